Background: an optimization exercise with open tools, aiming at small area. Do not read the settings as production practice. Where RTL was checked, it was by simulation tests only, not by an equivalence proof against the original. Order is by start time. A run may have started before the one above it ended, and the first run may already hold edits. Some runs may be left out. An edit can pass the tests and still lose a function that they never use. No functional check of the RTL was part of run 7. The clock cells of runs 8 to 17 come from the design's own scripts or RTL, not from TritonCTS. The flow treats the clock pin as an ideal source. Dropping or thinning the clock tree relies on that and would not hold on a real chip. Power is estimated from default activity; no workload was simulated.

File: flow/run.sh
#!/bin/bash
# synth_recipe.tcl (not shown) runs the flow's synth.tcl, then flattens the netlist and writes it again
# the make line also repeats each setting of config.mk as NAME=value (left out here)
make -C /OpenROAD-flow-scripts/flow DESIGN_CONFIG=/design/flow/config.mk WORK_HOME=/design/flow/orfs CLKGATE_MAP_FILE= SYNTH_SCRIPT=/design/flow/synth_recipe.tcl finish
File: flow/config.mk
export PLATFORM = sky130hd
export DESIGN_NAME = axi_stream_router
export DESIGN_NICKNAME = axi_stream_router
export VERILOG_FILES = /design/flow/design.v
export SDC_FILE = /design/flow/constraint.sdc
export NUM_CORES = 4
export LEC_CHECK = 0
export CAP_MARGIN = 20
export CORE_MARGIN = 2
export CORE_UTILIZATION = 40
export PLACE_DENSITY = 0.6
export SLEW_MARGIN = 20
File: flow/constraint.sdc
create_clock -name core_clock -period 4.0 [get_ports {clk}]
set_input_delay 0.8000 -clock core_clock [delete_from_list [all_inputs] [get_ports {clk}]]
set_output_delay 0.8000 -clock core_clock [all_outputs]
set_load 0.01 [all_outputs]
File: flow/design.v
typedef struct packed {
    logic [7:0] port0_count;
    logic [7:0] port1_count;
    logic [7:0] port2_count;
} config_t;
module axi_stream_router (
    input  logic         clk,
    input  logic         rst,
    input  logic         s_tvalid,
    input  logic [21:0]   s_tdata,
    output logic         s_tready,
    input  logic         config_tvalid,
    input  logic [23:0] config_tdata,  
    output logic         config_tready,
    output logic         m0_tvalid,
    output logic [21:0]   m0_tdata,
    input  logic         m0_tready,
    output logic         m1_tvalid,
    output logic [21:0]   m1_tdata,
    input  logic         m1_tready,
    output logic         m2_tvalid,
    output logic [21:0]   m2_tdata,
    input  logic         m2_tready
);
    typedef enum logic [2:0] {
        IDLE, CONFIG_READ, ROUTE_M0, ROUTE_M1, ROUTE_M2, DONE
    } state_t;
    state_t pre_state, next_state;
    config_t config_struct;
    logic [7:0] config_data[0:2];  
    logic [7:0] count0, count1, count2;
    logic flag;
    always_ff @(posedge clk or posedge rst) begin
        if (rst)
            pre_state <= IDLE;
        else
            pre_state <= next_state;
    end
    always_comb begin
        case (pre_state)
            IDLE:
                next_state = CONFIG_READ;
            CONFIG_READ:
                    if(config_tvalid && config_tready) next_state = ROUTE_M0;
                    else next_state = CONFIG_READ;
            ROUTE_M0:
                next_state = ((count0 == config_struct.port0_count) && m0_tvalid && m0_tready) ? ROUTE_M1 : ROUTE_M0;
            ROUTE_M1:
                next_state = ((count1 == config_struct.port1_count) && m1_tvalid && m1_tready) ? ROUTE_M2 : ROUTE_M1;
            ROUTE_M2:
                next_state = ((count2 == config_struct.port2_count) && m2_tvalid && m2_tready) ? DONE : ROUTE_M2;
            DONE:
                next_state = IDLE;
            default:
                next_state = IDLE;
        endcase
    end
    always_ff @(posedge clk or posedge rst) begin
        if (rst) begin
            m0_tdata <= 0;
            m1_tdata <= 0;
            m2_tdata <= 0;
            m0_tvalid<=0;
            m1_tvalid<=0;
            m2_tvalid<=0;
            count0 <= 0;
            count1 <= 0;
            count2 <= 0;
            config_struct<=0;
        end else  begin
            case (pre_state)
                IDLE: begin
                   m0_tdata <= 0;
                   m1_tdata <= 0;
                   m2_tdata <= 0;
                   m0_tvalid<=0;
                   m1_tvalid<=0;
                   m2_tvalid<=0;
                   count0 <= 0;
                   count1 <= 0;
                   count2 <= 0;
                   flag <= 0;
                end
                CONFIG_READ: begin
                     config_struct<=config_tdata;
                  end
                ROUTE_M0: begin
                    m1_tvalid<=0;
                    m2_tvalid<=0;
                    if(s_tvalid && s_tready && m0_tready) begin   
                        m0_tdata <= s_tdata;
                        m0_tvalid <= s_tvalid;
                        count0 <= count0+1'b1;
                    end
                    else begin
                        m0_tdata <=  m0_tdata;
                        m0_tvalid <= 1'b0;
                       count0 <= count0;
                    end
                end 
                ROUTE_M1: begin
                    m0_tvalid<=0;
                    m2_tvalid<=0;
                 if(s_tvalid && s_tready && m1_tready) begin
                        m1_tdata <= s_tdata;
                        m1_tvalid <= s_tvalid;
                        count1 <= count1+1'b1;
                    end
                    else begin
                        m1_tdata <=  m1_tdata;
                        m1_tvalid <= 1'b0;
                        count1 <= count1;
                    end
                  end
                ROUTE_M2: begin
                   m0_tvalid<=0;
                    m1_tvalid<=0;
                    if(s_tvalid && s_tready && m2_tready) begin
                        m2_tdata <= s_tdata;
                        m2_tvalid <= s_tvalid;
                       count2 <= count2+1'b1;
                    end
                    else begin
                        m2_tdata <=  m2_tdata;
                        m2_tvalid <= 1'b0;
                       count2 <= count2;
                    end
                end 
                DONE: begin
                   m0_tdata <= 0;
                   m1_tdata <= 0;
                   m2_tdata <= 0;
                   m0_tvalid<=0;
                   m1_tvalid<=0;
                   m2_tvalid<=0;
                end
           default: begin
                    m0_tdata <= 0;
                    m1_tdata <= 0;
                    m2_tdata <= 0;
                end
            endcase
        end
    end
    always_comb begin
            case(pre_state)
                IDLE: begin
                    s_tready = 1'b0;
                    config_tready = 1'b0;
                end
                CONFIG_READ: begin
                    s_tready = 1'b0;
                    config_tready = 1'b1;
                end
                ROUTE_M0: begin
                    s_tready = 1'b1;
                    config_tready = 1'b0;
                end 
                ROUTE_M1: begin
                    s_tready = 1'b1;
                    config_tready = 1'b0;
                end
                ROUTE_M2: begin
                    s_tready = 1'b1;
                    config_tready = 1'b0;
                end 
                DONE: begin
                    s_tready = 1'b0;
                    config_tready = 1'b0;
                end
           default: begin
                    s_tready = 1'b0;
                    config_tready = 1'b0;
                end  
           endcase
    end
endmodule
==> impl_metrics.json, run 1 <==
{
  "cp.arrival_ns": 2.43,
  "synthFlopType": "dfrtp_1",
  "irDropWorstVdd_mv": 0.245,
  "grt_max_degree": 67,
  "drt-initial-drc-count": 263,
  "grt_pass1_vias": 3780,
  "met3_usage_pct": 4.72,
  "cts_buffers": 17,
  "gr-total-overflow": 0,
  "die_y_um": 117,
  "clockBufferDepth": 2,
  "worstMarginPinSlew_ns": 1.03,
  "grt_util_met2_pct": 28.0,
  "place_hpwl_mm": 8.24,
  "worst-setup-path-type": "flop to output port",
  "core_area_sq_mm": 0.0125,
  "fmax_ghz": 0.310,
  "busiest_layer": "met2",
  "yosys_warnings": 1,
  "grt_pass1_wl_mm": 19.6,
  "vias": 3801,
  "slew_headroom_pct": 31.2,
  "yosysTopAreaCell": "dfrtp_1",
  "crit_path_max_fanout": 18,
  "nFillCells": 1076,
  "die-area_sq_mm": 0.0136,
  "cts_sinks": 120,
  "setup_viol": 0,
  "cts_tree": "done",
  "finalMaxSlewViolations": 0,
  "die_w_um": 117,
  "port_buffers": 123,
  "cts_hold_buf": 0,
  "synth_nets": 455,
  "avgSynthCellArea_sq_um": 12.7,
  "end_kind": "output port",
  "htree_num_levels": 4,
  "rsz0062_at_grt": "false",
  "postSynthCellCount": 399,
  "rows": 41,
  "postCtsSetupRepairBufs": 0,
  "place.gp.congestion": 0.861,
  "run_status": "timing/DRC/antenna clean",
  "grt_use_total_pct": 19.0,
  "power_mw": 4.88,
  "min_period_ns": 3.23,
  "skew_ns": 0.00789,
  "dr.pass1.iters": 4,
  "wl_mm": 12.3,
  "powerDensity_mw_per_mm2": 686,
  "drc": 0,
  "start_util_pct": 40.6,
  "synth_edf_count": 0,
  "cp-start-kind": "flop",
  "p_leak_nw": 3.11,
  "viasPerCell": 5.35,
  "areaGrowthSynthToFinish_pct": 40.2,
  "crit_required_ns": 3.20,
  "clock_latency_ns": 0.42,
  "synth.top_cell.area_share_pct": 59.1,
  "pin_count": 124,
  "drtAntennaViolNets": 0,
  "syn_area_sq_mm": 0.00508,
  "antennaDiodeCount": 0,
  "nets": 582,
  "ys_async_sr_fraction_pct": 100,
  "ys_types": 45,
  "grtUsageMet1_pct": 26.5,
  "setup_tns_ns": 0,
  "antenna_found_initial": 0,
  "post-route-period-util_pct": 80.7,
  "drive_gt1_share_pct": 13.8,
  "cts_resized": 0,
  "maxCapViolCount": 0,
  "wire_per_inst_um": 17.3,
  "ys_top_cells_by_area": "dfrtp_1, a22o_1, mux2_2, xor2_1, xnor2_1",
  "path_clk_slew_ns": 0.05,
  "hold_class": "flop to flop",
  "cts-root-buf": "clkbuf_16",
  "synth.yosys.seq_area_share_pct": 59.1,
  "final_hold_viol_count": 0,
  "synth_seq_cells": 120
}
routing by layer:
metal,vias to the layer above,wire [um]
met5,-,0
met4,0,308
met3,24,747
met2,135,5310
met1,1912,5940
li1,1730,-
worst paths after layout:
path | start | to | slack, ns | depth (start not counted)
max | pre_state[2] | s_tready | 0.77 | 3
min | m0_tdata[21] | m0_tdata[21] | 0.50 | 1
max reg2reg | pre_state[2] | m1_tdata[16] | 1.82 | 4
min reg2reg | m0_tdata[21] | m0_tdata[21] | 0.50 | 1
max in group asynchronous | rst | m2_tdata[0] | 2.36 | 3
min in group asynchronous | rst | config_struct[13] | 0.87 | 2
cell usage in the layout, fill, tap and decap left out, types with 2 or more instances in the layout:
master | synthesis | routed
and4_1 | 3 | 3
inv_1 | 5 | 4
or4_1 | 2 | 2
xnor2_1 | 17 | 17
a21o_1 | 3 | 3
nor2_2 | 1 | 2
nor3b_4 | 2 | 2
nand3_1 | 10 | 10
nand4_1 | 8 | 8
mux2_2 | 23 | 23
a31oi_1 | 2 | 2
nor4_1 | 9 | 9
nand2_1 | 17 | 17
clkbuf_8 | 0 | 5
o31ai_1 | 2 | 2
o21ai_0 | 8 | 7
nor3_1 | 3 | 2
and3_1 | 2 | 2
bufinv_16 | 0 | 3
and2_1 | 5 | 5
mux2i_1 | 2 | 2
nor2_1 | 20 | 19
clkinv_2 | 0 | 4
dfrtp_1 | 120 | 120
ha_1 | 3 | 3
a21oi_1 | 5 | 5
xor2_1 | 22 | 22
a22o_1 | 66 | 66
clkdlybuf4s50_1 | 0 | 123
clkbuf_16 | 0 | 17
buf_4 | 5 | 7
power by group:
group,switching (mW),internal [mW],leakage (nW)
Combinational,0.548,0.839,1.29
Clock,0.513,1.05,0.305
Sequential,0.325,1.60,1.52
Total,1.39,3.50,3.11
through the flow:
step	std cells	hold slack (ns)	util [%]	setup WS, ns	area, sq um
finish	710	0.500	56.9	0.772	7120
global route	710	0.513	56.9	0.673	7120
CTS	710	0.500	56.8	0.767	7110
detailed placement	679	0.481	51.9	0.933	6500
global placement	679	0.484	51.9	1.05	6500
floorplan	399	0.480	-	0.0142	5080
sequential cells by signal, summed over array words and instances, names as in the netlist:
signal         count
config_struct     24
count0             8
count1             8
count2             8
m0_tdata          22
m0_tvalid          1
m1_tdata          22
m1_tvalid          1
m2_tdata          22
m2_tvalid          1
pre_state          3
kinds of logic (layout without fill, tap and decap cells):
logic type	Yosys count	in the layout	share of synthesized area (%)
and+or+nand+nor	91	91	10.2
muxes	26	26	5.71
xor gates and xnor gates	39	39	6.72
AOI/OAI and AO/OA	92	92	14.6
buffers and inverters	28	167	2.86
adders and majority gates	3	3	0.739
DFF	120	120	59.1
synthesized netlist by cell type (2+ instances only):
cell type and number:
a21o_1 3, a21oi_1 5, a22o_1 66, a31oi_1 2, and2_1 5, and3_1 2, and4_1 3, buf_2 16
buf_4 5, dfrtp_1 120, ha_1 3, inv_1 5, mux2_2 23, mux2i_1 2, nand2_1 17, nand3_1 10
nand4_1 8, nor2_1 20, nor3_1 3, nor3b_4 2, nor4_1 9, o21ai_0 8, o31ai_1 2, or4_1 2
xnor2_1 17, xor2_1 22
layout make-up:
class                   count  area (sq um)  area share, %
clock inverters             8           118           1.65
inverters                   5          21.3          0.299
repair buffers            131          1300           18.3
well taps                 172           215           3.02
multi-input cells         251          1960           27.6
flip-flops and latches    120          3000           42.2
clock buffers              23           498           6.99
worst max-delay path, cell delays in order, from the launching register on:
cell	delay [ns]
dfrtp_1	0.78
or3b_4	0.51
o21ai_0	0.11
clkdlybuf4s50_1	0.61
==> inputs of run 2 (changes only) <==
==> flow/design.v (replaced) <==
typedef struct packed {
    logic [7:0] port0_count;
    logic [7:0] port1_count;
    logic [7:0] port2_count;
} config_t;
module axi_stream_router (
    input  logic         clk,
    input  logic         rst,
    input  logic         s_tvalid,
    input  logic [21:0]  s_tdata,
    output logic         s_tready,
    input  logic         config_tvalid,
    input  logic [23:0]  config_tdata,
    output logic         config_tready,
    output logic         m0_tvalid,
    output logic [21:0]  m0_tdata,
    input  logic         m0_tready,
    output logic         m1_tvalid,
    output logic [21:0]  m1_tdata,
    input  logic         m1_tready,
    output logic         m2_tvalid,
    output logic [21:0]  m2_tdata,
    input  logic         m2_tready
);
    logic [2:0]  ph;
    logic [21:0] data;
    logic [7:0]  rem;      
    logic [7:0]  cnt1, cnt2;
    wire st_idle   = ~ph[2] & ~ph[0];
    wire st_config =  ph[0] & ~ph[1];
    wire st_r0     =  ph[1] & ~ph[2];
    wire st_r1     =  ph[2] &  ph[0];
    wire st_r2     =  ph[1] & ~ph[0];
    wire st_done   =  ph[2] & ~ph[1];
    assign s_tready      = ph[1];
    assign config_tready = st_config;
    wire cap0 = st_r0 & s_tvalid & m0_tready;
    wire cap1 = st_r1 & s_tvalid & m1_tready;
    wire cap2 = st_r2 & s_tvalid & m2_tready;
    wire cap  = cap0 | cap1 | cap2;
    wire zero = (rem == 8'd0);
    wire fin  = zero & ((st_r0 & m0_tvalid & m0_tready) |
                        (st_r1 & m1_tvalid & m1_tready) |
                        (st_r2 & m2_tvalid & m2_tready));
    wire adv = st_idle | st_done | (st_config & config_tvalid) | fin;
    always_ff @(posedge clk or posedge rst) begin
        if (rst) begin
            ph        <= 3'b000;
            m0_tvalid <= 1'b0;
            m1_tvalid <= 1'b0;
            m2_tvalid <= 1'b0;
        end else begin
            if (adv) ph <= {ph[1], ph[0], ~ph[2]};
            m0_tvalid <= cap0;
            m1_tvalid <= cap1;
            m2_tvalid <= cap2;
        end
    end
    always_ff @(posedge clk) begin
        data <= s_tdata;
        if (!ph[1]) begin
            rem  <= config_tdata[23:16];
            cnt1 <= config_tdata[15:8];
            cnt2 <= config_tdata[7:0];
        end else if (fin) begin
            rem  <= cnt1;
            cnt1 <= cnt2;
        end else begin
            rem  <= rem - {7'd0, cap};
        end
    end
    assign m0_tdata = data;
    assign m1_tdata = data;
    assign m2_tdata = data;
endmodule
==> run 2 against run 1 <==
Via count down 62%. Worst hold slack gained 0.031 ns. Die area down 56%. Sequential share of layout area is 3.9 points lower. Clock-buffer cell count fell by 18. Largest cell class is now non-clock buffers.
==> impl_metrics.json, run 2 <==
{
  "die_y_um": 77.1,
  "slowest_stage": "dfrtp_1",
  "fmax_ghz": 0.370,
  "min_to": "rem[3]",
  "powerDensity_mw_per_mm2": 341,
  "reg2reg_from": "ph[1]",
  "min_path_cells": 2,
  "final_hold_viol_count": 0,
  "mostFrequentLayoutCells": "clkdlybuf4s50_1, dfxtp_1, edfxtp_1, nand2_1, mux2_2",
  "cp.arrival_ns": 1.90,
  "clockBufferDepth": 2,
  "worst-setup-path-type": "flop to output port",
  "areaGrowthSynthToFinish_pct": 50.7,
  "drtAntennaViolNets": 0,
  "nets": 315,
  "min_period_ns": 2.70,
  "synth_nets": 233,
  "postSynthCellCount": 178,
  "pin_count": 124,
  "synthFlopType": "dfxtp_1",
  "synth.yosys.seq_area_share_pct": 57.6,
  "avgSynthCellArea_sq_um": 12.0,
  "yosys_warnings": 1,
  "grt_pass1_wl_mm": 7.08,
  "setup_viol": 0,
  "maxUsedRoutingLayer": "met4",
  "wl_met1_mm": 1.79,
  "start_util_pct": 41.6,
  "largest_reg_flops": 22,
  "nFillCells": 447,
  "synthMostInstantiatedCell": "buf_4",
  "port_buffers": 123,
  "postLayoutCellArea_sq_mm": 0.00322,
  "ys_top_cells_by_area": "dfxtp_1, edfxtp_1, buf_4, dfrtp_1, mux2_2",
  "antenna_found_initial": 0,
  "die_w_um": 77.1,
  "rrSetupSlack_ns": 1.63,
  "cp-start-kind": "flop",
  "path_buf_inv": 2,
  "cts_resized": 0,
  "crit_path_max_fanout": 19,
  "synth.top_cell.area_share_pct": 28.1,
  "timing.rr.end": "rem[7]",
  "grt_use_total_pct": 15.3,
  "die-area_sq_mm": 0.00594,
  "drt-initial-drc-count": 36,
  "min-delay-start": "cnt1[3]",
  "postCtsSetupRepairBufs": 0,
  "crit_path_cell_trace": "buf_4, clkdlybuf4s50_1",
  "core_area_sq_mm": 0.00514,
  "post-route-period-util_pct": 67.5,
  "rows": 26,
  "end_kind": "output port",
  "grt_pass1_vias": 1459,
  "final_common_cell": "clkdlybuf4s50_1",
  "crit_required_ns": 3.20,
  "slew_headroom_pct": 63.8,
  "syn_area_sq_mm": 0.00214,
  "largest_register": "data",
  "htree_num_levels": 2,
  "place.gp.congestion": 0.763,
  "wl_mm": 4.45,
  "hold_class": "flop to flop",
  "worstMarginPinSlew_ns": 0.538,
  "cpPeakStageDelay_ns": 0.69,
  "cts_hold_buf": 0,
  "irDropWorstVdd_mv": 0.260,
  "gr-total-overflow": 0,
  "wire_per_inst_um": 13.5,
  "drive_gt1_share_pct": 7.66,
  "placed_area_sq_mm": 0.00311,
  "cts_buffers": 5,
  "synth_edf_count": 16,
  "run_status": "timing/DRC/antenna clean",
  "grt_max_degree": 21,
  "yosysTopAreaCell": "dfxtp_1",
  "place_hpwl_mm": 3.49,
  "dr.pass1.iters": 4,
  "synthTopCellsByCount": "buf_4, dfxtp_1, edfxtp_1",
  "path_clk_slew_ns": 0.09,
  "wl_met3_um": 324,
  "setup_tns_ns": 0,
  "ys_types": 32,
  "finalMaxSlewViolations": 0,
  "skew_ns": 0.00452,
  "reg2reg_depth": 8,
  "final_util_pct": 62.6,
  "drc": 0,
  "path_delay_family": "buffers and inverters",
  "cts-root-buf": "clkbuf_8",
  "clock_latency_ns": 0.30,
  "wl_met2_mm": 2.30,
  "viasPerCell": 4.32,
  "cts_sinks": 52,
  "vias": 1429,
  "maxCapViolCount": 0,
  "ys_async_sr_fraction_pct": 11.5,
  "rsz0062_at_grt": "false",
  "whs_ns": 0.531,
  "cts_tree": "done",
  "p_leak_nw": 1.26,
  "antennaDiodeCount": 0,
  "synth_seq_cells": 52
}
==> run 2: worst register-to-register path, delay by kind of cell (launching register included) <==
kind            cells  cell delay, ns
flops               1            0.69
compound gates      1            0.21
simple gates        5            1.07
xor+xnor            1            0.16
fa+ha+maj           1            0.15
==> run 2: cell type report <==
class                           count  area (sq um)  share of cell area, %
Inverter                            8          30.0                  0.933
Timing Repair Buffer              125          1250                   38.7
Tap cell                           70          87.6                   2.72
Multi-Input combinational cell     68           513                   15.9
Sequential cell                    52          1230                   38.2
Clock inverter                      3          42.5                   1.32
Clock buffer                        5          68.8                   2.14
==> run 2: kinds of logic (layout without fill, tap and decap cells) <==
| family | Yosys count | after routing | share of synthesized area [%] |
|---|---|---|---|
| compound gates | 16 | 16 | 6.86 |
| xor+xnor | 6 | 6 | 2.46 |
| fa+ha+maj | 2 | 2 | 1.17 |
| buf+inv | 58 | 141 | 18.3 |
| flops | 52 | 52 | 57.6 |
| mux | 8 | 8 | 4.22 |
| simple gates | 36 | 36 | 9.32 |
==> run 2: routing by layer <==
metal,track usage (%),vias up
met3,5.76,5
li1,-,727
met5,0,-
met2,26.1,48
met4,4.82,0
met1,17.8,649
==> run 2: worst max-delay path by stage <==
| stage | from | to | cells after the start |
|---|---|---|---|
| after floorplan | m1_tready | rem[4] | 8 |
| after global placement | s_tvalid | rem[7] | 9 |
| after detailed placement | s_tvalid | rem[7] | 9 |
| after CTS | ph[1] | s_tready | 2 |
| after global routing | ph[1] | s_tready | 2 |
| final | ph[1] | s_tready | 2 |
==> run 2: per-stage QoR <==
stage	cells	total power [mW]	setup slack, ns
2_1_floorplan	178	0.667	1.68
3_3_place_gp	323	0.761	1.11
3_5_place_dp	323	0.761	1.06
4_1_cts	331	1.11	1.25
5_1_grt	331	1.14	1.17
6_report	331	1.10	1.30
==> run 2: power by group <==
part           internal, mW  switching, mW  total [mW]
Clock                 0.185          0.164       0.349
Combinational         0.115         0.0482       0.163
Sequential            0.569         0.0156       0.584
Total                 0.869          0.228        1.10
==> inputs of run 3 (changes only) <==
==> flow/flow/run.sh (new file) <==
#!/bin/bash
# Standard ORFS layout, with the smallest buffer on the ports and small clock buffers
# without dummy loads in CTS. Each tool's output goes to a log of its own in this folder;
# ORFS keeps per-step logs under orfs/logs/.
set -euo pipefail
bash standard.sh \
  "BUFFER_PORTS_ARGS=-buffer_cell sky130_fd_sc_hd__buf_1" \
  "CTS_ARGS=-sink_clustering_enable -repair_clock_nets -dont_use_dummy_load -buf_list {sky130_fd_sc_hd__clkbuf_2 sky130_fd_sc_hd__clkbuf_4 sky130_fd_sc_hd__clkbuf_8}" \
  finish > make_finish.log 2>&1
==> flow/standard.sh (new file) <==
#!/bin/bash
# synth_recipe.tcl (not shown) runs the flow's synth.tcl, then flattens the netlist and writes it again
# the make line also repeats each setting of config.mk as NAME=value (left out here)
make -C /OpenROAD-flow-scripts/flow DESIGN_CONFIG=/design/flow/config.mk WORK_HOME=/design/flow/orfs CLKGATE_MAP_FILE= SYNTH_SCRIPT=/design/flow/synth_recipe.tcl "${@:-finish}"
removed: flow/run.sh
==> run 3 against run 2 <==
Die area stayed put. Largest power group unchanged. Sequential share of layout area is 13 points higher. Fmax is 19% higher. Critical endpoint is now rem[4]. Global-route usage is 2.4 points lower. Still clean. Total power is 15% lower. Non-clock buffer count is 1 lower. Highest routed layer unchanged. Worst hold slack worse by 0.14 ns. Setup slack better by 0.44 ns. First-iteration DRC count is 64% higher.
==> impl_metrics.json, run 3 <==
{
  "pin_count": 124,
  "synth_mux_area_share_pct": 4.22,
  "maxCapViolCount": 0,
  "fmax_ghz": 0.442,
  "rows": 26,
  "post-route-period-util_pct": 56.5,
  "core_area_sq_mm": 0.00514,
  "irDropWorstVdd_mv": 0.254,
  "synth_xor_area_share_pct": 2.46,
  "hold_class": "input port to asynchronous set/reset pin",
  "setup_viol": 0,
  "end_kind": "flop",
  "nFillCells": 529,
  "htree_num_levels": 2,
  "synthFlopType": "dfxtp_1",
  "grt_pass1_vias": 1383,
  "cts-root-buf": "clkbuf_8",
  "synth_compound_area_share_pct": 6.85,
  "drive_gt1_share_pct": 6.61,
  "wl_mm": 3.74,
  "setup_tns_ns": 0,
  "antennaDiodeCount": 0,
  "largest_reg_flops": 22,
  "synth_nets": 233,
  "antenna_found_initial": 0,
  "die_w_um": 77.1,
  "place.gp.congestion": 0.743,
  "areaGrowthSynthToFinish_pct": 12.4,
  "grt_use_total_pct": 12.9,
  "pwr-share-seq_pct": 62.8,
  "dr.pass1.iters": 4,
  "yosysTopAreaCell": "dfxtp_1",
  "synth.yosys.seq_area_share_pct": 57.6,
  "crit_required_ns": 4.13,
  "preCtsSetupSlack_ns": 1.43,
  "cts_sinks": 52,
  "synth_edf_count": 16,
  "worst_slack_ns": 1.74,
  "ys_top_cells_by_area": "dfxtp_1, edfxtp_1, buf_4, dfrtp_1, mux2_2",
  "p_leak_nw": 0.899,
  "run_status": "timing/DRC/antenna clean",
  "finalMaxSlewViolations": 0,
  "powerDensity_mw_per_mm2": 387,
  "largest_register": "data",
  "avgSynthCellArea_sq_um": 12.0,
  "worstMarginPinSlew_ns": 0.764,
  "cts_tree": "done",
  "vias": 1419,
  "final_hold_viol_count": 0,
  "synth_top_family_by_area": "buffers and inverters",
  "cts_hold_buf": 0,
  "drtAntennaViolNets": 0,
  "cts_resized": 0,
  "postCtsSetupRepairBufs": 0,
  "start_util_pct": 41.6,
  "grt_max_degree": 33,
  "synth.top_cell.area_share_pct": 28.1,
  "drt-initial-drc-count": 59,
  "gr-total-overflow": 0,
  "final_common_cell": "buf_1",
  "skew_ns": 0.0150,
  "place_hpwl_mm": 2.90,
  "port_buffers": 123,
  "mostFrequentLayoutCells": "buf_1, dfxtp_1, edfxtp_1, nand2_1, mux2_2",
  "synthMostInstantiatedCell": "buf_4",
  "ys_types": 32,
  "ys_async_sr_fraction_pct": 11.5,
  "p_switching_mw": 0.207,
  "power_mw": 0.928,
  "grt_pass1_wl_mm": 6.02,
  "yosys_warnings": 1,
  "cp.arrival_ns": 2.39,
  "p_comb_share_pct": 9.4,
  "viasPerCell": 4.34,
  "nets": 314,
  "wire_per_inst_um": 11.4,
  "synth_fa_ha_area_share_pct": 1.17,
  "cp-start-kind": "input port",
  "met3_usage_pct": 3.88,
  "slew_headroom_pct": 49.0,
  "synthTopCellsByCount": "buf_4, dfxtp_1, edfxtp_1",
  "die_y_um": 77.1,
  "min_period_ns": 2.26,
  "pwr-share-clk_pct": 27.8,
  "die-area_sq_mm": 0.00594,
  "drc": 0,
  "clockBufferDepth": 2,
  "worst-setup-path-type": "input port to flop",
  "clock_latency_ns": 0.30,
  "crit_path_max_fanout": 3,
  "grt_util_met2_pct": 21.3,
  "postSynthCellCount": 178,
  "syn_area_sq_mm": 0.00214,
  "rsz0062_at_grt": "false",
  "p_int_mw": 0.721,
  "p_sw_share_pct": 22.3,
  "busiest_layer": "met2",
  "cts_buffers": 5,
  "grtUsageMet1_pct": 15.4,
  "synth_seq_cells": 52,
  "synthSimpleGateAreaFrac_pct": 9.31,
  "path_clk_slew_ns": 0.08
}
run 3: cell types whose count changed in the layout (fill, tap and decap cells not counted), sizes merged:
cell           before  now
clkinv              3    1
clkdlybuf4s50     123    0
bufinv              1    0
buf                 2  124
run 3: per-layer routing:
metal / wire [um] / vias to the layer above
met4: 39 / 0
met5: 0 / -
met2: 1860 / 52
met1: 1570 / 641
met3: 272 / 4
li1: - / 722
run 3: cell type report:
class	count	area (sq um)	area share [%]
inverters	8	30.0	1.25
multi-input cells	68	513	21.4
clock buffers	5	68.8	2.87
flip-flops and latches	52	1230	51.3
repair buffers	124	469	19.6
well taps	70	87.6	3.65
run 3: power by group through the flow:
stage / Clock, mW / Sequential, mW / Combinational, mW
2_1_floorplan: 0 / 0.600 / 0.0672
6_report: 0.258 / 0.583 / 0.0872
3_5_place_dp: 0 / 0.595 / 0.0883
5_1_grt: 0.289 / 0.586 / 0.0974
3_3_place_gp: 0 / 0.595 / 0.0880
4_1_cts: 0.270 / 0.583 / 0.0889
run 3: per-stage QoR:
| stage | cell area [sq um] | hold WS, ns | util (%) | std cells |
|---|---|---|---|---|
| 2_1_floorplan | 2140 | 0.464 | - | 178 |
| 3_3_place_gp | 2330 | 0.504 | 45.4 | 322 |
| 3_5_place_dp | 2330 | 0.504 | 45.4 | 322 |
| 4_1_cts | 2400 | 0.390 | 46.7 | 327 |
| 5_1_grt | 2400 | 0.401 | 46.7 | 327 |
| 6_report | 2400 | 0.388 | 46.7 | 327 |
run 3: kinds of logic after synthesis:
kind of cell	count (synthesis)
AO/OA/AOI/OAI	16
XOR/XNOR	6
adder cells (fa/ha/maj)	2
buffers and inverters	58
flip-flops	52
multiplexers	8
AND/OR/NAND/NOR	36
run 3: worst paths after layout:
kind                       startpoint         to  slack (ns)  depth (start not counted)
min in group core_clock         ph[2]      ph[0]        0.51                          1
hold reg to reg                 ph[2]      ph[0]        0.51                          1
setup reg to reg                ph[0]     rem[4]        1.83                          8
setup / recovery            m1_tready     rem[4]        1.74                          9
hold / removal                    rst      ph[1]        0.39                          2
max in group asynchronous         rst  m0_tvalid        3.41                          2
run 3: critical path: stages:
cell	delay, ns
buf_1	0.08
and4_1	0.20
or3_1	0.38
ha_1	0.21
ha_1	0.22
nor3b_1	0.16
xor2_1	0.14
nand3_1	0.09
o221ai_1	0.11
==> inputs of run 4 (changes only) <==
--- a/flow/design.v
+++ b/flow/design.v
@@ -65,4 +65,3 @@
         end else if (fin) begin
-            rem  <= cnt1;
-            cnt1 <= cnt2;
+            rem  <= ph[2] ? cnt2 : cnt1;
         end else begin
==> flow/flow/run.sh (replaced) <==
#!/bin/bash
# Standard ORFS layout, with the smallest buffer on the ports and a small clock tree
# without dummy loads. Each tool's output goes to a log of its own in this folder;
# ORFS keeps per-step logs under orfs/logs/.
set -euo pipefail
bash standard.sh \
  "BUFFER_PORTS_ARGS=-buffer_cell sky130_fd_sc_hd__buf_1" \
  "CTS_ARGS=-repair_clock_nets -dont_use_dummy_load -root_buf sky130_fd_sc_hd__clkbuf_16 -buf_list {sky130_fd_sc_hd__clkbuf_16}" \
  finish > make_finish.log 2>&1
==> run 4 against run 3 <==
Still clean. Sequential share of layout area decreased by 0.080 points. Wire length increased by 4.8%. Synthesized cell count decreased by 5.6%. Via count decreased by 0.49%. Core utilization increased by 0.37 points. Critical endpoint is now rem[6].
==> impl_metrics.json, run 4 <==
{
  "antennaDiodeCount": 0,
  "synth_nets": 223,
  "postCtsSetupRepairBufs": 0,
  "yosys_warnings": 1,
  "pin_count": 124,
  "drt-initial-drc-count": 43,
  "cts_hold_buf": 0,
  "place_hpwl_mm": 2.92,
  "vias": 1412,
  "p_leak_nw": 0.871,
  "areaGrowthSynthToFinish_pct": 14.2,
  "postSynthCellCount": 168,
  "nets": 302,
  "synthMostInstantiatedCell": "buf_4",
  "p_switching_mw": 0.222,
  "slowest_stage": "dfrtp_1",
  "crit_path_max_fanout": 18,
  "grt_util_met2_pct": 22.3,
  "ys_top_cells_by_area": "dfxtp_1, edfxtp_1, buf_4, dfrtp_1, mux2i_1",
  "crit_path_cell_trace": "nand2_1, nor3b_1, or3_1, ha_1, ha_1, or3b_2, nor3_1, xor2_1, a31o_2",
  "die-area_sq_mm": 0.00586,
  "grt_pass1_vias": 1274,
  "pwr-share-clk_pct": 36.4,
  "p_sw_share_pct": 21.1,
  "min_period_ns": 2.76,
  "clockBufferDepth": 2,
  "p_comb_share_pct": 8.0,
  "cts-root-buf": "clkbuf_16",
  "cts_sinks": 52,
  "run_status": "timing/DRC/antenna clean",
  "slew_headroom_pct": 37.2,
  "viasPerCell": 4.48,
  "grt_use_total_pct": 13.6,
  "p_int_mw": 0.830,
  "worst-setup-path-type": "flop to flop",
  "place.gp.congestion": 0.761,
  "synth_edf_count": 16,
  "syn_area_sq_mm": 0.00210,
  "maxCapViolCount": 0,
  "antenna_found_initial": 0,
  "synthTopCellsByCount": "buf_4, dfxtp_1, edfxtp_1",
  "clock_latency_ns": 0.28,
  "yosysTopAreaCell": "dfxtp_1",
  "ys_types": 38,
  "wl_mm": 3.92,
  "skew_ns": 0.0118,
  "setup_tns_ns": 0,
  "port_buffers": 123,
  "finalMaxSlewViolations": 0,
  "grt_pass1_wl_mm": 6.12,
  "busiest_layer": "met2",
  "finalNonFillerCells": 315,
  "drc": 0,
  "synth.yosys.seq_area_share_pct": 58.5,
  "htree_num_levels": 2,
  "fmax_ghz": 0.363,
  "grt_max_degree": 27,
  "end_kind": "flop",
  "path_clk_slew_ns": 0.06,
  "ys_async_sr_fraction_pct": 11.5,
  "irDropWorstVdd_mv": 0.186,
  "cts_buffers": 5,
  "rsz0062_at_grt": "false",
  "met3_usage_pct": 4.62,
  "powerDensity_mw_per_mm2": 437,
  "whs_ns": 0.415,
  "cp-start-kind": "flop",
  "pwr-share-seq_pct": 55.5,
  "dr.pass1.iters": 4,
  "gr-total-overflow": 0,
  "largest_reg_flops": 22,
  "power_mw": 1.05,
  "hold_class": "input port to asynchronous set/reset pin",
  "synth_seq_cells": 52,
  "placed_cells": 310,
  "post-route-period-util_pct": 68.9,
  "cpPeakStageDelay_ns": 0.71,
  "avgSynthCellArea_sq_um": 12.5,
  "final_common_cell": "buf_1",
  "worstMarginPinSlew_ns": 0.941,
  "grtUsageMet1_pct": 16.3,
  "final_hold_viol_count": 0,
  "cts_tree": "done",
  "synth.top_cell.area_share_pct": 28.5,
  "drtAntennaViolNets": 0,
  "nFillCells": 506,
  "rows": 26,
  "start_util_pct": 41.2,
  "cp.arrival_ns": 2.93,
  "synthFlopType": "dfxtp_1",
  "crit_top_cell": "ha_1",
  "drive_gt1_share_pct": 6.53,
  "cts_resized": 0,
  "wire_per_inst_um": 12.5,
  "core_area_sq_mm": 0.00511,
  "die_y_um": 76.5,
  "crit_required_ns": 4.17,
  "mostFrequentLayoutCells": "buf_1, dfxtp_1, edfxtp_1, mux2i_1",
  "largest_register": "data",
  "die_w_um": 76.5,
  "setup_viol": 0
}
-- run 4: cell count changes after synthesis, moves of 3 or more --
cell	before	now
a31o_1	3	0
a31o_2	0	3
mux2_2	8	3
mux2i_1	0	10
nand2_1	13	6
nor2_1	6	1
o221ai_1	3	0
-- run 4: cell type report --
type / instances / area [sq um] / share of cell area [%]
flip-flops and latches: 52 / 1230 / 51.2
multi-input cells: 60 / 479 / 19.9
repair buffers: 123 / 462 / 19.2
clock buffers: 5 / 125 / 5.21
well taps: 70 / 87.6 / 3.64
inverters: 5 / 18.8 / 0.781
-- run 4: power groups by stage --
stage	clock network (mW)	registers, mW	logic, mW
after floorplan	0	0.599	0.0650
after global placement	0	0.594	0.0854
after detailed placement	0	0.595	0.0860
after CTS	0.397	0.584	0.0863
after global routing	0.421	0.587	0.0929
final	0.383	0.584	0.0846
-- run 4: metal layers --
metal | up-vias | wire, um
li1 | 689 | -
met5 | - | 0
met2 | 73 | 1930
met1 | 648 | 1630
met3 | 2 | 340
met4 | 0 | 25
-- run 4: worst max-delay path: cells and delay by family, from the launching register on --
kind            cells  cell delay [ns]
compound gates      1             0.25
xor+xnor            1             0.10
fa+ha+maj           2             0.34
flops               1             0.71
simple gates        5             1.26
-- run 4: final timing paths --
path / slack [ns] / depth (start not counted) / start / to
max: 1.24 / 9 / ph[1] / rem[6]
min: 0.41 / 2 / rst / ph[1]
max reg2reg: 1.24 / 9 / ph[1] / rem[6]
min reg2reg: 0.61 / 2 / cnt1[3] / rem[3]
max in group asynchronous: 3.39 / 2 / rst / m0_tvalid
min in group core_clock: 0.60 / 1 / s_tdata[5] / data[5]
-- run 4: metrics by stage --
| step | setup slack [ns] | area (sq um) | util (%) |
|---|---|---|---|
| 6_report | 1.24 | 2400 | 47.1 |
| 5_1_grt | 1.04 | 2400 | 47.1 |
| 4_1_cts | 1.22 | 2400 | 47.1 |
| 3_5_place_dp | 1.11 | 2280 | 44.6 |
| 3_3_place_gp | 1.19 | 2280 | 44.6 |
| 2_1_floorplan | 1.42 | 2100 | - |
-- run 4: cells by family (layout without fill, tap and decap cells) --
logic type,Yosys count,count (layout),synth area share (%)
AOI/OAI and AO/OA,14,14,5.41
xor gates and xnor gates,6,6,2.50
adders and majority gates,2,2,1.19
buffers and inverters,56,133,18.7
DFF,52,52,58.5
muxes,13,13,6.36
and+or+nand+nor,25,25,7.31
==> inputs of run 5 (changes only) <==
--- a/flow/flow/run.sh
+++ b/flow/flow/run.sh
@@ -7,3 +7,3 @@
   "BUFFER_PORTS_ARGS=-buffer_cell sky130_fd_sc_hd__buf_1" \
-  "CTS_ARGS=-repair_clock_nets -dont_use_dummy_load -root_buf sky130_fd_sc_hd__clkbuf_16 -buf_list {sky130_fd_sc_hd__clkbuf_16}" \
+  "CTS_ARGS=-sink_clustering_enable -sink_clustering_size 30 -sink_clustering_max_diameter 200 -repair_clock_nets -dont_use_dummy_load -root_buf sky130_fd_sc_hd__clkbuf_8 -buf_list {sky130_fd_sc_hd__clkbuf_8}" \
   finish > make_finish.log 2>&1
==> run 5 against run 4 <==
Global-route usage decreased by 0.21 points. Total power is 11% lower. Synthesized cell count unchanged. Clock-buffer cell count did not move. Clock skew rose by 0.0060 ns. Largest power group unchanged.
==> impl_metrics.json, run 5 <==
{
  "crit_required_ns": 4.19,
  "grt_pass1_wl_mm": 6.09,
  "place_hpwl_mm": 2.92,
  "core_area_sq_mm": 0.00511,
  "synthTopCellsByCount": "buf_4, dfxtp_1, edfxtp_1",
  "wire_per_inst_um": 12.4,
  "cts_tree": "done",
  "start_util_pct": 41.2,
  "setup_tns_ns": 0,
  "path_clk_slew_ns": 0.08,
  "setup_viol": 0,
  "gr-total-overflow": 0,
  "cp.arrival_ns": 2.95,
  "ys_top_cells_by_area": "dfxtp_1, edfxtp_1, buf_4, dfrtp_1, mux2i_1",
  "place.gp.congestion": 0.761,
  "port_buffers": 123,
  "power_mw": 0.931,
  "largest_register": "data",
  "worst_slack_ns": 1.24,
  "wl_mm": 3.90,
  "final_hold_viol_count": 0,
  "whs_ns": 0.401,
  "skew_ns": 0.0178,
  "grt_max_degree": 27,
  "htree_num_levels": 2,
  "cts_sinks": 52,
  "synthFlopType": "dfxtp_1",
  "drive_gt1_share_pct": 6.53,
  "synth.yosys.seq_area_share_pct": 58.5,
  "antennaDiodeCount": 0,
  "pin_count": 124,
  "postLayoutCellArea_sq_mm": 0.00235,
  "ys_async_sr_fraction_pct": 11.5,
  "fmax_ghz": 0.362,
  "cts_hold_buf": 0,
  "vias": 1419,
  "placed_cells": 310,
  "run_status": "timing/DRC/antenna clean",
  "end_kind": "flop",
  "hold_class": "input port to asynchronous set/reset pin",
  "viasPerCell": 4.50,
  "avgSynthCellArea_sq_um": 12.5,
  "nets": 302,
  "worstMarginPinSlew_ns": 0.944,
  "post-route-period-util_pct": 69.0,
  "antenna_found_initial": 0,
  "grt_pass1_vias": 1278,
  "mostFrequentLayoutCells": "buf_1, dfxtp_1, edfxtp_1, mux2i_1",
  "die_w_um": 76.5,
  "dr.pass1.iters": 4,
  "synthMostInstantiatedCell": "buf_4",
  "worst-setup-path-type": "flop to flop",
  "rsz0062_at_grt": "false",
  "synth_seq_cells": 52,
  "rows": 26,
  "clock_latency_ns": 0.30,
  "final_util_pct": 46.0,
  "busiest_layer": "met2",
  "preCtsSetupSlack_ns": 1.11,
  "synth.top_cell.area_share_pct": 28.5,
  "grt_use_total_pct": 13.4,
  "synth_edf_count": 16,
  "powerDensity_mw_per_mm2": 397,
  "crit_path_max_fanout": 18,
  "grtUsageMet1_pct": 16.3,
  "finalNonFillerCells": 315,
  "clockBufferDepth": 2,
  "yosys_warnings": 1,
  "finalMaxSlewViolations": 0,
  "drt-initial-drc-count": 27,
  "met3_usage_pct": 4.27,
  "p_leak_nw": 0.846,
  "maxCapViolCount": 0,
  "drtAntennaViolNets": 0,
  "postSynthCellCount": 168,
  "cts-root-buf": "clkbuf_8",
  "cp-start-kind": "flop",
  "min_period_ns": 2.76,
  "drc": 0,
  "final_common_cell": "buf_1",
  "syn_area_sq_mm": 0.00210,
  "slew_headroom_pct": 37.0,
  "cts_resized": 0,
  "yosysTopAreaCell": "dfxtp_1",
  "areaGrowthSynthToFinish_pct": 11.5,
  "cts_buffers": 5,
  "postCtsSetupRepairBufs": 0,
  "synth_nets": 223,
  "die-area_sq_mm": 0.00586,
  "ys_types": 38,
  "placed_area_sq_mm": 0.00228,
  "largest_reg_flops": 22,
  "die_y_um": 76.5,
  "irDropWorstVdd_mv": 0.174,
  "grt_util_met2_pct": 22.1
}
-- run 5: cell count changes in the layout (fill, tap and decap cells not counted) --
cell / previous run / this run
clkbuf_16: 5 / 0
clkbuf_8: 0 / 5
-- run 5: critical path: stages, from the launching register on --
cell	delay, ns
dfrtp_1	0.72
nand2_1	0.15
nor3b_1	0.29
or3_1	0.16
ha_1	0.16
ha_1	0.18
or3b_2	0.47
nor3_1	0.19
xor2_1	0.10
a31o_2	0.25
-- run 5: where the power goes --
| part | switching, mW | internal, mW |
|---|---|---|
| clock network | 0.150 | 0.113 |
| registers | 0.0142 | 0.569 |
| logic | 0.0456 | 0.0389 |
-- run 5: path summary, 6_finish.rpt --
kind                             startpoint   endpoint  slack (ns)  cells after the start
min in group core_clock         s_tdata[18]   data[18]        0.58                      1
max in group asynchronous               rst      ph[2]        3.41                      2
worst min register to register      cnt1[3]     rem[3]        0.61                      2
worst min-delay path                    rst  m1_tvalid        0.40                      2
worst max register to register        ph[1]     rem[6]        1.24                      9
worst max-delay path                  ph[1]     rem[6]        1.24                      9
-- run 5: final cells by class --
cell class | instances | area [sq um]
flip-flops and latches | 52 | 1230
well taps | 70 | 87.6
fillers | 511 | 2760
clock buffers | 5 | 68.8
multi-input cells | 60 | 479
inverters | 5 | 18.8
repair buffers | 123 | 462
-- run 5: layer usage --
metal	vias to the layer above	share of wire, %
li1	684	-
met3	5	9.2
met5	-	0
met1	653	40
met2	77	49
met4	0	1.4
-- run 5: kinds of logic (layout without fill, tap and decap cells) --
| group | count (synthesis) | count (layout) | share of synthesized area [%] |
|---|---|---|---|
| AO/OA/AOI/OAI | 14 | 14 | 5.41 |
| AND/OR/NAND/NOR | 25 | 25 | 7.31 |
| buffers and inverters | 56 | 133 | 18.7 |
| multiplexers | 13 | 13 | 6.36 |
| adder cells (fa/ha/maj) | 2 | 2 | 1.19 |
| flip-flops | 52 | 52 | 58.5 |
| XOR/XNOR | 6 | 6 | 2.50 |
==> inputs of run 6 (changes only) <==
==> flow/flow/run.sh (replaced) <==
#!/bin/bash
# Standard ORFS layout, with the smallest buffer on the ports and a small clock tree
# without dummy loads. Each tool's output goes to a log of its own in this folder;
# ORFS keeps per-step logs under orfs/logs/.
set -euo pipefail
bash standard.sh \
  "BUFFER_PORTS_ARGS=-buffer_cell sky130_fd_sc_hd__buf_1" \
  "CTS_ARGS=-sink_clustering_enable -repair_clock_nets -dont_use_dummy_load -root_buf sky130_fd_sc_hd__clkbuf_8 -buf_list {sky130_fd_sc_hd__clkbuf_8}" \
  finish > make_finish.log 2>&1
==> run 6 against run 5 <==
Sequential power hardly changed. Core utilization stayed put. Clock-buffer cell count stayed put. Combinational power hardly changed. Via count stayed put. Fmax stayed put. Critical path type unchanged. Largest power group unchanged.
==> impl_metrics.json, run 6 <==
{
  "p_comb_share_pct": 9.1,
  "cts_resized": 0,
  "fmax_ghz": 0.362,
  "crit_path_cell_trace": "nand2_1, nor3b_1, or3_1, ha_1, ha_1, or3b_2, nor3_1, xor2_1, a31o_2",
  "final_hold_viol_count": 0,
  "cpPeakStageDelay_ns": 0.72,
  "whs_ns": 0.401,
  "synth_fa_ha_area_share_pct": 1.19,
  "final_common_cell": "buf_1",
  "p_switching_mw": 0.210,
  "timing.rr.end": "rem[6]",
  "place_hpwl_mm": 2.92,
  "post-route-period-util_pct": 69.0,
  "synthMostInstantiatedCell": "buf_4",
  "cts_tree": "done",
  "cts_sinks": 52,
  "drc": 0,
  "nFillCells": 511,
  "reg2reg_depth": 9,
  "synth_top_family_by_area": "buffers and inverters",
  "viasPerCell": 4.50,
  "postSynthCellCount": 168,
  "synthFlopType": "dfxtp_1",
  "p_sw_share_pct": 22.5,
  "crit_required_ns": 4.19,
  "grt_use_total_pct": 13.4,
  "path_buf_inv": 0,
  "grt_pass1_wl_mm": 6.09,
  "slew_headroom_pct": 37.0,
  "reg2reg_from": "ph[1]",
  "dr.pass1.iters": 4,
  "die_w_um": 76.5,
  "synthTopCellsByCount": "buf_4, dfxtp_1, edfxtp_1",
  "largest_register": "data",
  "cp.arrival_ns": 2.95,
  "drive_gt1_share_pct": 6.53,
  "drt-initial-drc-count": 27,
  "synth.top_cell.area_share_pct": 28.5,
  "synth_xor_area_share_pct": 2.50,
  "postCtsSetupRepairBufs": 0,
  "maxCapViolCount": 0,
  "core_area_sq_mm": 0.00511,
  "clock_latency_ns": 0.30,
  "synth_edf_count": 16,
  "yosysTopAreaCell": "dfxtp_1",
  "nets": 302,
  "slowest_stage": "dfrtp_1",
  "synth.yosys.seq_area_share_pct": 58.5,
  "grt_max_degree": 27,
  "antenna_found_initial": 0,
  "rrSetupSlack_ns": 1.24,
  "end_kind": "flop",
  "setup_viol": 0,
  "avgSynthCellArea_sq_um": 12.5,
  "ys_top_cells_by_area": "dfxtp_1, edfxtp_1, buf_4, dfrtp_1, mux2i_1",
  "areaGrowthSynthToFinish_pct": 11.5,
  "powerDensity_mw_per_mm2": 397,
  "port_buffers": 123,
  "rows": 26,
  "hold_class": "input port to asynchronous set/reset pin",
  "start_util_pct": 41.2,
  "crit_path_max_fanout": 18,
  "pin_count": 124,
  "worstMarginPinSlew_ns": 0.944,
  "die_y_um": 76.5,
  "grt_pass1_vias": 1278,
  "synth_seq_cells": 52,
  "pwr-share-clk_pct": 28.3,
  "p_leak_nw": 0.846,
  "cts_buffers": 5,
  "synth_mux_area_share_pct": 6.36,
  "place.gp.congestion": 0.761,
  "skew_ns": 0.0178,
  "synth_nets": 223,
  "synth_compound_area_share_pct": 5.41,
  "gr-total-overflow": 0,
  "die-area_sq_mm": 0.00586,
  "wl_mm": 3.90,
  "run_status": "timing/DRC/antenna clean",
  "synthSimpleGateAreaFrac_pct": 7.31,
  "rsz0062_at_grt": "false",
  "final_util_pct": 46.0,
  "min_period_ns": 2.76,
  "cp-start-kind": "flop",
  "htree_num_levels": 2,
  "clockBufferDepth": 2,
  "antennaDiodeCount": 0,
  "cts_hold_buf": 0,
  "finalMaxSlewViolations": 0,
  "pwr-share-seq_pct": 62.7,
  "irDropWorstVdd_mv": 0.174,
  "ys_types": 38,
  "p_int_mw": 0.721,
  "path_clk_slew_ns": 0.08,
  "crit_top_cell": "ha_1",
  "syn_area_sq_mm": 0.00210,
  "cts-root-buf": "clkbuf_8",
  "wire_per_inst_um": 12.4,
  "path_delay_family": "simple AND/OR/NAND/NOR gates",
  "ys_async_sr_fraction_pct": 11.5,
  "drtAntennaViolNets": 0,
  "worst-setup-path-type": "flop to flop",
  "vias": 1419,
  "setup_tns_ns": 0,
  "mostFrequentLayoutCells": "buf_1, dfxtp_1, edfxtp_1, mux2i_1",
  "largest_reg_flops": 22,
  "yosys_warnings": 1
}
run 6: area by class of cell:
class | count | area, sq um | area share (%)
inverter | 5 | 18.8 | 0.800
timing repair buffer | 123 | 462 | 19.7
multi-input combinational | 60 | 479 | 20.4
tap | 70 | 87.6 | 3.73
clock buffer | 5 | 68.8 | 2.93
sequential | 52 | 1230 | 52.5
run 6: through the flow:
stage          cell area (sq um)  cells  power [mW]  setup WS (ns)
2_1_floorplan               2100    168       0.664           1.42
3_3_place_gp                2280    310       0.680           1.19
3_5_place_dp                2280    310       0.681           1.11
4_1_cts                     2350    315       0.945           1.22
5_1_grt                     2350    315       0.977           1.05
6_report                    2350    315       0.931           1.24
run 6: worst max path at each step:
stage / start / end / cells after the start
final: ph[1] / rem[6] / 9
after detailed placement: s_tvalid / rem[6] / 10
after global routing: ph[1] / rem[6] / 9
after CTS: ph[1] / rem[6] / 9
after global placement: s_tvalid / rem[6] / 10
after floorplan: s_tvalid / rem[6] / 9
run 6: per-layer routing:
metal | part of all wire, % | up-vias | track usage (%)
met1 | 40 | 653 | 16.3
met2 | 49 | 77 | 22.1
met4 | 1.4 | 0 | 4.91
met5 | 0 | - | 0
met3 | 9.2 | 5 | 4.27
li1 | - | 684 | -
run 6: cells by family (layout without fill, tap and decap cells):
kind of cell	count (synthesis)	count (layout)
simple gates	25	25
buf+inv	56	133
fa+ha+maj	2	2
flops	52	52
xor+xnor	6	6
mux	13	13
compound gates	14	14
run 6: power by group through the flow:
stage                     registers (mW)  clock network [mW]  logic (mW)
after floorplan                    0.599                   0      0.0650
after detailed placement           0.595                   0      0.0860
after global placement             0.594                   0      0.0854
after global routing               0.587               0.298      0.0929
after CTS                          0.583               0.276      0.0863
final                              0.583               0.263      0.0846
==> inputs of run 7 (changes only) <==
--- a/flow/design.v
+++ b/flow/design.v
@@ -58,2 +58,11 @@
     end
+    wire f0 = fin & ~ph[2];
+    wire f1 = fin &  ph[2] & ph[0];
+    wire capc = cap & ~fin;
+    logic [7:0] t;
+    always_comb begin
+        t[0] = capc;
+        for (int i = 1; i < 8; i++) t[i] = t[i-1] & ~rem[i-1];
+    end
+    wire [7:0] tog = t | ({8{f0}} & cnt1) | ({8{f1}} & cnt2);
     always_ff @(posedge clk) begin
@@ -64,6 +73,4 @@
             cnt2 <= config_tdata[7:0];
-        end else if (fin) begin
-            rem  <= ph[2] ? cnt2 : cnt1;
         end else begin
-            rem  <= rem - {7'd0, cap};
+            rem  <= rem ^ tog;
         end
==> flow/flow/run.sh (replaced) <==
#!/bin/bash
# Standard ORFS layout with three changes:
#  - synthesis maps the logic with an area-oriented ABC script (flow/abc_area.script)
#    instead of ORFS's speed script; everything else in synthesis is the standard flow's own script;
#  - the port buffers use the smallest buffer cell;
#  - CTS uses clkbuf_8 only and inserts no dummy loads.
# Each tool's output goes to a log of its own in this folder (make_finish.log holds the
# make run; ORFS keeps per-step logs under orfs/logs/).
set -euo pipefail
WD=$(pwd)
cat > "$WD/synth_area.tcl" <<TCL
puts "synth_area.tcl: mapping with $WD/flow/abc_area.script"
proc abc {args} {
  set i [lsearch -exact \$args -script]
  if {\$i >= 0} { set args [lreplace \$args \$i [expr {\$i + 1}] -script $WD/flow/abc_area.script] }
  yosys abc {*}\$args
}
source $WD/synth_recipe.tcl
TCL
bash standard.sh \
  "SYNTH_SCRIPT=$WD/synth_area.tcl" \
  "BUFFER_PORTS_ARGS=-buffer_cell sky130_fd_sc_hd__buf_1" \
  "CTS_ARGS=-sink_clustering_enable -repair_clock_nets -dont_use_dummy_load -root_buf sky130_fd_sc_hd__clkbuf_8 -buf_list {sky130_fd_sc_hd__clkbuf_8}" \
  finish > make_finish.log 2>&1
==> flow/flow/abc_area.script (new file) <==
&get -n
&st
&dch
&nf -a -R 1000
&put
==> run 7 against run 6 <==
Still clean on timing, DRC and antenna. Synthesized area shrank 7.1%. Combinational power shrank 8.6%. Wire length shrank 6.4%. Critical path depth grew 3. Setup slack lost 0.053 ns. First-iteration DRC count grew 140%. Total power shrank 0.92%. Clock skew shrank 0.0013 ns. Synthesized cell count shrank 0.60%. Final cell count grew 1.3%. Sequential share of layout area grew 2.3 points. Non-clock buffer count grew 1. Critical endpoint is now rem[7].
==> impl_metrics.json, run 7 <==
{
  "ys_async_sr_fraction_pct": 11.5,
  "min_period_ns": 2.81,
  "skew_ns": 0.0165,
  "slew_headroom_pct": 58.2,
  "finalMaxSlewViolations": 0,
  "die_w_um": 73.9,
  "grt_max_degree": 22,
  "synth.top_cell.area_share_pct": 30.7,
  "vias": 1371,
  "wire_per_inst_um": 11.5,
  "cts_resized": 0,
  "placed_cells": 314,
  "start_util_pct": 41.4,
  "p_switching_mw": 0.207,
  "worst_slack_ns": 1.19,
  "rsz0062_at_grt": "false",
  "viasPerCell": 4.30,
  "ys_types": 23,
  "cts_sinks": 52,
  "place.gp.congestion": 0.828,
  "gr-total-overflow": 0,
  "grt_pass1_wl_mm": 5.31,
  "finalNonFillerCells": 319,
  "cts-root-buf": "clkbuf_8",
  "post-route-period-util_pct": 70.3,
  "synthTopCellsByCount": "buf_4, dfxtp_1, nor2_1",
  "antennaDiodeCount": 0,
  "die-area_sq_mm": 0.00546,
  "rows": 25,
  "path_clk_slew_ns": 0.09,
  "yosys_warnings": 1,
  "hold_class": "input port to asynchronous set/reset pin",
  "htree_num_levels": 2,
  "antenna_found_initial": 0,
  "end_kind": "flop",
  "synthFlopType": "dfxtp_1",
  "avgSynthCellArea_sq_um": 11.7,
  "placed_area_sq_mm": 0.00218,
  "clockBufferDepth": 2,
  "syn_area_sq_mm": 0.00196,
  "grt_use_total_pct": 13.0,
  "run_status": "timing/DRC/antenna clean",
  "drtAntennaViolNets": 0,
  "areaGrowthSynthToFinish_pct": 14.9,
  "cp.arrival_ns": 2.97,
  "synth_nets": 220,
  "p_comb_share_pct": 8.4,
  "mostFrequentLayoutCells": "buf_1, dfxtp_1, nor2_1, edfxtp_1, a21oi_1",
  "postCtsSetupRepairBufs": 0,
  "irDropWorstVdd_mv": 0.191,
  "largest_register": "data",
  "pwr-share-clk_pct": 28.3,
  "ys_top_cells_by_area": "dfxtp_1, edfxtp_1, buf_4, dfrtp_1, nor2_1",
  "synth_edf_count": 16,
  "p_leak_nw": 0.793,
  "place_hpwl_mm": 2.83,
  "p_sw_share_pct": 22.4,
  "clock_latency_ns": 0.29,
  "synth_seq_cells": 52,
  "synth.yosys.seq_area_share_pct": 63.0,
  "synthMostInstantiatedCell": "buf_4",
  "final_common_cell": "buf_1",
  "setup_viol": 0,
  "fmax_ghz": 0.356,
  "cp-start-kind": "flop",
  "crit_path_max_fanout": 21,
  "cts_tree": "done",
  "core_area_sq_mm": 0.00472,
  "crit_required_ns": 4.16,
  "port_buffers": 123,
  "setup_tns_ns": 0,
  "maxCapViolCount": 0,
  "worstMarginPinSlew_ns": 0.626,
  "drt-initial-drc-count": 65,
  "worst-setup-path-type": "flop to flop",
  "dr.pass1.iters": 4,
  "drive_gt1_share_pct": 2.38,
  "nets": 307,
  "postSynthCellCount": 167,
  "drc": 0,
  "cts_buffers": 5,
  "yosysTopAreaCell": "dfxtp_1",
  "power_mw": 0.922,
  "powerDensity_mw_per_mm2": 410,
  "pin_count": 124,
  "final_hold_viol_count": 0,
  "wl_mm": 3.66,
  "pwr-share-seq_pct": 63.4,
  "p_int_mw": 0.715,
  "largest_reg_flops": 22,
  "grt_pass1_vias": 1209,
  "die_y_um": 73.9,
  "preCtsSetupSlack_ns": 1.21,
  "postLayoutCellArea_sq_mm": 0.00225,
  "cts_hold_buf": 0
}
[run 7: cell count changes in the layout (fill, tap and decap cells not counted), moves of 3 or more]
| cell | change |
|---|---|
| a21oi_1 | +7 |
| a221oi_1 | +5 |
| a31o_2 | -3 |
| clkinv_1 | +3 |
| inv_1 | -5 |
| mux2_2 | -3 |
| mux2i_1 | -10 |
| nor2_1 | +18 |
| nor4_1 | +3 |
[run 7: worst paths after layout]
path / from / endpoint / slack, ns / cells after the start
worst max register to register: ph[1] / rem[7] / 1.19 / 12
worst min register to register: ph[2] / ph[0] / 0.57 / 1
max in group asynchronous: rst / m2_tvalid / 3.50 / 2
worst max-delay path: ph[1] / rem[7] / 1.19 / 12
min in group core_clock: ph[2] / ph[0] / 0.57 / 1
worst min-delay path: rst / m1_tvalid / 0.34 / 2
[run 7: logic make-up (layout without fill, tap and decap cells)]
logic type      count (synthesis)  count (layout)  share of synthesized area [%]
mux                             1               1                          0.576
flops                          52              52                           63.0
compound gates                 18              18                           6.08
xor+xnor                        8               8                           3.58
simple gates                   41              41                           9.34
buf+inv                        47             132                           17.5
[run 7: layout make-up]
| class | count | area (sq um) |
|---|---|---|
| Sequential cell | 52 | 1230 |
| Clock buffer | 5 | 68.8 |
| Fill cell | 453 | 2480 |
| Timing Repair Buffer | 124 | 469 |
| Multi-Input combinational cell | 68 | 383 |
| Tap cell | 67 | 83.8 |
| Inverter | 3 | 11.3 |
[run 7: power by group through the flow]
| stage | clock network (mW) | logic (mW) | registers (mW) |
|---|---|---|---|
| final | 0.261 | 0.0773 | 0.584 |
| after CTS | 0.274 | 0.0786 | 0.585 |
| after global routing | 0.295 | 0.0870 | 0.587 |
| after global placement | 0 | 0.0777 | 0.596 |
| after detailed placement | 0 | 0.0783 | 0.596 |
| after floorplan | 0 | 0.0587 | 0.600 |
[run 7: critical path: stages, from the launching register on]
cell	delay, ns
dfrtp_1	0.75
clkinv_1	0.24
nor2_1	0.18
nand3_1	0.10
nand3_1	0.10
nand3_1	0.15
o31ai_1	0.16
nor3_1	0.11
nand2b_1	0.17
nor4_1	0.08
a222oi_1	0.39
xor2_1	0.17
a21oi_1	0.07
[run 7: routing by layer]
layer / routed length [um] / GRT usage [%]
met5: 0 / 0
met4: 44 / 5.86
met3: 267 / 3.98
met2: 1770 / 20.6
met1: 1570 / 16.4
[run 7: per-stage QoR]
| step | hold slack (ns) | util (%) |
|---|---|---|
| 2_1_floorplan | 0.515 | - |
| 3_3_place_gp | 0.558 | 46.1 |
| 3_5_place_dp | 0.557 | 46.1 |
| 4_1_cts | 0.341 | 47.6 |
| 5_1_grt | 0.345 | 47.6 |
| 6_report | 0.345 | 47.6 |
==> inputs of run 8 (changes only) <==
--- a/flow/design.v
+++ b/flow/design.v
@@ -26,21 +26,15 @@
     logic [21:0] data;
-    logic [7:0]  rem;      
+    logic [7:0]  rem;
     logic [7:0]  cnt1, cnt2;
-    wire st_idle   = ~ph[2] & ~ph[0];
-    wire st_config =  ph[0] & ~ph[1];
-    wire st_r0     =  ph[1] & ~ph[2];
-    wire st_r1     =  ph[2] &  ph[0];
-    wire st_r2     =  ph[1] & ~ph[0];
-    wire st_done   =  ph[2] & ~ph[1];
     assign s_tready      = ph[1];
-    assign config_tready = st_config;
-    wire cap0 = st_r0 & s_tvalid & m0_tready;
-    wire cap1 = st_r1 & s_tvalid & m1_tready;
-    wire cap2 = st_r2 & s_tvalid & m2_tready;
+    assign config_tready = ph[0] & ~ph[1];
+    wire cap0 = ph[1] & ~ph[2] & s_tvalid & m0_tready;
+    wire cap1 = ph[2] &  ph[0] & s_tvalid & m1_tready;
+    wire cap2 = ph[1] & ~ph[0] & s_tvalid & m2_tready;
     wire cap  = cap0 | cap1 | cap2;
     wire zero = (rem == 8'd0);
-    wire fin  = zero & ((st_r0 & m0_tvalid & m0_tready) |
-                        (st_r1 & m1_tvalid & m1_tready) |
-                        (st_r2 & m2_tvalid & m2_tready));
-    wire adv = st_idle | st_done | (st_config & config_tvalid) | fin;
+    wire fin0 = zero & m0_tvalid & m0_tready & ~ph[2];
+    wire fin1 = zero & m1_tvalid & m1_tready &  ph[0];
+    wire fin2 = zero & m2_tvalid & m2_tready &  ph[1];
+    wire fin  = fin0 | fin1 | fin2;
     always_ff @(posedge clk or posedge rst) begin
@@ -52,3 +46,5 @@
         end else begin
-            if (adv) ph <= {ph[1], ph[0], ~ph[2]};
+            ph[0]     <= ph[0] ? ~fin1 : ~ph[2];
+            ph[1]     <= ph[1] ? ~fin2 : (ph[0] & config_tvalid);
+            ph[2]     <= ph[2] ? ph[1] : fin0;
             m0_tvalid <= cap0;
@@ -58,4 +54,2 @@
     end
-    wire f0 = fin & ~ph[2];
-    wire f1 = fin &  ph[2] & ph[0];
     wire capc = cap & ~fin;
@@ -66,3 +60,3 @@
     end
-    wire [7:0] tog = t | ({8{f0}} & cnt1) | ({8{f1}} & cnt2);
+    wire [7:0] tog = t | ({8{fin0}} & cnt1) | ({8{fin1}} & cnt2);
     always_ff @(posedge clk) begin
--- a/flow/flow/run.sh
+++ b/flow/flow/run.sh
@@ -5,3 +5,3 @@
 #  - the port buffers use the smallest buffer cell;
-#  - CTS uses clkbuf_8 only and inserts no dummy loads.
+#  - the clock tree is 2 clkbuf_16, one per group of registers (flow/cts_pre.tcl).
 # Each tool's output goes to a log of its own in this folder (make_finish.log holds the
@@ -19,2 +19,4 @@
 TCL
+export CLK_BUF_CELL=sky130_fd_sc_hd__clkbuf_16
+export CLK_BUF_GROUPS=2
 bash standard.sh \
@@ -22,3 +24,3 @@
   "BUFFER_PORTS_ARGS=-buffer_cell sky130_fd_sc_hd__buf_1" \
-  "CTS_ARGS=-sink_clustering_enable -repair_clock_nets -dont_use_dummy_load -root_buf sky130_fd_sc_hd__clkbuf_8 -buf_list {sky130_fd_sc_hd__clkbuf_8}" \
+  "PRE_CTS_TCL=$WD/flow/cts_pre.tcl" \
   finish > make_finish.log 2>&1
==> flow/flow/cts_pre.tcl (new file) <==
# Clock tree: the registers' clock pins are split into CLK_BUF_GROUPS groups by position
# (k-means), and each group gets one clock buffer at its centre, driven by the clock port.
# This replaces TritonCTS, which builds a root and four leaf buffers for this small design.
set cts_block [ord::get_db_block]
set cts_dbu [$cts_block getDbUnitsPerMicron]
set cts_net [$cts_block findNet clk]
set cts_k $::env(CLK_BUF_GROUPS)
set pins {}
foreach it [$cts_net getITerms] {
  set inst [$it getInst]
  set box [$inst getBBox]
  lappend pins [list "[$inst getName]/[[$it getMTerm] getName]" \
    [expr { ([$box xMin] + [$box xMax]) / 2.0 / $cts_dbu }] \
    [expr { ([$box yMin] + [$box yMax]) / 2.0 / $cts_dbu }]]
}
set pins [lsort -real -index 1 $pins]
set n [llength $pins]
# start from k slices along x
set cents {}
for { set c 0 } { $c < $cts_k } { incr c } {
  set p [lindex $pins [expr { int(($c + 0.5) * $n / $cts_k) }]]
  lappend cents [list [lindex $p 1] [lindex $p 2]]
}
for { set iter 0 } { $iter < 50 } { incr iter } {
  set groups {}
  for { set c 0 } { $c < $cts_k } { incr c } { lappend groups {} }
  foreach p $pins {
    set best 0
    set bd 1e30
    for { set c 0 } { $c < $cts_k } { incr c } {
      set dx [expr { [lindex $p 1] - [lindex $cents $c 0] }]
      set dy [expr { [lindex $p 2] - [lindex $cents $c 1] }]
      set d [expr { $dx * $dx + $dy * $dy }]
      if { $d < $bd } { set bd $d; set best $c }
    }
    lset groups $best [concat [lindex $groups $best] [list $p]]
  }
  set cents {}
  foreach g $groups {
    set sx 0.0; set sy 0.0
    foreach p $g { set sx [expr { $sx + [lindex $p 1] }]; set sy [expr { $sy + [lindex $p 2] }] }
    set m [expr { max(1, [llength $g]) }]
    lappend cents [list [expr { $sx / $m }] [expr { $sy / $m }]]
  }
}
set c 0
foreach g $groups cent $cents {
  if { [llength $g] == 0 } { continue }
  set loads {}
  foreach p $g { lappend loads [get_pins [lindex $p 0]] }
  puts "cts_pre: group $c, [llength $g] clock pins, $::env(CLK_BUF_CELL) at $cent"
  insert_buffer -buffer_cell $::env(CLK_BUF_CELL) -net clk -load_pins $loads -location $cent \
    -buffer_name clkbuf_leaf_$c -net_name clk_leaf_$c
  incr c
}
rename clock_tree_synthesis tritoncts_clock_tree_synthesis
proc clock_tree_synthesis { args } {
  puts "clock_tree_synthesis replaced by the clock buffers above"
  set_propagated_clock [all_clocks]
}
==> run 8 against run 7 <==
Critical path depth stayed put. First-iteration DRC count is 57% lower. Clock skew is 0.0019 ns higher. Critical endpoint unchanged. Die area is 0.42% lower. Setup slack worse by 0.29 ns. Critical path type unchanged. Global-route usage is 1.1 points lower. Largest power group unchanged. Synthesized area is 0.45% lower.
==> impl_metrics.json, run 8 <==
{
  "wire_per_inst_um": 11.4,
  "slowest_stage": "or4_1",
  "synthSimpleGateAreaFrac_pct": 9.00,
  "synth_mux_area_share_pct": 0,
  "p_comb_share_pct": 14.2,
  "synth_compound_area_share_pct": 6.43,
  "reg2reg_from": "rem[0]",
  "postCtsSetupRepairBufs": 0,
  "place.gp.congestion": 0.835,
  "vias": 1353,
  "rrSetupSlack_ns": 0.90,
  "synth_top_family_by_area": "buffers and inverters",
  "path_clk_slew_ns": 0.10,
  "cp-start-kind": "flop",
  "crit_path_max_fanout": 9,
  "grt_pass1_vias": 1211,
  "pwr-share-clk_pct": 21.4,
  "grt_pass1_wl_mm": 5.39,
  "synth_xor_area_share_pct": 3.60,
  "p_switching_mw": 0.237,
  "largest_register": "data",
  "die_y_um": 73.8,
  "drc": 0,
  "crit_path_cell_trace": "or4_1, nor2_1, nand3_1, nor2_1, nor4_1, nor2b_1, nor2b_1, nand2b_1, nor4_1, a222oi_1, xor2_1, a21oi_1",
  "setup_tns_ns": 0,
  "finalMaxSlewViolations": 0,
  "synth.top_cell.area_share_pct": 30.8,
  "place_hpwl_mm": 2.74,
  "ys_top_cells_by_area": "dfxtp_1, edfxtp_1, buf_4, dfrtp_1, nor2_1",
  "p_sw_share_pct": 23.7,
  "grt_max_degree": 31,
  "wl_mm": 3.56,
  "antenna_found_initial": 0,
  "setup_viol": 0,
  "die_w_um": 73.8,
  "end_kind": "flop",
  "slew_headroom_pct": 51.0,
  "avgSynthCellArea_sq_um": 12.0,
  "hold_class": "input port to asynchronous set/reset pin",
  "timing.rr.end": "rem[7]",
  "maxCapViolCount": 0,
  "yosysTopAreaCell": "dfxtp_1",
  "nFillCells": 459,
  "min_period_ns": 3.10,
  "clock_latency_ns": 0.17,
  "cts_hold_buf": 0,
  "start_util_pct": 41.2,
  "fmax_ghz": 0.322,
  "synth_nets": 215,
  "areaGrowthSynthToFinish_pct": 14.4,
  "irDropWorstVdd_mv": 0.313,
  "ys_async_sr_fraction_pct": 11.5,
  "run_status": "timing/DRC/antenna clean",
  "rsz0062_at_grt": "false",
  "p_int_mw": 0.763,
  "synth_fa_ha_area_share_pct": 0,
  "dr.pass1.iters": 4,
  "postSynthCellCount": 162,
  "port_buffers": 123,
  "powerDensity_mw_per_mm2": 449,
  "nets": 300,
  "synthMostInstantiatedCell": "buf_4",
  "die-area_sq_mm": 0.00544,
  "drive_gt1_share_pct": 1.63,
  "core_area_sq_mm": 0.00472,
  "antennaDiodeCount": 0,
  "synth_seq_cells": 52,
  "worstMarginPinSlew_ns": 0.735,
  "syn_area_sq_mm": 0.00195,
  "mostFrequentLayoutCells": "buf_1, dfxtp_1, edfxtp_1, nor2_1, a21oi_1",
  "placed_cells": 310,
  "drtAntennaViolNets": 0,
  "post-route-period-util_pct": 77.6,
  "synthTopCellsByCount": "buf_4, dfxtp_1, edfxtp_1",
  "skew_ns": 0.0184,
  "final_common_cell": "buf_1",
  "synth_edf_count": 16,
  "yosys_warnings": 1,
  "grt_use_total_pct": 12.0,
  "cp.arrival_ns": 3.11,
  "cpPeakStageDelay_ns": 0.53,
  "final_hold_viol_count": 0,
  "cts_resized": 0,
  "drt-initial-drc-count": 28,
  "gr-total-overflow": 0,
  "rows": 25,
  "worst-setup-path-type": "flop to flop",
  "largest_reg_flops": 22,
  "synthFlopType": "dfxtp_1",
  "finalNonFillerCells": 312,
  "viasPerCell": 4.34,
  "ys_types": 23,
  "pwr-share-seq_pct": 64.4,
  "p_leak_nw": 0.788,
  "crit_required_ns": 4.01,
  "reg2reg_depth": 12,
  "synth.yosys.seq_area_share_pct": 63.2,
  "pin_count": 124
}
-- run 8: changes by cell type after synthesis, sizes merged, moves of 2 or more --
cell,change
nor2,-5
and3,-2
and4,+2
nand2,-2
or4,+2
-- run 8: cell type report, clock buffers not listed --
type	count	area, sq um	area share (%)
sequential	52	1230	55.3
timing repair buffer	125	477	21.4
multi-input combinational	62	370	16.6
tap	67	83.8	3.76
inverter	4	15.0	0.674
-- run 8: power groups by stage --
| stage | sequential [mW] | clock [mW] | combinational, mW |
|---|---|---|---|
| global placement | 0.654 | 0 | 0.141 |
| finish | 0.644 | 0.214 | 0.142 |
| detailed placement | 0.656 | 0 | 0.144 |
| global route | 0.654 | 0.241 | 0.165 |
| floorplan | 0.653 | 0 | 0.115 |
| CTS | 0.645 | 0.228 | 0.145 |
-- run 8: worst max-delay path, delay by kind of cell (launching register included) --
family                    cells  cell delay [ns]
xor gates and xnor gates      1             0.18
and+or+nand+nor               9             2.07
DFF                           1             0.34
AOI/OAI and AO/OA             2             0.37
-- run 8: worst max path at each step --
stage            from     end  slack (ns)  cells past startpoint
2_1_floorplan  rem[0]  rem[7]        1.34                     12
5_1_grt         ph[1]  rem[6]        0.59                     10
4_1_cts        rem[0]  rem[7]        0.88                     12
3_3_place_gp   rem[0]  rem[7]        1.07                     12
6_report       rem[0]  rem[7]        0.90                     12
3_5_place_dp   rem[0]  rem[7]        0.92                     12
-- run 8: cell families after synthesis --
kind of cell / Yosys count
buffers and inverters: 48
DFF: 52
AOI/OAI and AO/OA: 19
xor gates and xnor gates: 8
and+or+nand+nor: 35
-- run 8: metrics by stage --
stage	util, %	hold WS, ns	total power [mW]	setup slack, ns	area (sq um)
finish	47.2	0.493	1.00	0.897	2230
global route	47.2	0.502	1.06	0.587	2230
CTS	47.2	0.494	1.02	0.882	2230
detailed placement	46.1	0.519	0.800	0.921	2180
global placement	46.1	0.527	0.795	1.07	2180
floorplan	-	0.489	0.768	1.34	1950
-- run 8: per-layer routing --
metal / global-route usage (%) / up-vias / wire (um)
li1: - / 681 / -
met1: 17.0 / 595 / 1520
met2: 20.1 / 75 / 1670
met3: 1.65 / 2 / 337
met4: 1.41 / 0 / 37
met5: 0 / - / 0
==> inputs of run 9 (changes only) <==
--- a/flow/flow/run.sh
+++ b/flow/flow/run.sh
@@ -5,3 +5,3 @@
 #  - the port buffers use the smallest buffer cell;
-#  - the clock tree is 2 clkbuf_16, one per group of registers (flow/cts_pre.tcl).
+#  - the clock tree is 3 clkbuf_8, one per group of registers (flow/cts_pre.tcl).
 # Each tool's output goes to a log of its own in this folder (make_finish.log holds the
@@ -19,4 +19,4 @@
 TCL
-export CLK_BUF_CELL=sky130_fd_sc_hd__clkbuf_16
-export CLK_BUF_GROUPS=2
+export CLK_BUF_CELL=sky130_fd_sc_hd__clkbuf_8
+export CLK_BUF_GROUPS=3
 bash standard.sh \
==> run 9 against run 8 <==
Critical path type unchanged. Setup slack got worse by 0.024 ns. Still clean. Register-to-register slack worse by 0.02 ns. Final cell count rose by 0.32%. Total power is 1.8% lower. Cell area fell by 0.39%.
==> impl_metrics.json, run 9 <==
{
  "ys_async_sr_fraction_pct": 11.5,
  "cts_resized": 0,
  "crit_path_max_fanout": 9,
  "wire_per_inst_um": 11.4,
  "start_util_pct": 41.2,
  "p_leak_nw": 0.785,
  "post-route-period-util_pct": 78.2,
  "cpPeakStageDelay_ns": 0.53,
  "final_util_pct": 47.0,
  "synth.yosys.seq_area_share_pct": 63.2,
  "place_hpwl_mm": 2.74,
  "hold_class": "input port to asynchronous set/reset pin",
  "crit_required_ns": 4.00,
  "ys_types": 23,
  "cp.arrival_ns": 3.13,
  "synthFlopType": "dfxtp_1",
  "die-area_sq_mm": 0.00544,
  "run_status": "timing/DRC/antenna clean",
  "place.gp.congestion": 0.835,
  "largest_reg_flops": 22,
  "powerDensity_mw_per_mm2": 443,
  "synth_nets": 215,
  "port_buffers": 123,
  "final_hold_viol_count": 0,
  "path_delay_family": "simple AND/OR/NAND/NOR gates",
  "skew_ns": 0.0152,
  "maxUsedRoutingLayer": "met4",
  "grt_pass1_vias": 1216,
  "rows": 25,
  "vias": 1354,
  "grt_pass1_wl_mm": 5.47,
  "grt_max_degree": 25,
  "setup_tns_ns": 0,
  "wl_mm": 3.58,
  "synth_seq_cells": 52,
  "dr.pass1.iters": 4,
  "wl_met2_mm": 1.65,
  "pin_count": 124,
  "antenna_found_initial": 0,
  "drt-initial-drc-count": 46,
  "mostFrequentLayoutCells": "buf_1, dfxtp_1, edfxtp_1, nor2_1, a21oi_1",
  "min_period_ns": 3.13,
  "ys_top_cells_by_area": "dfxtp_1, edfxtp_1, buf_4, dfrtp_1, nor2_1",
  "cts_hold_buf": 0,
  "avgSynthCellArea_sq_um": 12.0,
  "antennaDiodeCount": 0,
  "postSynthCellCount": 162,
  "yosysTopAreaCell": "dfxtp_1",
  "synth_edf_count": 16,
  "maxCapViolCount": 0,
  "wl_met3_um": 338,
  "whs_ns": 0.491,
  "syn_area_sq_mm": 0.00195,
  "die_y_um": 73.8,
  "worst-setup-path-type": "flop to flop",
  "gr-total-overflow": 0,
  "fmax_ghz": 0.320,
  "synthMostInstantiatedCell": "buf_4",
  "yosys_warnings": 1,
  "drive_gt1_share_pct": 2.03,
  "synth.top_cell.area_share_pct": 30.8,
  "postCtsSetupRepairBufs": 0,
  "crit_path_cell_trace": "or4_1, nor2_1, nand3_1, nor2_1, nor4_1, nor2b_1, nor2b_1, nand2b_1, nor4_1, a222oi_1, xor2_1, a21oi_1",
  "clock_latency_ns": 0.16,
  "viasPerCell": 4.33,
  "synthTopCellsByCount": "buf_4, dfxtp_1, edfxtp_1",
  "slew_headroom_pct": 52.6,
  "largest_register": "data",
  "slowest_stage": "or4_1",
  "wl_met1_mm": 1.53,
  "core_area_sq_mm": 0.00472,
  "end_kind": "flop",
  "irDropWorstVdd_mv": 0.256,
  "rsz0062_at_grt": "false",
  "path_buf_inv": 0,
  "worstMarginPinSlew_ns": 0.712,
  "cp-start-kind": "flop",
  "final_common_cell": "buf_1",
  "grt_use_total_pct": 12.2,
  "drtAntennaViolNets": 0,
  "nets": 301,
  "drc": 0,
  "die_w_um": 73.8,
  "setup_viol": 0,
  "path_clk_slew_ns": 0.11,
  "finalMaxSlewViolations": 0,
  "areaGrowthSynthToFinish_pct": 13.9
}
run 9: cells by family (layout without fill, tap and decap cells):
logic type | Yosys count | after routing | synth area share [%]
flip-flops | 52 | 52 | 63.2
buffers and inverters | 48 | 132 | 17.7
AND/OR/NAND/NOR | 35 | 35 | 9.00
AO/OA/AOI/OAI | 19 | 19 | 6.43
XOR/XNOR | 8 | 8 | 3.60
run 9: path summary, 6_finish.rpt:
path | start | endpoint | depth (start not counted) | slack (ns)
setup reg to reg | rem[0] | rem[7] | 12 | 0.87
max in group asynchronous | rst | m1_tvalid | 2 | 3.36
setup / recovery | rem[0] | rem[7] | 12 | 0.87
hold / removal | rst | m0_tvalid | 2 | 0.49
min in group core_clock | ph[2] | ph[0] | 1 | 0.54
hold reg to reg | ph[2] | ph[0] | 1 | 0.54
run 9: area by class of cell, clock buffers not listed:
type / count / area [sq um]
fill: 462 / 2500
sequential: 52 / 1230
inverter: 4 / 15.0
multi-input combinational: 62 / 370
tap: 67 / 83.8
timing repair buffer: 125 / 477
run 9: metal layers:
layer | track usage [%] | vias up
li1 | - | 682
met1 | 17.1 | 591
met2 | 20.6 | 77
met3 | 1.65 | 4
met4 | 1.82 | 0
met5 | 0 | -
run 9: worst reg2reg max path, stage by stage, from the launching register on:
cell,delay (ns)
dfxtp_1,0.34
or4_1,0.53
nor2_1,0.23
nand3_1,0.13
nor2_1,0.48
nor4_1,0.14
nor2b_1,0.17
nor2b_1,0.14
nand2b_1,0.13
nor4_1,0.09
a222oi_1,0.29
xor2_1,0.19
a21oi_1,0.09
run 9: stage by stage:
step           cell area [sq um]  worst slack (ns)  std cells  total power, mW
4_1_cts                     2220             0.861        313            0.993
2_1_floorplan               1950              1.34        162            0.768
3_5_place_dp                2180             0.921        310            0.800
6_report                    2220             0.873        313            0.982
3_3_place_gp                2180              1.07        310            0.795
5_1_grt                     2220             0.566        313             1.04
run 9: power breakdown:
part	internal, mW	switching, mW
clock network	0.0697	0.125
registers	0.599	0.0450
logic	0.0716	0.0716
total	0.741	0.241
==> inputs of run 10 (changes only) <==
--- a/flow/design.v
+++ b/flow/design.v
@@ -54,2 +54,3 @@
     end
+    wire fcfg = ph[0] & ~ph[1] & config_tvalid;
     wire capc = cap & ~fin;
@@ -60,11 +61,10 @@
     end
-    wire [7:0] tog = t | ({8{fin0}} & cnt1) | ({8{fin1}} & cnt2);
+    wire [7:0] tog = t | ({8{fcfg}} & config_tdata[23:16]) |
+                     ({8{fin0}} & cnt1) | ({8{fin1}} & cnt2);
     always_ff @(posedge clk) begin
         data <= s_tdata;
+        rem  <= (~ph[2] & ~ph[0]) ? 8'd0 : rem ^ tog;
         if (!ph[1]) begin
-            rem  <= config_tdata[23:16];
             cnt1 <= config_tdata[15:8];
             cnt2 <= config_tdata[7:0];
-        end else begin
-            rem  <= rem ^ tog;
         end
==> run 10 against run 9 <==
Still clean on timing, DRC and antenna. Cell area is 2.3% lower. First-iteration DRC count rose by 63%. Global-route usage fell by 1.2 points. Synthesized area down 1.3%.
==> impl_metrics.json, run 10 <==
{
  "powerDensity_mw_per_mm2": 453,
  "wl_mm": 3.52,
  "final_common_cell": "buf_1",
  "gr-total-overflow": 0,
  "rsz0062_at_grt": "false",
  "min_period_ns": 2.57,
  "final_hold_viol_count": 0,
  "finalMaxSlewViolations": 0,
  "drc": 0,
  "cts_resized": 0,
  "finalNonFillerCells": 289,
  "core_area_sq_mm": 0.00466,
  "worst-setup-path-type": "flop to flop",
  "postSynthCellCount": 152,
  "die_y_um": 73.3,
  "synth_seq_cells": 52,
  "run_status": "timing/DRC/antenna clean",
  "avgSynthCellArea_sq_um": 12.6,
  "setup_viol": 0,
  "placed_cells": 286,
  "skew_ns": 0.0312,
  "hold_class": "input port to asynchronous set/reset pin",
  "pin_count": 124,
  "irDropWorstVdd_mv": 0.214,
  "place_hpwl_mm": 2.68,
  "cp-start-kind": "flop",
  "path_clk_slew_ns": 0.12,
  "synth.yosys.seq_area_share_pct": 64.1,
  "die_w_um": 73.3,
  "yosys_warnings": 1,
  "vias": 1373,
  "synth_nets": 205,
  "slew_headroom_pct": 73.5,
  "syn_area_sq_mm": 0.00192,
  "setup_tns_ns": 0,
  "wire_per_inst_um": 12.2,
  "yosysTopAreaCell": "dfxtp_1",
  "synth.top_cell.area_share_pct": 31.3,
  "synthMostInstantiatedCell": "buf_4",
  "cts_hold_buf": 0,
  "nFillCells": 451,
  "synth_edf_count": 16,
  "drive_gt1_share_pct": 1.70,
  "ys_async_sr_fraction_pct": 11.5,
  "largest_register": "data",
  "fmax_ghz": 0.389,
  "p_leak_nw": 0.782,
  "mostFrequentLayoutCells": "buf_1, dfxtp_1, edfxtp_1, a21oi_1",
  "synthTopCellsByCount": "buf_4, dfxtp_1, edfxtp_1",
  "crit_required_ns": 4.06,
  "dr.pass1.iters": 5,
  "cp.arrival_ns": 2.63,
  "ys_top_cells_by_area": "dfxtp_1, edfxtp_1, buf_4, dfrtp_1, a222oi_1",
  "nets": 290,
  "grt_pass1_wl_mm": 4.83,
  "clock_latency_ns": 0.17,
  "post-route-period-util_pct": 64.2,
  "drt-initial-drc-count": 75,
  "antenna_found_initial": 0,
  "power_mw": 0.982,
  "worstMarginPinSlew_ns": 0.398,
  "start_util_pct": 41.2,
  "antennaDiodeCount": 0,
  "grt_max_degree": 23,
  "viasPerCell": 4.75,
  "maxCapViolCount": 0,
  "drtAntennaViolNets": 0,
  "crit_path_max_fanout": 10,
  "grt_pass1_vias": 1102,
  "port_buffers": 123,
  "synthFlopType": "dfxtp_1",
  "areaGrowthSynthToFinish_pct": 12.9,
  "postCtsSetupRepairBufs": 0,
  "place.gp.congestion": 0.830,
  "ys_types": 22,
  "end_kind": "flop",
  "rows": 25,
  "grt_use_total_pct": 11.0,
  "die-area_sq_mm": 0.00537,
  "largest_reg_flops": 22
}
[run 10: cell count changes after synthesis, moves of 2 or more]
cell      before  now
o22ai_1        0    8
xnor2_1        3    0
nand3_1        4    1
xor2_1         5    0
a222oi_1       1    8
o21ai_0        1    3
nor4_1         2    0
and3_1         0    3
nand2b_1       1    3
nand2_1        5    3
nor3_1         2    0
nor2_1        14    3
a221oi_1       5    0
[run 10: through the flow]
stage | util (%) | hold slack, ns | cell area (sq um) | setup WS, ns
finish | 46.5 | 0.470 | 2170 | 1.43
global route | 46.5 | 0.490 | 2170 | 1.27
CTS | 46.5 | 0.466 | 2170 | 1.44
detailed placement | 45.6 | 0.446 | 2130 | 1.35
global placement | 45.6 | 0.444 | 2130 | 1.42
floorplan | - | 0.423 | 1920 | 1.65
[run 10: path summary, 6_finish.rpt]
check                       start   endpoint  slack (ns)  cells after the start
max in group asynchronous     rst  m1_tvalid        3.39                      2
hold / removal                rst      ph[0]        0.47                      2
setup reg to reg           rem[1]     rem[7]        1.43                     11
min in group core_clock    rem[7]     rem[7]        0.47                      1
setup / recovery           rem[1]     rem[7]        1.43                     11
hold reg to reg            rem[7]     rem[7]        0.47                      1
[run 10: kinds of logic (layout without fill, tap and decap cells)]
logic type | Yosys count | in the layout | share of synthesized area (%)
flip-flops | 52 | 52 | 64.1
buffers and inverters | 47 | 130 | 17.8
AO/OA/AOI/OAI | 33 | 33 | 11.9
AND/OR/NAND/NOR | 20 | 20 | 6.19
[run 10: critical path: stages, from the launching register on]
cell and delay (ns):
dfxtp_1 0.36, or4_1 0.54, nor2_1 0.21, and4_1 0.47, nor2_1 0.09, o31a_1 0.11
o21a_1 0.13, nand2b_1 0.11, or3_1 0.13, o21ai_0 0.10, o22ai_1 0.15, a21oi_1 0.05
[run 10: report_power, final]
part	switching (mW)	internal, mW	leakage [nW]
logic	0.0701	0.0609	0.287
registers	0.0468	0.610	0.473
clock network	0.124	0.0697	0.0216
[run 10: cell type report, clock buffers not listed]
cell class                 count  area (sq um)  area share [%]
multi-input combinational     53           348            16.0
sequential                    52          1230            56.8
timing repair buffer         124           469            21.6
tap                           54          67.6            3.12
inverter                       3          11.3           0.519
[run 10: per-layer routing]
metal / global-route usage (%) / routed length (um) / up-vias
met5: 0 / 0 / -
met2: 18.5 / 1610 / 83
met4: 1.21 / 44 / 0
li1: - / - / 676
met3: 1.65 / 355 / 4
met1: 15.7 / 1510 / 610
==> inputs of run 11 (changes only) <==
--- a/flow/config.mk
+++ b/flow/config.mk
@@ -8,5 +8,5 @@
 export CAP_MARGIN = 20
-export CORE_MARGIN = 2
-export CORE_UTILIZATION = 40
-export PLACE_DENSITY = 0.6
+export CORE_AREA = 3 3 77 77
+export DIE_AREA = 0 0 80 80
+export PLACE_DENSITY = 0.9
 export SLEW_MARGIN = 20
==> run 11 against run 10 <==
Still clean. Worst hold slack worse by 0.0026 ns. Register-to-register slack better by 0.03 ns. Fmax is 1.1% higher. Synthesized cell count stayed put. Sequential share of layout area is 0.33 points lower. Cell area is 0.58% higher. Critical path depth stayed put. Sequential cell count stayed put. Clock power is 2% higher. Wire length is 14% higher. Final cell count is 5.2% higher. Clock skew is 0.020 ns lower. Highest routed layer unchanged.
==> impl_metrics.json, run 11 <==
{
  "run_status": "timing/DRC/antenna clean",
  "crit_required_ns": 4.06,
  "antennaDiodeCount": 0,
  "rows": 26,
  "cts_resized": 0,
  "syn_area_sq_mm": 0.00192,
  "powerDensity_mw_per_mm2": 453,
  "finalNonFillerCells": 304,
  "start_util_pct": 36.9,
  "cp-start-kind": "flop",
  "placed_area_sq_mm": 0.00214,
  "whs_ns": 0.468,
  "worst-setup-path-type": "flop to flop",
  "p_sw_share_pct": 25.1,
  "synth_nets": 205,
  "synth_edf_count": 16,
  "worstMarginPinSlew_ns": 0.570,
  "synth.yosys.seq_area_share_pct": 64.1,
  "vias": 1377,
  "rsz0062_at_grt": "false",
  "path_clk_slew_ns": 0.11,
  "ys_top_cells_by_area": "dfxtp_1, edfxtp_1, buf_4, dfrtp_1, a222oi_1",
  "synthFlopType": "dfxtp_1",
  "grt_max_degree": 20,
  "pin_count": 124,
  "wire_per_inst_um": 13.2,
  "placed_cells": 301,
  "yosysTopAreaCell": "dfxtp_1",
  "ys_async_sr_fraction_pct": 11.5,
  "grt_pass1_vias": 1246,
  "largest_reg_flops": 22,
  "reg2reg_from": "rem[0]",
  "viasPerCell": 4.53,
  "synth_compound_area_share_pct": 11.9,
  "die_y_um": 80,
  "crit_path_max_fanout": 10,
  "place_hpwl_mm": 3.22,
  "clock_latency_ns": 0.16,
  "synth_seq_cells": 52,
  "pwr-share-seq_pct": 66.7,
  "finalMaxSlewViolations": 0,
  "dr.pass1.iters": 4,
  "cp.arrival_ns": 2.60,
  "synthTopCellsByCount": "buf_4, dfxtp_1, edfxtp_1",
  "postSynthCellCount": 152,
  "synth_mux_area_share_pct": 0,
  "synth.top_cell.area_share_pct": 31.3,
  "avgSynthCellArea_sq_um": 12.6,
  "end_kind": "flop",
  "largest_register": "data",
  "areaGrowthSynthToFinish_pct": 13.6,
  "die_w_um": 80,
  "hold_class": "input port to asynchronous set/reset pin",
  "pwr-share-clk_pct": 19.9,
  "synth_xor_area_share_pct": 0,
  "multi_input_area_sq_um": 348,
  "fmax_ghz": 0.394,
  "nets": 289,
  "postCtsSetupRepairBufs": 0,
  "p_switching_mw": 0.248,
  "maxCapViolCount": 0,
  "drc": 0,
  "drt-initial-drc-count": 86,
  "p_int_mw": 0.740,
  "grt_use_total_pct": 11.3,
  "port_buffers": 123,
  "synth_fa_ha_area_share_pct": 0,
  "gr-total-overflow": 0,
  "die-area_sq_mm": 0.00640,
  "antenna_found_initial": 0,
  "p_leak_nw": 0.776,
  "min_period_ns": 2.54,
  "core_area_sq_mm": 0.00520,
  "drtAntennaViolNets": 0,
  "setup_tns_ns": 0,
  "synthMostInstantiatedCell": "buf_4",
  "final_hold_viol_count": 0,
  "slew_headroom_pct": 61.8,
  "drive_gt1_share_pct": 1.28,
  "synthSimpleGateAreaFrac_pct": 6.19,
  "place.gp.congestion": 0.797,
  "yosys_warnings": 1,
  "cts_hold_buf": 0,
  "setup_viol": 0,
  "p_comb_share_pct": 13.4,
  "critPathLaunch": "rem[0]",
  "nFillCells": 523,
  "skew_ns": 0.0113,
  "irDropWorstVdd_mv": 0.245,
  "ys_types": 22,
  "wl_mm": 4.01,
  "register_area_sq_mm": 0.00123,
  "final_common_cell": "buf_1",
  "mostFrequentLayoutCells": "buf_1, dfxtp_1, edfxtp_1, a21oi_1",
  "post-route-period-util_pct": 63.5,
  "postLayoutCellArea_sq_mm": 0.00218,
  "synth_top_family_by_area": "buffers and inverters",
  "grt_pass1_wl_mm": 5.82
}
==> run 11: per-layer routing <==
| layer | up-vias | part of all wire (%) | global-route usage [%] |
|---|---|---|---|
| met1 | 621 | 39 | 14.9 |
| met4 | 0 | 1.2 | 1.35 |
| met5 | - | 0 | 0 |
| met3 | 6 | 10 | 2.48 |
| li1 | 674 | - | - |
| met2 | 76 | 50 | 19.5 |
==> run 11: area by class of cell, clock buffers not listed <==
cell class                      instances  area share [%]
Timing Repair Buffer                  123            21.2
Inverter                                3           0.516
Tap cell                               70            4.02
Multi-Input combinational cell         53            15.9
Sequential cell                        52            56.5
==> run 11: kinds of logic after synthesis <==
group                  count (synthesis)
AOI/OAI and AO/OA                     33
DFF                                   52
and+or+nand+nor                       20
buffers and inverters                 47
==> run 11: worst paths after layout <==
path | end | slack, ns | cells after the start
min in group core_clock | rem[7] | 0.47 | 1
hold reg to reg | rem[7] | 0.47 | 1
setup reg to reg | rem[7] | 1.46 | 11
setup / recovery | rem[7] | 1.46 | 11
max in group asynchronous | ph[2] | 3.39 | 2
hold / removal | ph[0] | 0.47 | 2
==> run 11: metrics by stage <==
stage / setup slack, ns / util [%] / total power [mW]
2_1_floorplan: 1.65 / - / 0.769
3_3_place_gp: 1.45 / 41.1 / 0.794
3_5_place_dp: 1.35 / 41.1 / 0.804
4_1_cts: 1.49 / 41.9 / 0.995
5_1_grt: 1.25 / 41.9 / 1.04
6_report: 1.46 / 41.9 / 0.987
==> run 11: power by group through the flow <==
stage	Sequential [mW]	Combinational, mW	Clock [mW]
finish	0.658	0.133	0.197
global route	0.668	0.149	0.226
CTS	0.658	0.135	0.202
detailed placement	0.670	0.134	0
global placement	0.665	0.128	0
floorplan	0.666	0.103	0
==> run 11: worst max-delay path: stages, from the launching register on <==
cell	delay (ns)
dfxtp_1	0.35
or4_1	0.54
nor2_1	0.20
and4_1	0.48
nor2_1	0.10
o31a_1	0.12
o21a_1	0.13
nand2b_1	0.12
or3_1	0.13
o21ai_0	0.10
o22ai_1	0.13
a21oi_1	0.05
==> inputs of run 12 (changes only) <==
--- a/flow/flow/run.sh
+++ b/flow/flow/run.sh
@@ -5,3 +5,3 @@
 #  - the port buffers use the smallest buffer cell;
-#  - the clock tree is 3 clkbuf_8, one per group of registers (flow/cts_pre.tcl).
+#  - the clock tree is 4 buf_4, one per group of registers (flow/cts_pre.tcl).
 # Each tool's output goes to a log of its own in this folder (make_finish.log holds the
@@ -19,4 +19,4 @@
 TCL
-export CLK_BUF_CELL=sky130_fd_sc_hd__clkbuf_8
-export CLK_BUF_GROUPS=3
+export CLK_BUF_CELL=sky130_fd_sc_hd__buf_4
+export CLK_BUF_GROUPS=4
 bash standard.sh \
==> run 12 against run 11 <==
Critical path type unchanged. Core utilization fell by 0.22 points. Critical path depth unchanged. First-iteration DRC count down 10%. Combinational power hardly changed. Largest power group unchanged. Synthesized area unchanged. Global-route usage grew 0.072 points. Register-to-register slack barely moved. Still clean.
==> impl_metrics.json, run 12 <==
{
  "run_status": "timing/DRC/antenna clean",
  "synthFlopType": "dfxtp_1",
  "drt-initial-drc-count": 77,
  "irDropWorstVdd_mv": 0.236,
  "final_util_pct": 41.7,
  "synth.yosys.seq_area_share_pct": 64.1,
  "synth_xor_area_share_pct": 0,
  "p_leak_nw": 0.774,
  "slew_headroom_pct": 61.7,
  "ys_top_cells_by_area": "dfxtp_1, edfxtp_1, buf_4, dfrtp_1, a222oi_1",
  "finalMaxSlewViolations": 0,
  "synth_mux_area_share_pct": 0,
  "dr.pass1.iters": 4,
  "wire_per_inst_um": 13.1,
  "skew_ns": 0.0190,
  "place_hpwl_mm": 3.22,
  "cp.arrival_ns": 2.60,
  "synthSimpleGateAreaFrac_pct": 6.19,
  "maxCapViolCount": 0,
  "yosys_warnings": 1,
  "pin_count": 124,
  "grt_pass1_wl_mm": 5.87,
  "syn_area_sq_mm": 0.00192,
  "nets": 290,
  "antennaDiodeCount": 0,
  "synth_top_family_by_area": "buffers and inverters",
  "largest_register": "data",
  "min_period_ns": 2.54,
  "synth.top_cell.area_share_pct": 31.3,
  "die_w_um": 80,
  "synth_fa_ha_area_share_pct": 0,
  "cts_hold_buf": 0,
  "crit_path_max_fanout": 10,
  "cp-start-kind": "flop",
  "post-route-period-util_pct": 63.6,
  "grt_pass1_vias": 1266,
  "busiest_layer": "met2",
  "setup_viol": 0,
  "synthMostInstantiatedCell": "buf_4",
  "path_clk_slew_ns": 0.12,
  "rows": 26,
  "synth_seq_cells": 52,
  "grt_max_degree": 19,
  "place.gp.congestion": 0.797,
  "yosysTopAreaCell": "dfxtp_1",
  "drive_gt1_share_pct": 1.70,
  "core_area_sq_mm": 0.00520,
  "die_y_um": 80,
  "synth_edf_count": 16,
  "hold_class": "flop to flop",
  "grtUsageMet1_pct": 14.8,
  "ys_async_sr_fraction_pct": 11.5,
  "rsz0062_at_grt": "false",
  "areaGrowthSynthToFinish_pct": 13.0,
  "grt_use_total_pct": 11.4,
  "fmax_ghz": 0.393,
  "met3_usage_pct": 2.26,
  "antenna_found_initial": 0,
  "final_common_cell": "buf_1",
  "nFillCells": 526,
  "avgSynthCellArea_sq_um": 12.6,
  "vias": 1373,
  "clock_latency_ns": 0.15,
  "viasPerCell": 4.50,
  "gr-total-overflow": 0,
  "worst-setup-path-type": "flop to flop",
  "grt_util_met2_pct": 19.6,
  "mostFrequentLayoutCells": "buf_1, dfxtp_1, edfxtp_1, a21oi_1",
  "die-area_sq_mm": 0.00640,
  "wl_mm": 4.00,
  "ys_types": 22,
  "worstMarginPinSlew_ns": 0.571,
  "largest_reg_flops": 22,
  "postCtsSetupRepairBufs": 0,
  "drc": 0,
  "synth_compound_area_share_pct": 11.9,
  "end_kind": "flop",
  "powerDensity_mw_per_mm2": 446,
  "setup_tns_ns": 0,
  "start_util_pct": 36.9,
  "drtAntennaViolNets": 0,
  "synthTopCellsByCount": "buf_4, dfxtp_1, edfxtp_1",
  "port_buffers": 123,
  "postSynthCellCount": 152,
  "final_hold_viol_count": 0,
  "synth_nets": 205,
  "crit_required_ns": 4.05,
  "cts_resized": 0
}
run 12: per-stage QoR:
stage / hold WS (ns) / total power, mW / setup slack, ns / area [sq um] / instances
6_report: 0.472 / 0.967 / 1.46 / 2170 / 305
5_1_grt: 0.498 / 1.03 / 1.24 / 2170 / 305
4_1_cts: 0.469 / 0.979 / 1.49 / 2170 / 305
3_5_place_dp: 0.452 / 0.804 / 1.35 / 2140 / 301
3_3_place_gp: 0.442 / 0.794 / 1.45 / 2140 / 301
2_1_floorplan: 0.423 / 0.769 / 1.65 / 1920 / 152
run 12: worst max-delay path, stage by stage (launching register included):
cell,delay (ns)
dfxtp_1,0.36
or4_1,0.53
nor2_1,0.20
and4_1,0.48
nor2_1,0.10
o31a_1,0.12
o21a_1,0.13
nand2b_1,0.12
or3_1,0.13
o21ai_0,0.10
o22ai_1,0.13
a21oi_1,0.05
run 12: routing by layer:
| layer | share of wire [%] | wire length, um | vias to the layer above |
|---|---|---|---|
| li1 | - | - | 676 |
| met1 | 38 | 1530 | 621 |
| met2 | 50 | 2010 | 67 |
| met3 | 9.7 | 387 | 9 |
| met4 | 1.9 | 77 | 0 |
| met5 | 0 | 0 | - |
run 12: power by group:
part           total [mW]  switching [mW]  internal (mW)
clock               0.176           0.123         0.0530
sequential          0.659          0.0485          0.610
combinational       0.132          0.0724         0.0598
run 12: logic make-up (layout without fill, tap and decap cells):
kind of cell	Yosys count	after routing
AND/OR/NAND/NOR	20	20
flip-flops	52	52
buffers and inverters	47	130
AO/OA/AOI/OAI	33	33
run 12: layout make-up, clock buffers not listed:
type                    count  area [sq um]  area share (%)
inverters                   3          11.3           0.519
multi-input cells          53           348            16.0
flip-flops and latches     52          1230            56.7
well taps                  70          87.6            4.04
repair buffers            123           462            21.3
run 12: path summary, 6_finish.rpt:
kind,startpoint,to,slack [ns],cells past startpoint
min reg2reg,rem[3],rem[3],0.47,1
min,rem[3],rem[3],0.47,1
max reg2reg,rem[1],rem[7],1.46,11
max,rem[1],rem[7],1.46,11
min in group asynchronous,rst,ph[0],0.50,2
max in group asynchronous,rst,ph[2],3.36,2
==> inputs of run 13 (changes only) <==
--- a/flow/flow/run.sh
+++ b/flow/flow/run.sh
@@ -2,3 +2,3 @@
 # Standard ORFS layout with three changes:
-#  - synthesis maps the logic with an area-oriented ABC script (flow/abc_area.script)
+#  - synthesis maps the logic with an area-oriented ABC script with mfs3 area recovery (flow/abc_area.script)
 #    instead of ORFS's speed script; everything else in synthesis is the standard flow's own script;
==> flow/flow/abc_area.script (replaced) <==
&get -n
&st
&dch
&nf -a -R 1000
&put
mfs3 -a
topo
--- a/flow/flow/cts_pre.tcl
+++ b/flow/flow/cts_pre.tcl
@@ -1,3 +1,3 @@
-# Clock tree: the registers' clock pins are split into CLK_BUF_GROUPS groups by position
-# (k-means), and each group gets one clock buffer at its centre, driven by the clock port.
+# Clock tree: the registers' clock pins are split into CLK_BUF_GROUPS groups of equal size by
+# position (k-means), and each group gets one clock buffer at its centre, driven by the clock port.
 # This replaces TritonCTS, which builds a root and four leaf buffers for this small design.
@@ -23,8 +23,9 @@
 }
-for { set iter 0 } { $iter < 50 } { incr iter } {
-  set groups {}
-  for { set c 0 } { $c < $cts_k } { incr c } { lappend groups {} }
-  foreach p $pins {
-    set best 0
-    set bd 1e30
+# k-means with equal group sizes: each round assigns the closest pin-centre pairs first, with
+# at most ceil(n / k) pins per group, then moves each centre to the mean of its group.
+set cap [expr { ($n + $cts_k - 1) / $cts_k }]
+for { set iter 0 } { $iter < 30 } { incr iter } {
+  set pairs {}
+  for { set i 0 } { $i < $n } { incr i } {
+    set p [lindex $pins $i]
     for { set c 0 } { $c < $cts_k } { incr c } {
@@ -32,6 +33,15 @@
       set dy [expr { [lindex $p 2] - [lindex $cents $c 1] }]
-      set d [expr { $dx * $dx + $dy * $dy }]
-      if { $d < $bd } { set bd $d; set best $c }
+      lappend pairs [list [expr { $dx * $dx + $dy * $dy }] $i $c]
     }
-    lset groups $best [concat [lindex $groups $best] [list $p]]
+  }
+  set pairs [lsort -real -index 0 $pairs]
+  set taken [lrepeat $n 0]
+  set sizes [lrepeat $cts_k 0]
+  set groups [lrepeat $cts_k {}]
+  foreach pr $pairs {
+    lassign $pr d i c
+    if { [lindex $taken $i] || [lindex $sizes $c] >= $cap } { continue }
+    lset taken $i 1
+    lset sizes $c [expr { [lindex $sizes $c] + 1 }]
+    lset groups $c [concat [lindex $groups $c] [list [lindex $pins $i]]]
   }
==> run 13 against run 12 <==
Still clean. Clock power rose by 5%. Worst hold slack better by 0.0020 ns. Fmax is 1.6% lower. Sequential share of layout area grew 0.13 points. Global-route usage increased by 0.053 points. Setup slack worse by 0.042 ns. Total power grew 1.1%. Critical path depth unchanged. Register-to-register slack about the same. Critical path type is now input port to flop. Largest cell class unchanged.
==> impl_metrics.json, run 13 <==
{
  "run_status": "timing/DRC/antenna clean",
  "drt-initial-drc-count": 98,
  "synthTopCellsByCount": "buf_4, dfxtp_1, edfxtp_1",
  "grt_use_total_pct": 11.4,
  "crit_path_max_fanout": 10,
  "worst-setup-path-type": "input port to flop",
  "drive_gt1_share_pct": 1.69,
  "p_switching_mw": 0.256,
  "powerDensity_mw_per_mm2": 452,
  "p_comb_share_pct": 13.4,
  "post-route-period-util_pct": 64.7,
  "min_period_ns": 2.59,
  "vias": 1408,
  "synth_fa_ha_area_share_pct": 0,
  "p_int_mw": 0.722,
  "setup_viol": 0,
  "gr-total-overflow": 0,
  "core_area_sq_mm": 0.00520,
  "die_w_um": 80,
  "synth_seq_cells": 52,
  "nets": 291,
  "ys_types": 23,
  "worstMarginPinSlew_ns": 0.580,
  "grt_max_degree": 19,
  "cts_resized": 0,
  "antennaDiodeCount": 0,
  "skew_ns": 0.00994,
  "cp-start-kind": "input port",
  "largest_reg_flops": 22,
  "place_hpwl_mm": 3.17,
  "pwr-share-seq_pct": 67.7,
  "synthMostInstantiatedCell": "buf_4",
  "rrSetupSlack_ns": 1.47,
  "pin_count": 124,
  "rows": 26,
  "crit_top_cell": "o21ai_0",
  "postCtsSetupRepairBufs": 0,
  "wire_per_inst_um": 13.4,
  "p_leak_nw": 0.773,
  "largest_register": "data",
  "path_delay_family": "simple AND/OR/NAND/NOR gates",
  "drc": 0,
  "final_hold_viol_count": 0,
  "place.gp.congestion": 0.729,
  "path_clk_slew_ns": 0.13,
  "p_sw_share_pct": 26.2,
  "crit_path_cell_trace": "buf_1, nor2b_1, and3_1, nor2_1, o31a_1, o21ai_0, nand2b_1, or3_1, o21ai_0, o22ai_1, a21oi_1",
  "fmax_ghz": 0.387,
  "cp.arrival_ns": 2.68,
  "synth_nets": 206,
  "drtAntennaViolNets": 0,
  "finalNonFillerCells": 306,
  "synth_mux_area_share_pct": 0,
  "port_buffers": 123,
  "dr.pass1.iters": 4,
  "placed_cells": 302,
  "synthFlopType": "dfxtp_1",
  "rsz0062_at_grt": "false",
  "path_buf_inv": 1,
  "synth_edf_count": 16,
  "cts_hold_buf": 0,
  "nFillCells": 531,
  "wl_mm": 4.11,
  "end_kind": "flop",
  "synth_compound_area_share_pct": 11.8,
  "final_common_cell": "buf_1",
  "grt_pass1_vias": 1345,
  "multi_input_area_sq_um": 343,
  "syn_area_sq_mm": 0.00192,
  "synthSimpleGateAreaFrac_pct": 6.07,
  "start_util_pct": 36.8,
  "cpPeakStageDelay_ns": 0.34,
  "synth.yosys.seq_area_share_pct": 64.3,
  "pwr-share-clk_pct": 18.9,
  "synth_xor_area_share_pct": 0,
  "postSynthCellCount": 153,
  "setup_tns_ns": 0,
  "slowest_stage": "or3_1",
  "placed_area_sq_mm": 0.00213,
  "postLayoutCellArea_sq_mm": 0.00216,
  "finalMaxSlewViolations": 0,
  "die-area_sq_mm": 0.00640,
  "ys_async_sr_fraction_pct": 11.5,
  "antenna_found_initial": 0,
  "clock_latency_ns": 0.16,
  "die_y_um": 80,
  "mostFrequentLayoutCells": "buf_1, dfxtp_1, edfxtp_1, a21oi_1",
  "synth.top_cell.area_share_pct": 31.4,
  "hold_class": "input port to asynchronous set/reset pin",
  "slew_headroom_pct": 61.1,
  "viasPerCell": 4.60,
  "ys_top_cells_by_area": "dfxtp_1, edfxtp_1, buf_4, dfrtp_1, a222oi_1",
  "synth_top_family_by_area": "buffers and inverters",
  "yosys_warnings": 1,
  "yosysTopAreaCell": "dfxtp_1",
  "register_area_sq_mm": 0.00123,
  "avgSynthCellArea_sq_um": 12.5,
  "crit_required_ns": 4.10,
  "maxCapViolCount": 0,
  "irDropWorstVdd_mv": 0.168,
  "areaGrowthSynthToFinish_pct": 13.0,
  "grt_pass1_wl_mm": 5.93
}
run 13: cell types whose count changed after synthesis:
cell	before	now
nand3_1	1	2
o21ai_0	3	4
nand2b_1	3	1
and2_0	0	1
or4_1	2	0
nor4_1	0	2
or2_0	0	1
and4_1	3	2
nand2_1	3	4
o21a_1	1	0
run 13: routing by layer:
layer	up-vias	global-route usage, %	share of wire, %
li1	682	-	-
met1	644	13.3	35
met2	77	19.4	50
met3	5	5.19	14
met4	0	2.03	1.1
met5	-	0	0
run 13: kinds of logic after synthesis:
kind of cell	count (synthesis)
and+or+nand+nor	21
DFF	52
buffers and inverters	47
AOI/OAI and AO/OA	33
run 13: worst paths after layout:
kind                            from        end  depth (start not counted)
max reg2reg                   rem[1]     rem[7]                         11
max                        m0_tready     rem[7]                         11
max in group asynchronous        rst      ph[2]                          2
min in group core_clock       rem[7]     rem[7]                          1
min reg2reg                   rem[7]     rem[7]                          1
min                              rst  m2_tvalid                          2
run 13: layout make-up, clock buffers not listed:
class,count,area share (%)
inverter,3,0.520
multi-input combinational,54,15.8
sequential,52,56.9
tap,70,4.05
timing repair buffer,123,21.3
run 13: power groups by stage:
stage          logic, mW  clock network [mW]  registers, mW
6_report           0.131               0.185          0.662
5_1_grt            0.147               0.219          0.672
4_1_cts            0.133               0.197          0.661
3_5_place_dp       0.133                   0          0.672
3_3_place_gp       0.127                   0          0.668
2_1_floorplan      0.102                   0          0.668
run 13: through the flow:
| step | hold WS, ns | worst slack, ns | total power, mW | util, % |
|---|---|---|---|---|
| after floorplan | 0.433 | 1.58 | 0.770 | - |
| after global placement | 0.445 | 1.37 | 0.794 | 41.0 |
| after detailed placement | 0.463 | 1.25 | 0.805 | 41.0 |
| after CTS | 0.460 | 1.42 | 0.992 | 41.6 |
| after global routing | 0.464 | 1.27 | 1.04 | 41.6 |
| final | 0.474 | 1.41 | 0.978 | 41.6 |
==> inputs of run 14 (changes only) <==
--- a/flow/flow/run.sh
+++ b/flow/flow/run.sh
@@ -5,3 +5,4 @@
 #  - the port buffers use the smallest buffer cell;
-#  - the clock tree is 4 buf_4, one per group of registers (flow/cts_pre.tcl).
+#  - the clock tree is 4 buffers, one per group of registers, each sized up from buf_4
+#    until its estimated slew is low enough (flow/cts_pre.tcl).
 # Each tool's output goes to a log of its own in this folder (make_finish.log holds the
@@ -21,2 +22,3 @@
 export CLK_BUF_GROUPS=4
+export CLK_SLEW_EST_NS=0.130
 bash standard.sh \
--- a/flow/flow/cts_pre.tcl
+++ b/flow/flow/cts_pre.tcl
@@ -65,2 +65,26 @@
 }
+# Size each clock buffer up until the placement estimate of the slew at its registers' clock
+# pins is at most CLK_SLEW_EST_NS (the estimate reads about 15 ps above the signed-off slew).
+set_propagated_clock [all_clocks]
+set cts_sizes {sky130_fd_sc_hd__buf_4 sky130_fd_sc_hd__buf_6 sky130_fd_sc_hd__clkbuf_8 sky130_fd_sc_hd__clkbuf_16}
+proc cts_worst_slew { inst } {
+  set w 0.0
+  set net [get_nets -of_objects [get_pins [get_full_name $inst]/X]]
+  foreach p [get_pins -of_objects $net -filter "direction == input"] {
+    set s [get_property $p slew_max]
+    if { $s > $w } { set w $s }
+  }
+  return $w
+}
+estimate_parasitics -placement
+foreach inst [get_cells clkbuf_leaf_*] {
+  set i [lsearch -exact $cts_sizes [get_property $inst ref_name]]
+  while { [set w [cts_worst_slew $inst]] > $::env(CLK_SLEW_EST_NS) && $i >= 0 && $i < [llength $cts_sizes] - 1 } {
+    incr i
+    puts "cts_pre: [get_full_name $inst] estimated slew $w ns, now [lindex $cts_sizes $i]"
+    replace_cell $inst [lindex $cts_sizes $i]
+    estimate_parasitics -placement
+  }
+  puts "cts_pre: [get_full_name $inst] [get_property $inst ref_name], estimated slew [cts_worst_slew $inst] ns"
+}
 rename clock_tree_synthesis tritoncts_clock_tree_synthesis
==> run 14 against run 13 <==
Still clean. Synthesized area is the same. Global-route usage is the same. First-iteration DRC count did not move. Final cell count stayed put. Total power increased by 0.70%. Setup slack got worse by 0.0015 ns.
==> impl_metrics.json, run 14 <==
{
  "synthTopCellsByCount": "buf_4, dfxtp_1, edfxtp_1",
  "post-route-period-util_pct": 64.7,
  "pin_count": 124,
  "drt-initial-drc-count": 98,
  "grt_pass1_vias": 1345,
  "grt_pass1_wl_mm": 5.93,
  "rows": 26,
  "yosysTopAreaCell": "dfxtp_1",
  "rsz0062_at_grt": "false",
  "worstMarginPinSlew_ns": 0.580,
  "antennaDiodeCount": 0,
  "place_hpwl_mm": 3.17,
  "die_w_um": 80,
  "fmax_ghz": 0.386,
  "die_y_um": 80,
  "postCtsSetupRepairBufs": 0,
  "rrSetupSlack_ns": 1.47,
  "synth.yosys.seq_area_share_pct": 64.3,
  "timing.rr.end": "rem[7]",
  "end_kind": "flop",
  "cts_resized": 0,
  "crit_required_ns": 4.10,
  "port_buffers": 123,
  "synth_seq_cells": 52,
  "synth_edf_count": 16,
  "crit_end": "rem[7]",
  "cp-start-kind": "input port",
  "finalNonFillerCells": 306,
  "skew_ns": 0.0349,
  "placed_cells": 302,
  "grt_max_degree": 19,
  "clock_latency_ns": 0.16,
  "antenna_found_initial": 0,
  "synth_nets": 206,
  "viasPerCell": 4.60,
  "final_util_pct": 41.7,
  "wire_per_inst_um": 13.4,
  "reg2reg_depth": 11,
  "synthFlopType": "dfxtp_1",
  "cp.arrival_ns": 2.68,
  "ys_top_cells_by_area": "dfxtp_1, edfxtp_1, buf_4, dfrtp_1, a222oi_1",
  "vias": 1409,
  "avgSynthCellArea_sq_um": 12.5,
  "syn_area_sq_mm": 0.00192,
  "finalMaxSlewViolations": 0,
  "gr-total-overflow": 0,
  "final_common_cell": "buf_1",
  "crit_path_max_fanout": 10,
  "critPathLaunch": "m0_tready",
  "ys_async_sr_fraction_pct": 11.5,
  "hold_class": "input port to asynchronous set/reset pin",
  "synthMostInstantiatedCell": "buf_4",
  "areaGrowthSynthToFinish_pct": 13.2,
  "postSynthCellCount": 153,
  "core_area_sq_mm": 0.00520,
  "start_util_pct": 36.8,
  "mostFrequentLayoutCells": "buf_1, dfxtp_1, edfxtp_1, a21oi_1",
  "nets": 291,
  "wl_mm": 4.11,
  "run_status": "timing/DRC/antenna clean",
  "place.gp.congestion": 0.729,
  "p_leak_nw": 0.774,
  "cts_hold_buf": 0,
  "setup_tns_ns": 0,
  "reg2reg_from": "rem[1]",
  "powerDensity_mw_per_mm2": 454,
  "grt_use_total_pct": 11.4,
  "min_period_ns": 2.59,
  "irDropWorstVdd_mv": 0.187,
  "drive_gt1_share_pct": 1.69,
  "largest_reg_flops": 22,
  "worst-setup-path-type": "input port to flop",
  "drc": 0,
  "die-area_sq_mm": 0.00640,
  "largest_register": "data",
  "dr.pass1.iters": 4,
  "synth.top_cell.area_share_pct": 31.4,
  "final_hold_viol_count": 0,
  "maxCapViolCount": 0,
  "drtAntennaViolNets": 0,
  "ys_types": 23,
  "setup_viol": 0,
  "slew_headroom_pct": 61.1,
  "yosys_warnings": 1,
  "path_clk_slew_ns": 0.12
}
[run 14: cell counts after synthesis]
No cell type changed its count.
[run 14: how the worst min path moves through the flow]
stage / start / slack [ns] / end
after floorplan: rem[3] / 0.43 / rem[3]
after global placement: rem[7] / 0.45 / rem[7]
after detailed placement: rem[7] / 0.46 / rem[7]
after CTS: rst / 0.48 / ph[1]
after global routing: rst / 0.47 / ph[1]
final: rst / 0.48 / ph[1]
[run 14: metrics by stage]
stage | cell area [sq um] | hold slack [ns] | power, mW | worst slack [ns]
3_5_place_dp | 2130 | 0.463 | 0.805 | 1.25
2_1_floorplan | 1920 | 0.433 | 0.770 | 1.58
4_1_cts | 2170 | 0.479 | 0.999 | 1.42
5_1_grt | 2170 | 0.473 | 1.04 | 1.27
3_3_place_gp | 2130 | 0.445 | 0.794 | 1.37
6_report | 2170 | 0.475 | 0.985 | 1.41
[run 14: cells by family (layout without fill, tap and decap cells)]
| group | Yosys count | in the layout | synth area share [%] |
|---|---|---|---|
| flip-flops | 52 | 52 | 64.3 |
| buffers and inverters | 47 | 130 | 17.8 |
| AO/OA/AOI/OAI | 33 | 33 | 11.8 |
| AND/OR/NAND/NOR | 21 | 21 | 6.08 |
[run 14: cell type report, clock buffers not listed]
cell class	count	area (sq um)
Fill cell	532	3040
Inverter	3	11.3
Multi-Input combinational cell	54	343
Sequential cell	52	1230
Tap cell	70	87.6
Timing Repair Buffer	123	462
[run 14: power breakdown]
part | internal [mW] | switching (mW)
clock network | 0.0599 | 0.132
logic | 0.0585 | 0.0725
registers | 0.610 | 0.0514
[run 14: critical path: stages]
cell and delay [ns]:
buf_1 0.07, nor2b_1 0.13, and3_1 0.30, nor2_1 0.13, o31a_1 0.13, o21ai_0 0.11
nand2b_1 0.22, or3_1 0.34, o21ai_0 0.23, o22ai_1 0.11, a21oi_1 0.12
[run 14: metal layers]
metal  global-route usage (%)  vias to the layer above  wire, um
met3                     5.19                        5       595
met5                        0                        -         0
met2                     19.4                       77      2050
met4                     2.03                        0        45
met1                     13.3                      644      1420
li1                         -                      683         -
==> inputs of run 15 (changes only) <==
--- a/flow/flow/run.sh
+++ b/flow/flow/run.sh
@@ -22,3 +22,3 @@
 export CLK_BUF_GROUPS=4
-export CLK_SLEW_EST_NS=0.130
+export CLK_SLEW_EST_NS=0.120
 bash standard.sh \
==> run 15 against run 14 <==
Still clean. Synthesized cell count is the same. Worst hold slack gained 0.0064 ns. Final cell count is the same. Die area is the same. Sequential share of layout area shrank 0.098 points. Sequential cell count is the same. Combinational power is essentially flat. Fmax is essentially flat. Sequential power is essentially flat. Register-to-register slack is essentially flat. Synthesized area is the same. Critical path type unchanged. Critical endpoint unchanged. Largest cell class unchanged. Largest power group unchanged.
==> impl_metrics.json, run 15 <==
{
  "dr.pass1.iters": 6,
  "register_area_sq_mm": 0.00123,
  "synth_top_family_by_area": "buffers and inverters",
  "min_period_ns": 2.59,
  "drt-initial-drc-count": 96,
  "synthFlopType": "dfxtp_1",
  "largest_register": "data",
  "rows": 26,
  "drc": 0,
  "core_area_sq_mm": 0.00520,
  "wire_per_inst_um": 13.4,
  "fmax_ghz": 0.386,
  "drive_gt1_share_pct": 1.69,
  "crit_path_cell_trace": "buf_1, nor2b_1, and3_1, nor2_1, o31a_1, o21ai_0, nand2b_1, or3_1, o21ai_0, o22ai_1, a21oi_1",
  "synth_edf_count": 16,
  "areaGrowthSynthToFinish_pct": 13.4,
  "ys_async_sr_fraction_pct": 11.5,
  "nets": 291,
  "die_w_um": 80,
  "path_buf_inv": 1,
  "synth_compound_area_share_pct": 11.8,
  "avgSynthCellArea_sq_um": 12.5,
  "clock_latency_ns": 0.15,
  "irDropWorstVdd_mv": 0.187,
  "cpPeakStageDelay_ns": 0.34,
  "placed_cells": 302,
  "syn_area_sq_mm": 0.00192,
  "synth_fa_ha_area_share_pct": 0,
  "slowest_stage": "or3_1",
  "worst-setup-path-type": "input port to flop",
  "final_common_cell": "buf_1",
  "slew_headroom_pct": 60.9,
  "cts_resized": 0,
  "ys_types": 23,
  "yosysTopAreaCell": "dfxtp_1",
  "pin_count": 124,
  "wl_mm": 4.11,
  "antennaDiodeCount": 0,
  "maxCapViolCount": 0,
  "run_status": "timing/DRC/antenna clean",
  "synth_xor_area_share_pct": 0,
  "postSynthCellCount": 153,
  "synthMostInstantiatedCell": "buf_4",
  "cts_hold_buf": 0,
  "worstMarginPinSlew_ns": 0.583,
  "grt_pass1_wl_mm": 5.93,
  "crit_top_cell": "o21ai_0",
  "synthSimpleGateAreaFrac_pct": 6.07,
  "grt_max_degree": 19,
  "post-route-period-util_pct": 64.7,
  "path_clk_slew_ns": 0.12,
  "hold_class": "input port to asynchronous set/reset pin",
  "place_hpwl_mm": 3.17,
  "finalNonFillerCells": 306,
  "path_delay_family": "simple AND/OR/NAND/NOR gates",
  "crit_path_max_fanout": 10,
  "postCtsSetupRepairBufs": 0,
  "yosys_warnings": 1,
  "cp.arrival_ns": 2.68,
  "largest_reg_flops": 22,
  "powerDensity_mw_per_mm2": 457,
  "synth_mux_area_share_pct": 0,
  "synthTopCellsByCount": "buf_4, dfxtp_1, edfxtp_1",
  "die_y_um": 80,
  "setup_tns_ns": 0,
  "start_util_pct": 36.8,
  "end_kind": "flop",
  "grt_pass1_vias": 1345,
  "reg2reg_from": "rem[1]",
  "path_depth": 11,
  "final_hold_viol_count": 0,
  "crit_required_ns": 4.10,
  "skew_ns": 0.0304,
  "place.gp.congestion": 0.729,
  "ys_top_cells_by_area": "dfxtp_1, edfxtp_1, buf_4, dfrtp_1, a222oi_1",
  "grt_use_total_pct": 11.4,
  "setup_viol": 0,
  "reg2reg_depth": 11,
  "rsz0062_at_grt": "false",
  "nFillCells": 530,
  "synth_seq_cells": 52,
  "antenna_found_initial": 0,
  "mostFrequentLayoutCells": "buf_1, dfxtp_1, edfxtp_1, a21oi_1",
  "p_leak_nw": 0.776,
  "vias": 1420,
  "gr-total-overflow": 0,
  "die-area_sq_mm": 0.00640,
  "whs_ns": 0.482,
  "viasPerCell": 4.64,
  "cp-start-kind": "input port",
  "port_buffers": 123,
  "drtAntennaViolNets": 0,
  "synth_nets": 206,
  "multi_input_area_sq_um": 343,
  "finalMaxSlewViolations": 0,
  "synth.top_cell.area_share_pct": 31.4,
  "critPathLaunch": "m0_tready",
  "synth.yosys.seq_area_share_pct": 64.3
}
-- run 15: cells by family after synthesis --
logic type / after synthesis
compound gates: 33
buf+inv: 47
flops: 52
simple gates: 21
-- run 15: layout make-up, clock buffers not listed --
type | instances | area share (%)
Sequential cell | 52 | 56.7
Tap cell | 70 | 4.03
Multi-Input combinational cell | 54 | 15.8
Inverter | 3 | 0.518
Timing Repair Buffer | 123 | 21.3
-- run 15: where the power goes --
part,switching [mW],internal (mW)
Sequential,0.0514,0.610
Combinational,0.0726,0.0585
Clock,0.132,0.0667
-- run 15: worst paths after layout --
path | to | slack (ns)
setup / recovery | rem[7] | 1.41
hold / removal | ph[0] | 0.48
setup reg to reg | rem[7] | 1.48
hold reg to reg | rem[7] | 0.49
max in group asynchronous | ph[1] | 3.34
min in group core_clock | rem[7] | 0.49
-- run 15: worst register-to-register path, delay by kind of cell, from the launching register on --
family,cells,cell delay (ns)
AO/OA/AOI/OAI,5,0.52
flip-flops,1,0.36
AND/OR/NAND/NOR,6,1.53
-- run 15: metal layers --
layer	vias up	track usage (%)	wire length, um
li1	682	-	-
met1	651	13.3	1400
met2	82	19.4	2050
met3	5	5.19	606
met4	0	2.03	45
met5	-	0	0
-- run 15: stage by stage --
stage	instance area, sq um	setup WS [ns]	total power [mW]	util (%)
floorplan	1920	1.58	0.770	-
global placement	2130	1.37	0.794	41.0
detailed placement	2130	1.25	0.805	41.0
CTS	2170	1.42	1.01	41.7
global route	2170	1.24	1.05	41.7
finish	2170	1.41	0.992	41.7
==> inputs of run 16 (changes only) <==
--- a/flow/flow/run.sh
+++ b/flow/flow/run.sh
@@ -5,3 +5,3 @@
 #  - the port buffers use the smallest buffer cell;
-#  - the clock tree is 4 buffers, one per group of registers, each sized up from buf_4
+#  - the clock tree is 3 buffers, one per group of registers, each sized up from buf_6
 #    until its estimated slew is low enough (flow/cts_pre.tcl).
@@ -20,5 +20,5 @@
 TCL
-export CLK_BUF_CELL=sky130_fd_sc_hd__buf_4
-export CLK_BUF_GROUPS=4
-export CLK_SLEW_EST_NS=0.120
+export CLK_BUF_CELL=sky130_fd_sc_hd__buf_6
+export CLK_BUF_GROUPS=3
+export CLK_SLEW_EST_NS=0.118
 bash standard.sh \
==> run 16 against run 15 <==
Die area unchanged. Fmax fell by 0.41%. Sequential cell count did not move. Critical path type unchanged. Worst hold slack better by 0.0077 ns. Sequential share of layout area is essentially flat. Synthesized cell count did not move. Setup slack got worse by 0.011 ns. Critical path depth is the same. Still clean. Final cell count shrank 0.33%. Core utilization hardly changed. Register-to-register slack improved by 0.02 ns. First-iteration DRC count shrank 19%.
==> impl_metrics.json, run 16 <==
{
  "postSynthCellCount": 153,
  "areaGrowthSynthToFinish_pct": 13.3,
  "cts_resized": 0,
  "ys_types": 23,
  "final_common_cell": "buf_1",
  "p_sw_share_pct": 25.3,
  "run_status": "timing/DRC/antenna clean",
  "p_leak_nw": 0.773,
  "wl_mm": 3.98,
  "reg2reg_depth": 11,
  "setup_viol": 0,
  "yosys_warnings": 1,
  "vias": 1411,
  "p_switching_mw": 0.248,
  "setup_tns_ns": 0,
  "final_util_pct": 41.7,
  "pwr-share-clk_pct": 19.2,
  "slowest_stage": "or3_1",
  "finalMaxSlewViolations": 0,
  "maxCapViolCount": 0,
  "synth_edf_count": 16,
  "ys_async_sr_fraction_pct": 11.5,
  "antennaDiodeCount": 0,
  "start_util_pct": 36.8,
  "synthFlopType": "dfxtp_1",
  "die_y_um": 80,
  "synth.yosys.seq_area_share_pct": 64.3,
  "viasPerCell": 4.63,
  "synthTopCellsByCount": "buf_4, dfxtp_1, edfxtp_1",
  "final_hold_viol_count": 0,
  "powerDensity_mw_per_mm2": 452,
  "postLayoutCellArea_sq_mm": 0.00217,
  "crit_path_max_fanout": 10,
  "fmax_ghz": 0.385,
  "min_to": "rem[3]",
  "synth.top_cell.area_share_pct": 31.4,
  "drive_gt1_share_pct": 1.28,
  "p_int_mw": 0.733,
  "gr-total-overflow": 0,
  "crit_required_ns": 4.08,
  "end_kind": "flop",
  "wire_per_inst_um": 13.0,
  "synth_seq_cells": 52,
  "grt_use_total_pct": 11.0,
  "pin_count": 124,
  "hold_class": "flop to flop",
  "die-area_sq_mm": 0.00640,
  "power_mw": 0.980,
  "pwr-share-seq_pct": 67.4,
  "port_buffers": 123,
  "largest_register": "data",
  "min_period_ns": 2.60,
  "postCtsSetupRepairBufs": 0,
  "path_clk_slew_ns": 0.11,
  "timing.rr.end": "rem[7]",
  "rrSetupSlack_ns": 1.50,
  "yosysTopAreaCell": "dfxtp_1",
  "place.gp.congestion": 0.729,
  "min_path_cells": 1,
  "cpPeakStageDelay_ns": 0.34,
  "preCtsSetupSlack_ns": 1.25,
  "placed_area_sq_mm": 0.00213,
  "worstMarginPinSlew_ns": 0.576,
  "crit_top_cell": "o21ai_0",
  "syn_area_sq_mm": 0.00192,
  "slew_headroom_pct": 61.4,
  "ys_top_cells_by_area": "dfxtp_1, edfxtp_1, buf_4, dfrtp_1, a222oi_1",
  "irDropWorstVdd_mv": 0.179,
  "worst_slack_ns": 1.40,
  "rows": 26,
  "post-route-period-util_pct": 65.0,
  "min-delay-start": "rem[3]",
  "drtAntennaViolNets": 0,
  "place_hpwl_mm": 3.17,
  "grt_pass1_wl_mm": 5.79,
  "grt_max_degree": 19,
  "p_comb_share_pct": 13.3,
  "synth_nets": 206,
  "avgSynthCellArea_sq_um": 12.5,
  "mostFrequentLayoutCells": "buf_1, dfxtp_1, edfxtp_1, a21oi_1",
  "drt-initial-drc-count": 78,
  "clock_latency_ns": 0.16,
  "antenna_found_initial": 0,
  "cp.arrival_ns": 2.68,
  "cts_hold_buf": 0,
  "largest_reg_flops": 22,
  "cp-start-kind": "input port",
  "die_w_um": 80,
  "critPathLaunch": "m0_tready",
  "nets": 290,
  "skew_ns": 0.0261,
  "drc": 0,
  "synthMostInstantiatedCell": "buf_4",
  "worst-setup-path-type": "input port to flop",
  "reg2reg_from": "rem[1]",
  "crit_path_cell_trace": "buf_1, nor2b_1, and3_1, nor2_1, o31a_1, o21ai_0, nand2b_1, or3_1, o21ai_0, o22ai_1, a21oi_1",
  "core_area_sq_mm": 0.00520,
  "dr.pass1.iters": 6,
  "rsz0062_at_grt": "false",
  "grt_pass1_vias": 1330
}
## run 16: kinds of logic (layout without fill, tap and decap cells)
family          count (synthesis)  in the layout  share of synthesized area [%]
buf+inv                        47            129                           17.8
simple gates                   21             21                           6.08
compound gates                 33             33                           11.8
flops                          52             52                           64.3
## run 16: metrics by stage
| stage | hold slack [ns] | std cells |
|---|---|---|
| 4_1_cts | 0.486 | 305 |
| 3_3_place_gp | 0.445 | 302 |
| 3_5_place_dp | 0.463 | 302 |
| 5_1_grt | 0.495 | 305 |
| 6_report | 0.489 | 305 |
| 2_1_floorplan | 0.433 | 153 |
## run 16: critical path, delay by kind of cell
family | cells | cell delay [ns]
AOI/OAI and AO/OA | 5 | 0.70
and+or+nand+nor | 5 | 1.12
buffers and inverters | 1 | 0.07
## run 16: power by group through the flow
stage / Sequential, mW / Combinational, mW / Clock (mW)
2_1_floorplan: 0.668 / 0.102 / 0
3_3_place_gp: 0.668 / 0.127 / 0
3_5_place_dp: 0.672 / 0.133 / 0
4_1_cts: 0.661 / 0.133 / 0.199
5_1_grt: 0.671 / 0.146 / 0.219
6_report: 0.661 / 0.131 / 0.189
## run 16: cell type report, clock buffers not listed
type,instances,area (sq um)
Inverter,3,11.3
Sequential cell,52,1230
Multi-Input combinational cell,54,343
Fill cell,528,3030
Timing Repair Buffer,123,462
Tap cell,70,87.6
## run 16: worst max-delay path by stage
stage | endpoint | slack [ns]
floorplan | rem[7] | 1.58
global placement | rem[7] | 1.37
detailed placement | rem[7] | 1.25
CTS | rem[7] | 1.41
global route | rem[7] | 1.29
finish | rem[7] | 1.40
## run 16: layer usage
layer  routed length, um  GRT usage (%)
met5                   0              0
met1                1380           12.3
met3                 565           4.85
met2                1980           19.5
met4                  46           1.69
==> inputs of run 17 (changes only) <==
--- a/flow/flow/run.sh
+++ b/flow/flow/run.sh
@@ -5,3 +5,3 @@
 #  - the port buffers use the smallest buffer cell;
-#  - the clock tree is 3 buffers, one per group of registers, each sized up from buf_6
+#  - the clock tree is 4 buffers, one per group of registers, each sized up from buf_4
 #    until its estimated slew is low enough (flow/cts_pre.tcl).
@@ -20,5 +20,5 @@
 TCL
-export CLK_BUF_CELL=sky130_fd_sc_hd__buf_6
-export CLK_BUF_GROUPS=3
-export CLK_SLEW_EST_NS=0.118
+export CLK_BUF_CELL=sky130_fd_sc_hd__buf_4
+export CLK_BUF_GROUPS=4
+export CLK_SLEW_EST_NS=0.125
 bash standard.sh \
==> run 17 against run 16 <==
Still clean. Global-route usage increased by 0.43 points. Core utilization about the same. Sequential share of layout area about the same. Clock power increased by 5%. Worst hold slack got worse by 0.0077 ns. Combinational power about the same. Final cell count increased by 0.33%.
==> impl_metrics.json, run 17 <==
{
  "run_status": "timing/DRC/antenna clean",
  "cts_hold_buf": 0,
  "antenna_found_initial": 0,
  "crit_path_cell_trace": "buf_1, nor2b_1, and3_1, nor2_1, o31a_1, o21ai_0, nand2b_1, or3_1, o21ai_0, o22ai_1, a21oi_1",
  "grt_max_degree": 19,
  "crit_required_ns": 4.10,
  "cpPeakStageDelay_ns": 0.34,
  "synth.yosys.seq_area_share_pct": 64.3,
  "powerDensity_mw_per_mm2": 457,
  "rsz0062_at_grt": "false",
  "place.gp.congestion": 0.729,
  "rows": 26,
  "skew_ns": 0.0304,
  "die_w_um": 80,
  "p_leak_nw": 0.776,
  "post-route-period-util_pct": 64.7,
  "reg2reg_from": "rem[1]",
  "path_depth": 11,
  "drc": 0,
  "final_hold_viol_count": 0,
  "synthFlopType": "dfxtp_1",
  "placed_area_sq_mm": 0.00213,
  "postLayoutCellArea_sq_mm": 0.00217,
  "grt_pass1_wl_mm": 5.93,
  "synthMostInstantiatedCell": "buf_4",
  "drive_gt1_share_pct": 1.69,
  "yosys_warnings": 1,
  "finalNonFillerCells": 306,
  "reg2reg_depth": 11,
  "end_kind": "flop",
  "avgSynthCellArea_sq_um": 12.5,
  "grt_use_total_pct": 11.4,
  "wl_mm": 4.11,
  "min_period_ns": 2.59,
  "path_clk_slew_ns": 0.12,
  "ys_types": 23,
  "worst-setup-path-type": "input port to flop",
  "crit_top_cell": "o21ai_0",
  "cp-start-kind": "input port",
  "setup_viol": 0,
  "port_buffers": 123,
  "crit_path_max_fanout": 10,
  "slowest_stage": "or3_1",
  "die-area_sq_mm": 0.00640,
  "setup_tns_ns": 0,
  "vias": 1420,
  "mostFrequentLayoutCells": "buf_1, dfxtp_1, edfxtp_1, a21oi_1",
  "synth.top_cell.area_share_pct": 31.4,
  "cts_resized": 0,
  "viasPerCell": 4.64,
  "syn_area_sq_mm": 0.00192,
  "placed_cells": 302,
  "critPathLaunch": "m0_tready",
  "path_buf_inv": 1,
  "place_hpwl_mm": 3.17,
  "wire_per_inst_um": 13.4,
  "dr.pass1.iters": 6,
  "largest_register": "data",
  "postCtsSetupRepairBufs": 0,
  "grt_pass1_vias": 1345,
  "ys_async_sr_fraction_pct": 11.5,
  "irDropWorstVdd_mv": 0.187,
  "synth_edf_count": 16,
  "final_common_cell": "buf_1",
  "antennaDiodeCount": 0,
  "synth_seq_cells": 52,
  "maxCapViolCount": 0,
  "worst_slack_ns": 1.41,
  "yosysTopAreaCell": "dfxtp_1",
  "synth_nets": 206,
  "clock_latency_ns": 0.15,
  "gr-total-overflow": 0,
  "die_y_um": 80,
  "fmax_ghz": 0.386,
  "preCtsSetupSlack_ns": 1.25,
  "finalMaxSlewViolations": 0,
  "largest_reg_flops": 22,
  "postSynthCellCount": 153,
  "areaGrowthSynthToFinish_pct": 13.4,
  "drtAntennaViolNets": 0,
  "worstMarginPinSlew_ns": 0.583,
  "start_util_pct": 36.8,
  "hold_class": "input port to asynchronous set/reset pin",
  "cp.arrival_ns": 2.68,
  "synthTopCellsByCount": "buf_4, dfxtp_1, edfxtp_1",
  "whs_ns": 0.482,
  "path_delay_family": "simple AND/OR/NAND/NOR gates",
  "power_mw": 0.992,
  "nets": 291,
  "ys_top_cells_by_area": "dfxtp_1, edfxtp_1, buf_4, dfrtp_1, a222oi_1",
  "drt-initial-drc-count": 96,
  "slew_headroom_pct": 60.9,
  "final_util_pct": 41.7,
  "pin_count": 124,
  "core_area_sq_mm": 0.00520
}
run 17: metal layers:
layer | part of all wire (%) | track usage (%) | vias up
met2 | 50 | 19.4 | 82
met5 | 0 | 0 | -
met1 | 34 | 13.3 | 651
met3 | 15 | 5.19 | 5
met4 | 1.1 | 2.03 | 0
li1 | - | - | 682
run 17: worst reg2reg max path, cell delays in order (launching register included):
cell	delay [ns]
dfxtp_1	0.36
nor4_1	0.41
and2_0	0.25
and4_1	0.45
nor2_1	0.09
o31a_1	0.11
o21ai_0	0.11
nand2b_1	0.20
or3_1	0.13
o21ai_0	0.10
o22ai_1	0.15
a21oi_1	0.05
run 17: path summary, 6_finish.rpt:
check / to / slack (ns)
max: rem[7] / 1.41
min: ph[0] / 0.48
max reg2reg: rem[7] / 1.48
min reg2reg: rem[7] / 0.49
max in group asynchronous: ph[1] / 3.34
min in group core_clock: rem[7] / 0.49
run 17: area by class of cell, clock buffers not listed:
cell class | instances | area [sq um]
well taps | 70 | 87.6
fillers | 530 | 3030
repair buffers | 123 | 462
inverters | 3 | 11.3
multi-input cells | 54 | 343
flip-flops and latches | 52 | 1230
run 17: kinds of logic after synthesis:
| logic type | Yosys count | synth area share [%] |
|---|---|---|
| compound gates | 33 | 11.8 |
| flops | 52 | 64.3 |
| buf+inv | 47 | 17.8 |
| simple gates | 21 | 6.08 |
run 17: where the power goes:
part | internal, mW | switching, mW
clock network | 0.0667 | 0.132
logic | 0.0585 | 0.0726
registers | 0.610 | 0.0514

[port drivers added, routing unchanged]
The results above use ideal ports. As a check the final layouts listed here were re-extracted and re-timed, cells and wires unchanged.
Step 1, drivers: a clkbuf_16 drives clk and a buf_2 each remaining input, both assumed.
Step 2 also shifts input and output timing later by t, the mid clock arrival at the registers, as if the neighbouring blocks saw the same clock.
Slacks: ideal / step 1 / step 2; pairs: ideal / step 1.
| run | t, ns | setup WS [ns] | worst setup path at the end | worst register clock-pin slew, ns |
|---|---|---|---|---|
| run 1 | 0.451 | 0.772 / 0.734 / 0.907 | input to register | 0.05 / 0.05 |
| run 2 | 0.320 | 1.300 / 1.276 / 1.075 | input to register | 0.09 / 0.09 |
| run 3 | 0.316 | 1.740 / 1.738 / 1.423 | input to register | 0.09 / 0.09 |
| run 4 | 0.306 | 1.244 / 1.244 / 1.114 | input to register | 0.07 / 0.07 |
| run 5 | 0.315 | 1.241 / 1.241 / 1.117 | input to register | 0.09 / 0.09 |
| run 6 | 0.315 | 1.241 / 1.241 / 1.117 | input to register | 0.09 / 0.09 |
| run 7 | 0.309 | 1.188 / 1.188 / 1.188 | register to register | 0.09 / 0.09 |
| run 8 | 0.202 | 0.897 / 0.897 / 0.897 | register to register | 0.10 / 0.10 |
| run 9 | 0.203 | 0.873 / 0.873 / 0.873 | register to register | 0.11 / 0.11 |
| run 10 | 0.198 | 1.431 / 1.431 / 1.304 | input to register | 0.12 / 0.12 |
| run 11 | 0.206 | 1.459 / 1.459 / 1.322 | input to register | 0.11 / 0.11 |
| run 12 | 0.192 | 1.455 / 1.455 / 1.327 | input to register | 0.12 / 0.12 |
| run 13 | 0.200 | 1.413 / 1.435 / 1.236 | input to register | 0.13 / 0.13 |
| run 14 | 0.188 | 1.412 / 1.436 / 1.248 | input to register | 0.12 / 0.12 |
| run 15 | 0.189 | 1.412 / 1.439 / 1.250 | input to register | 0.12 / 0.12 |
| run 16 | 0.192 | 1.401 / 1.425 / 1.233 | input to register | 0.11 / 0.11 |
| run 17 | 0.189 | 1.412 / 1.439 / 1.250 | input to register | 0.12 / 0.12 |
After both steps setup and hold are still met in every run listed. For run 3, which loses most, drivers alone change the setup slack by -0.002 ns; drivers and shift together by -0.317 ns.
